Context: an optimization exercise on an open-source flow, tuned for small area. The choices shown serve that exercise and are no tape-out recipe. RTL that was checked went through simulation tests only; none was proved equivalent to the original. The runs stand in the order in which they began. Some may have run side by side, so a run need not build on the results above it, and the first need not be the original design. Not every run is shown, and edits may drop behaviour that the tests do not exercise. Only the layout flow was run in runs 2 and 6; the RTL was not checked for function there.

==> design/flow/design.v <==
module Brent_Kung_Adder(A,B,S);
	input	[64 - 1:0]	A;
	input	[64 - 1:0]	B;
	output	[64:0]		S;
	wire	[64 / 4 * 2 - 1:0]	r_temp;
	wire	[64 / 4 * 2 - 1:0]	r;
	wire	[64 / 4:0]		cin;
	wire	[64 / 4 * 2 - 1:0]	q;
	assign cin[0] = 1'b0;
	generate
	genvar i;
	for(i = 0;i < 64 / 4;i = i + 1) begin: parallel_FA_CLA_prefix
		group_q_generation #(.Groupsize(4))
		f(.a(A[4 * (i + 1) - 1:4 * i]),
		  .b(B[4 * (i + 1) - 1:4 * i]),
		  .cin(cin[i]),
		  .s(S[4 * (i + 1) - 1:4 * i]),
		  .qg(q[i * 2 + 1:i * 2]));
	end
	parallel_prefix_tree_first_half #(.Treesize(64 / 4))
	t1(.q(q[64 / 4 * 2 - 1:0]),
	   .r(r_temp[64 / 4 * 2 - 1:0]));
	parallel_prefix_tree_second_half #(.Treesize(64 / 4))
	t2(.q(r_temp[64 / 4 * 2 - 1:0]),
	   .r(r[64 / 4 * 2 - 1:0]));
	for(i = 0;i < 64 / 4;i = i + 1) begin: cin_generation
		cin_generation_logic f(.r(r[2 * i + 1:2 * i]),
							   .c0(1'b0),
							   .cin(cin[i + 1]));
	end
	assign S[64] = cin[64 / 4];
	endgenerate
endmodule
module parallel_prefix_tree_first_half #(parameter Treesize = 64 / 4)(q,r);
	input	[Treesize * 2 - 1:0]	q;
	output	[Treesize * 2 - 1:0]	r;
	generate
	genvar i;
	if(Treesize == 2) begin: trival_case
		assign r[1:0] = q[1:0];
		prefix_logic f(.ql(q[1:0]),
					   .qh(q[3:2]),
					   .r(r[3:2]));
	end
	else begin: recursive_case
		wire	[Treesize * 2 - 1:0]	r_temp;
		parallel_prefix_tree_first_half #(.Treesize(Treesize / 2))
		recursion_lsbh(.q(q[Treesize - 1:0]),
					   .r(r_temp[Treesize - 1:0]));
		parallel_prefix_tree_first_half #(.Treesize(Treesize / 2))
		recursion_msbh(.q(q[Treesize * 2 - 1:Treesize]),
					   .r(r_temp[Treesize * 2 - 1:Treesize]));
		for(i = 0;i < Treesize * 2;i = i + 2) begin: parallel_stitch_up
			if(i != Treesize * 2 - 2) begin: parallel_stitch_up_pass
				assign r[i + 1:i] = r_temp[i + 1:i];
			end
			else begin: parallel_stitch_up_produce
				prefix_logic f(.ql(r_temp[Treesize - 1:Treesize - 2]),
							   .qh(r_temp[Treesize * 2 - 1:Treesize * 2 - 2]),
							   .r(r[Treesize * 2 - 1:Treesize * 2 - 2]));
			end
		end
	end
	endgenerate
endmodule
module parallel_prefix_tree_second_half #(parameter Treesize = 64 / 4)(q,r);
	input	[Treesize * 2 - 1:0]	q;
	output	[Treesize * 2 - 1:0]	r;
	wire	[Treesize * 2 * ($clog2(Treesize) - 1) - 1:0]	r_temp;
	assign r_temp[Treesize * 2 - 1:0] = q[Treesize * 2 - 1:0];
	generate
	genvar i, j;
	for(i = 0;i < $clog2(Treesize) - 2;i = i + 1) begin: second_half_level
		assign r_temp[Treesize * 2 * (i + 1) + ((Treesize / (2 ** i)) - 1 - 2 ** ($clog2(Treesize / 4) - i)) * 2 - 1:Treesize * 2 * (i + 1)] = r_temp[Treesize * 2 * i + ((Treesize / (2 ** i)) - 1 - 2 ** ($clog2(Treesize / 4) - i)) * 2 - 1:Treesize * 2 * i];
		for(j = (Treesize / (2 ** i)) - 1 - 2 ** ($clog2(Treesize / 4) - i);j < Treesize;j = j + 2 ** ($clog2(Treesize / 2) - i)) begin: second_half_level_logic
			prefix_logic f(.ql(r_temp[Treesize * 2 * i + (j - 2 ** ($clog2(Treesize / 4) - i)) * 2 + 1:Treesize * 2 * i + (j - 2 ** ($clog2(Treesize / 4) - i)) * 2]),
						   .qh(r_temp[Treesize * 2 * i + j * 2 + 1:Treesize * 2 * i + j * 2]),
						   .r(r_temp[Treesize * 2 * (i + 1) + j * 2 + 1:Treesize * 2 * (i + 1) + j * 2]));
			if(j != Treesize - 1 - 2 ** ($clog2(Treesize / 4) - i)) begin: second_half_level_direct_connect
				assign r_temp[Treesize * 2 * (i + 1) + (j + 2 ** ($clog2(Treesize / 2) - i)) * 2 - 1:Treesize * 2 * (i + 1) + j * 2 + 2] = r_temp[Treesize * 2 * i + (j + 2 ** ($clog2(Treesize / 2) - i)) * 2 - 1:Treesize * 2 * i + j * 2 + 2];
			end
		end
		assign r_temp[Treesize * 2 * (i + 2) - 1:Treesize * 2 * (i + 2) - (2 ** ($clog2(Treesize / 4) - i)) * 2] = r_temp[Treesize * 2 * (i + 1) - 1:Treesize * 2 * (i + 1) - (2 ** ($clog2(Treesize / 4) - i)) * 2];
	end
	assign r[1:0] = r_temp[Treesize * 2 * ($clog2(Treesize) - 2) + 1:Treesize * 2 * ($clog2(Treesize) - 2)];
	for(i = 1;i < Treesize;i = i + 2) begin: final_r_odd
		assign r[i * 2 + 1:i * 2] = r_temp[Treesize * 2 * ($clog2(Treesize) - 2) + i * 2 + 1:Treesize * 2 * ($clog2(Treesize) - 2) + i * 2];
	end
	for(i = 2;i < Treesize;i = i + 2) begin: final_r_even
		prefix_logic f(.ql(r_temp[Treesize * 2 * ($clog2(Treesize) - 2) + i * 2 - 1:Treesize * 2 * ($clog2(Treesize) - 2) + i * 2 - 2]),
					   .qh(r_temp[Treesize * 2 * ($clog2(Treesize) - 2) + i * 2 + 1:Treesize * 2 * ($clog2(Treesize) - 2) + i * 2]),
					   .r(r[i * 2 + 1:i * 2]));
	end
	endgenerate
endmodule
module group_q_generation #(parameter Groupsize = 4)(a,b,cin,s,qg);
	input	[Groupsize - 1:0]	a;
	input	[Groupsize - 1:0]	b;
	input				cin;
	output	[Groupsize - 1:0]	s;
	output	[1:0]			qg;
	wire	[2 * Groupsize - 1:0]	q;
	wire	[Groupsize - 1:0]	c;
	assign c[0] = cin;
	generate
	genvar i;
	for(i = 0;i < Groupsize;i = i + 1) begin: parallel_FA_CLA_prefix
		FA_CLA_prefix f(.a(a[i]),
						.b(b[i]),
						.cin(c[i]),
						.s(s[i]),
						.q(q[i * 2 + 1:i * 2]));
		if(i != Groupsize - 1)begin: special_case
			assign c[i + 1] = q[i * 2 + 1] | q[i * 2] & c[i];
		end
	end
	if(Groupsize == 1) begin: case_gs1
		assign qg[1] = q[1];
		assign qg[0] = q[0];
	end
	else if(Groupsize == 2) begin: case_gs2
		assign qg[1] = q[3] | (q[1] & q[2]);
		assign qg[0] = q[2] & q[0];
	end
	else if(Groupsize == 4) begin: case_gs4
		assign qg[1] = q[7] | (q[5] & q[6]) | (q[3] & q[6] & q[4]) | (q[1] & q[6] & q[4] & q[2]);
		assign qg[0] = q[6] & q[4] & q[2] & q[0];
	end
	else if(Groupsize == 8) begin: case_gs8
		assign qg[1] = q[15] | (q[13] & q[14]) | (q[11] & q[14] & q[12]) | (q[9] & q[14] & q[12] & q[10]) | (q[7] & q[14] & q[12] & q[10] & q[8]) | (q[5] & q[14] & q[12] & q[10] & q[8] & q[6]) | (q[3] & q[14] & q[12] & q[10] & q[8] & q[6] & q[4]) | (q[1] & q[14] & q[12] & q[10] & q[8] & q[6] & q[4] & q[2]);
		assign qg[0] = q[14] & q[12] & q[10] & q[8] & q[6] & q[4] & q[2] & q[0];
	end
	endgenerate
endmodule
module cin_generation_logic(r,c0,cin);
	input	[1:0]	r;
	input		c0;
	output		cin;
	assign cin = (r[0] & c0) | r[1];
endmodule
module prefix_logic(ql,qh,r);
	input	[1:0]	ql;
	input	[1:0]	qh;
	output	[1:0]	r;
	assign r[0] = qh[0] & ql[0];
	assign r[1] = (qh[0] & ql[1]) | qh[1];
endmodule
module FA_CLA_prefix(a,b,cin,s,q);
	input 		a;
	input 		b;
	input 		cin;
	output 		s;
	output	[1:0]	q;
	assign q[0] = a ^ b;
	assign s = q[0] ^ cin;
	assign q[1] = a & b;
endmodule
module MULT3 (
	clock,
	dataa,
	datab,
	result);
	input	  clock;
	input signed	[31:0]  dataa;
	input signed	[31:0]  datab;
	output signed	[63:0]  result;
assign result = dataa * datab;
endmodule
module mont_reduce_1(
a,
t
);
parameter MONT = -1044 ;   
parameter QINV = 58728449  ;  
parameter WIDTH = 32    ;  
input signed [63:0] a;       
output reg signed [WIDTH-1:0] t;  
always @* begin
    t = a * QINV;   
end
endmodule
module mont_reduce_2(
a,
t,
result
);
parameter KYBER_Q = 8380417 ; 
parameter WIDTH = 32    ;  
input signed [63:0] a;       
input signed [31:0] t;       
output reg signed [WIDTH-1:0] result;  
reg signed [63:0] t2;
always @* begin
    t2 = a - t*KYBER_Q;     
    result = t2[63:32];         
end
endmodule
module mux_xx2_p(clk, rst_n, a,b,c,d,s,o);
    input clk;
	 input rst_n;
    input [1:0] s;
    input [31:0] a,b,c,d;
    output reg [31:0] o;
    always @(posedge clk) begin
	     if(rst_n) begin
		     o <= 'd0;
		  end
		  else begin
		     case(s)
           2'b00 : o <= a;
           2'b01 : o <= b;
           2'b10 : o <= c;
           default : o <= d;
           endcase
		  end
	 end
endmodule
module butterfly(
	clk,
	rst,
	mode,
	a,
	b,
	w,
	c,
	d
	);
	input clk;
	input rst;
	input [31:0] a;
	input [31:0] b;
	input [31:0] w;
	input [1:0] mode;  
	output [31:0] c;
	output [31:0] d;
	wire [31:0] c_ntt,c_intt,c_bp;
	wire [31:0] d_ntt,d_intt,d_bp;
	wire [63:0] sum; 
	wire [63:0] sub;
	wire [63:0] mult_vw, mult_uw;
	wire [31:0] t_vw;
	wire [31:0] ba_vw;
	wire [63:0] add_a,add_b,sub_a,sub_b, sub_t;
	wire [31:0] cmux,dmux;
	wire [31:0] sub_m;
	wire sum_c, sub_c;
	reg [31:0] a1, b1, a2, b2, a3, b3, a4, b4, a5, b5;
   reg [31:0] t_vw1, ba_vw1;
   reg [63:0] mult_vw1, mult_uw1, mult_vw2, mult_uw2, mult_vw3, mult_uw3;
	reg [63:0] sum1;
	reg [63:0] sub1, sub_t1;
	reg [63:0] add_a1,add_b1,sub_a1,sub_b1;
   reg [1:0] mode1, mode2, mode3, mode4, mode5;
	MULT3 iMULT_0(clk,b,w,mult_vw);
	MULT3 iMULT_1(clk,a,w,mult_uw);
   always @(posedge clk) begin
	   if(rst) begin
		   a1 <= 'd0;
			b1 <= 'd0;
		   mult_vw1 <= 'd0;
			mult_uw1 <= 'd0;
			mode1 <= 'd0;
		end else begin
		   a1 <= a;
			b1 <= b;
		   mult_vw1 <= mult_vw;
			mult_uw1 <= mult_uw;
		   mode1 <= mode;	
		end
	end
	mont_reduce_1 imont_reduce_1_0 (mult_vw1,t_vw);
	always @(posedge clk) begin
	   if(rst) begin
		   a2 <= 'd0;
			b2 <= 'd0;
		   mult_vw2 <= 'd0;
			mult_uw2 <= 'd0;
			t_vw1 <= 'd0;
			mode2 <= 'd0;	
		end else begin
		   a2 <= a1;
			b2 <= b1;
		   mult_vw2 <= mult_vw1;
			mult_uw2 <= mult_uw1;
			t_vw1 <= t_vw;
			mode2 <= mode1;	
		end
	end
	mont_reduce_2 imont_reduce_2_0 (mult_vw2,t_vw1,ba_vw);
	always @(posedge clk) begin
	   if(rst) begin
		   a3 <= 'd0;
			b3 <= 'd0;
		   ba_vw1 <= 'd0;
			mode3 <= 'd0;
		   mult_vw3 <= 'd0;
			mult_uw3 <= 'd0;			
		end else begin
		   a3 <= a2;
			b3 <= b2;
		   ba_vw1 <= ba_vw;
			mode3 <= mode2;	
		   mult_vw3 <= mult_vw2;
			mult_uw3 <= mult_uw2;
		end
	end
	assign add_a = {32'b0, a3};
	assign add_b = (mode3==2'b00)? {32'b0, ba_vw1} : {32'b0, b3};
	assign sub_a = (mode3==2'b00)? {32'b0, a3} : mult_uw3;
	assign sub_b = (mode3==2'b00)? (~{32'b0, ba_vw1} + 1) : (~mult_vw3 + 1);
	always @(posedge clk) begin
	   if(rst) begin
		   a4 <= 'd0;
			b4 <= 'd0;
			mode4 <= 'd0;
			add_a1 <= 'd0;
			add_b1 <= 'd0;
			sub_a1 <= 'd0;
			sub_b1 <= 'd0;
		end else begin
		   a4 <= a3;
			b4 <= b3;
			mode4 <= mode3;
			add_a1 <= add_a;
			add_b1 <= add_b;
			sub_a1 <= sub_a;
			sub_b1 <= sub_b;
		end
	end
	Brent_Kung_Adder  iBKmodADD (add_a1,add_b1,{sum_c,sum});
	Brent_Kung_Adder  iBKmodSUB (sub_a1,sub_b1,{sub_c,sub});
	mont_reduce_1 imont_reduce_sub_1 (sub,sub_t);
	always @(posedge clk) begin
	   if(rst) begin
		   a5 <= 'd0;
			b5 <= 'd0;
		   sum1 <= 'd0;
			sub1 <= 'd0;
			sub_t1 <= 'd0;
			mode5 <= 'd0;
		end else begin
		   a5 <= a4;
			b5 <= b4;
		   sum1 <= sum;
			sub1 <= sub;
			sub_t1 <= sub_t;
			mode5 <= mode4;
		end
	end
	mont_reduce_2 imont_reduce_sub_2 (sub1,sub_t1,sub_m);
	assign c_ntt = sum1[31:0];
	assign d_ntt = sub1[31:0];
	assign c_intt = sum1[31:0];
	assign d_intt = sub_m[31:0];
	assign c_bp = a5;
	assign d_bp = b5;
	mux_xx2_p imux_xx21 (clk,rst,c_ntt,c_intt,c_bp,16'b0,mode5,cmux);
	mux_xx2_p imux_xx22 (clk,rst,d_ntt,d_intt,d_bp,16'b0,mode5,dmux);
	assign c = cmux;
	assign d = dmux;
endmodule
==> design/flow/run.sh <==
#!/bin/bash
# synth_recipe.tcl (not shown) runs the flow's synth.tcl, then flattens the netlist and writes it again
# the make line also repeats each setting of config.mk as NAME=value (left out here)
make -C /OpenROAD-flow-scripts/flow DESIGN_CONFIG=/design/flow/config.mk WORK_HOME=/design/flow/orfs CLKGATE_MAP_FILE= SYNTH_SCRIPT=/design/flow/synth_recipe.tcl finish
==> design/flow/config.mk <==
export PLATFORM = sky130hd
export DESIGN_NAME = butterfly
export DESIGN_NICKNAME = butterfly
export VERILOG_FILES = /design/flow/design.v
export SDC_FILE = /design/flow/constraint.sdc
export NUM_CORES = 4
export LEC_CHECK = 0
export CAP_MARGIN = 20
export CORE_MARGIN = 2
export CORE_UTILIZATION = 45
export SLEW_MARGIN = 20
==> design/flow/constraint.sdc <==
create_clock -name core_clock -period 10.0 [get_ports {clk}]
set_input_delay 2.0000 -clock core_clock [delete_from_list [all_inputs] [get_ports {clk}]]
set_output_delay 2.0000 -clock core_clock [all_outputs]
set_load 0.01 [all_outputs]
==> results of run 1 <==
worst max-delay path by stage:
| stage | slack, ps | depth (start not counted) | endpoint | start |
|---|---|---|---|---|
| detailed placement | -210 | 29 | mult_uw1[57] | a[17] |
| global route | 0.4 | 35 | ba_vw1[29] | t_vw1[5] |
| CTS | 240 | 34 | imux_xx22.o[31] | sub_t1[13] |
| global placement | -90 | 28 | mult_uw1[57] | a[23] |
| finish | 540 | 35 | ba_vw1[29] | t_vw1[5] |
| floorplan | 330 | 26 | mult_uw1[60] | w[5] |
cell usage after synthesis, types with 30 or more instances:
master / number
sky130_fd_sc_hd__o21a_1: 50
sky130_fd_sc_hd__a21boi_0: 35
sky130_fd_sc_hd__nand3_1: 73
sky130_fd_sc_hd__o32a_1: 33
sky130_fd_sc_hd__fa_1: 2744
sky130_fd_sc_hd__or3_1: 41
sky130_fd_sc_hd__a21o_1: 228
sky130_fd_sc_hd__mux2i_1: 38
sky130_fd_sc_hd__inv_1: 3048
sky130_fd_sc_hd__dfxtp_1: 1104
sky130_fd_sc_hd__o21ai_0: 189
sky130_fd_sc_hd__clkbuf_1: 605
sky130_fd_sc_hd__and2_1: 548
sky130_fd_sc_hd__o21bai_1: 69
sky130_fd_sc_hd__xnor2_1: 270
sky130_fd_sc_hd__and3_1: 37
sky130_fd_sc_hd__nand4_1: 60
sky130_fd_sc_hd__nand2b_1: 97
sky130_fd_sc_hd__a31oi_1: 44
sky130_fd_sc_hd__nor3_1: 69
sky130_fd_sc_hd__nor2b_1: 741
sky130_fd_sc_hd__nand2_1: 1750
sky130_fd_sc_hd__nor2_1: 472
sky130_fd_sc_hd__a211oi_1: 30
sky130_fd_sc_hd__ha_1: 1136
sky130_fd_sc_hd__xor2_1: 158
sky130_fd_sc_hd__a21oi_1: 418
cell families (layout without fill, tap and decap cells):
family                     count (synthesis)  after routing  share of synthesized area
and+or+nand+nor                         3997           3997                      0.142
adders and majority gates               3880           3880                      0.505
buffers and inverters                   3670           4060                      0.101
AOI/OAI and AO/OA                       1274           1274                     0.0602
DFF                                     1104           1104                      0.161
xor gates and xnor gates                 429            429                     0.0275
muxes                                     50             50                    0.00376
other                                      0              4                          0
registers in the layout, indices dropped and copies added (netlist names), 51 cells and up:
signal	cells
mult_uw3	64
sub_b1	64
mult_uw2	64
mult_vw2	51
mult_vw1	64
sub_a1	64
mult_uw1	64
sub1	64
mult_vw3	64
cell type report:
type / count / area [µm²] / share of cell area
diodes: 4 / 10.0 / 0.0000661
clock buffers: 151 / 3260 / 0.0215
clock inverters: 64 / 942 / 0.00622
inverters: 3048 / 11400 / 0.0755
multi-input cells: 9630 / 101000 / 0.668
flip-flops and latches: 1104 / 22100 / 0.146
well taps: 3978 / 4980 / 0.0328
repair buffers: 797 / 7620 / 0.0503
metal layers:
layer	global-route usage	routed length, µm	vias to the layer above
met5	0	62	-
met4	0.0873	14700	10
met3	0.0329	23500	498
met2	0.398	169000	2765
met1	0.363	172000	47743
li1	-	-	43715
per-stage QoR:
| step | hold slack (ps) | utilization | instance area [µm²] |
|---|---|---|---|
| after global routing | 406 | 0.500 | 152000 |
| after CTS | 388 | 0.500 | 151000 |
| after floorplan | 414 | - | 137000 |
| after global placement | 418 | 0.486 | 147000 |
| final | 374 | 0.500 | 152000 |
| after detailed placement | 420 | 0.486 | 147000 |
==> flow_summary.ini, run 1 <==
[critical_path]
crit_path_end_kind = register
regToRegSetupSlack_ps = 540
sort_of_element_at_the_start_of_the_critical_path = register
ff2ff_path_depth = 35
buffer_and_inverter_count_on_the_worst_path = 6
slowest_delay_ps = 550
criticalPathCategory = reg2reg
critical_path_peak_fanout = 6
critPathArrivalTime_ps = 10000
worst_path_max_delay_cell = sky130_fd_sc_hd__fa_1
crit_top_cell = sky130_fd_sc_hd__fa_1
critPathRequiredTime_ps = 10540
crit_family = adder cells
critical_r2r_capture = ba_vw1[29]
worst_r2r_startpoint = t_vw1[5]

[grt]
overflow = 0
groute.usage.overall = 0.254
initial_antenna_violation_count = 23
pin_count_of_the_biggest_net_entering_global_routing = 182
grt_pass1_wl_mm = 603
grt_pass1_vias = 101433

[die]
die_width_um = 556
dieHeight_um = 556
floorplan.rows = 202
fp.coreArea_mm2 = 0.303
floorplan.io_pins = 164
full_die_area_mm2 = 0.309
start_util = 0.452

[synth]
synthesis.area_per_instance_um2 = 9.51
synthDistinctLibCells = 89
synth_top_cells_by_area = sky130_fd_sc_hd__fa_1 (40%), sky130_fd_sc_hd__dfxtp_1 (16%), sky130_fd_sc_hd__ha_1 (10%)
synth_area_leader_cell = sky130_fd_sc_hd__fa_1
yosys_warnings = 6
yosys_most_used_dff = sky130_fd_sc_hd__dfxtp_1
syn-instance-count = 14404
ys_seq_elements = 1104
postSynth.asyncResetShare = 0
synth.yosys.seq_area_share = 0.161
synth_enable_flop_cells = 0
syn_area_mm2 = 0.137
synth_top_area_frac = 0.401

[route]
vias = 94731
dr.pass1.iters = 5
detail_route.vias_per_cell = 5.05
post_drt_wl_per_cell_um = 20.2
drt_first_iter_violations = 6082
post-route-drc-count = 0
ant_nets = 0
totalWireLength_mm = 379

[worst_hold_path]
hold_path_end = b3[28]
worst_hold_path_type = reg2reg
worstHoldPathCells = 1
worst_hold_startpoint = b2[28]

[place]
dp_slack_ps = -211
hpwlAfterDp_mm = 323
port_buffers = 163
numPlacedInstances = 18557
gpl.final_weighted_congestion = 0.934

[cts]
path_clk_slew_ps = 70
clock_network_latency_to_the_later_pin_of_the_worst_skew_pair_ps = 800
cts_repair_resize_count = 0
clock_tree.htree_level_count = 3
cts.hold.buffers_added = 0
cts_max_path_buffers = 3
tritoncts = built
cts-root-buf = sky130_fd_sc_hd__clkbuf_16
cts_num_sinks = 1104
postCtsSetupRepairBufs = 0
cts_made_buffers = 116

[finish]
fillCellCount = 28441
layout-drive-gt1-share = 0.0646
mostFrequentLayoutCells = sky130_fd_sc_hd__inv_1 (3047), sky130_fd_sc_hd__fa_1 (2744), sky130_fd_sc_hd__nand2_1 (1750), sky130_fd_sc_hd__ha_1 (1136), sky130_fd_sc_hd__dfxtp_1 (1101)
layout.cells.non_filler = 18776
final_common_cell = sky130_fd_sc_hd__inv_1
layout.nets = 18677
synthToLayoutAreaGrowth_pct = 10.6

[timing]
period_minus_slack_ps = 9460
worstMarginPinSlew_ps = 1040
finalSetupViolCount = 0
setup_slack_ps = 542
tns_ps = 0
skew_ps = 96.6
relative_slew_slack = 0.307
unrepaired_setup_endpoints_after_global_routing = false
max_clock_freq_mhz = 106
total_count_of_hold_check_failures_in_the_final_report = 0
drv_slew = 0
layout_worst_path_cycle_share = 0.946

[status]
outcome = timing/DRC/antenna clean

[job]
timing.max_cap.violations = 0
Power of run 1 is left out: the tool's default activity adds up to more than one toggle a clock period on the data nets, which glitch-free logic cannot reach.
--- run 2: outline of the changes from run 1 ---
design/flow/design.v: 361 -> 3910 lines; modules unchanged: 0
  butterfly: edited, 144 -> 3888 lines, shown in part
  bf_fa: new, 6 lines
  bf_ha: new, 6 lines
  bf_bsel: new, 5 lines
  bf_bseln: new, 5 lines
  removed: Brent_Kung_Adder, parallel_prefix_tree_first_half, parallel_prefix_tree_second_half, group_q_generation, cin_generation_logic, prefix_logic, FA_CLA_prefix, MULT3, mont_reduce_1, mont_reduce_2, mux_xx2_p
==> module butterfly as of run 2, first 6 of 3888 lines <==
module butterfly(clk, rst, mode, a, b, w, c, d);
  input clk;
  input rst;
  input [1:0] mode;
  input [31:0] a, b, w;
  output reg [31:0] c, d;
==> module bf_fa as of run 2 <==
module bf_fa(a, b, c, s, co);
  input a, b, c;
  output s, co;
  assign s = a ^ b ^ c;
  assign co = (a & b) | (a & c) | (b & c);
endmodule
==> module bf_ha as of run 2 <==
module bf_ha(a, b, s, co);
  input a, b;
  output s, co;
  assign s = a ^ b;
  assign co = a & b;
endmodule
==> module bf_bsel as of run 2 <==
module bf_bsel(one, two, neg, y1, y0, pp);
  input one, two, neg, y1, y0;
  output pp;
  assign pp = ((one & y1) | (two & y0)) ^ neg;
endmodule
==> module bf_bseln as of run 2 <==
module bf_bseln(one, two, neg, y1, y0, pp);
  input one, two, neg, y1, y0;
  output pp;
  assign pp = ~(((one & y1) | (two & y0)) ^ neg);
endmodule
--- a/design/flow/config.mk
+++ b/design/flow/config.mk
@@ -9,3 +9,4 @@
 export CORE_MARGIN = 2
 export CORE_UTILIZATION = 45
 export SLEW_MARGIN = 20
+export SYNTH_HIERARCHICAL = 1
==> run 2 against run 1 <==
Effect of this change:
- the layout now fails its checks (negative setup slack)
- count of clock-buffer cells in the layout decreased by 101
- wire length decreased by 65%
- global-route usage increased by 1.9 points
- die area decreased by 68%
- sequential cell count decreased by 681
- sequential share of layout area increased by 0.47 points
- non-clock buffer count increased by 42
- register-to-register slack got worse by 890 ps
- critical endpoint is now c2[31]
==> flow_summary.ini, run 2 <==
[critical_path]
crit_top_cell = sky130_fd_sc_hd__a21o_1
critPathArrivalTime_ps = 10800
sort_of_element_at_the_start_of_the_critical_path = register
critPathRequiredTime_ps = 10450
critical_path_peak_fanout = 3
worst_path_max_delay_cell = sky130_fd_sc_hd__fa_2
criticalPathCategory = reg2reg
crit_path_end_kind = register
slowest_delay_ps = 560

[synth]
synth_area_leader_cell = sky130_fd_sc_hd__fa_1
ys_seq_elements = 423
synth_top_cells_by_area = sky130_fd_sc_hd__fa_1 (27%), sky130_fd_sc_hd__dfxtp_1 (20%), sky130_fd_sc_hd__a22oi_2 (15%)
syn-instance-count = 3778
synthDistinctLibCells = 71
synth_enable_flop_cells = 0
syn_area_mm2 = 0.0434
yosys_most_used_dff = sky130_fd_sc_hd__dfxtp_1
synth_commonest_cells = sky130_fd_sc_hd__xnor2_1 (620), sky130_fd_sc_hd__fa_1 (575), sky130_fd_sc_hd__a22oi_2 (528)
yosys.cell_count.top_type = sky130_fd_sc_hd__xnor2_1
synth_top_area_frac = 0.266
synthesis.area_per_instance_um2 = 11.5
postSynth.asyncResetShare = 0
synth.yosys.seq_area_share = 0.195
yosys_warnings = 7

[finish]
layout-drive-gt1-share = 0.362
largest_reg_flops = 64
mostFrequentLayoutCells = sky130_fd_sc_hd__buf_4 (593), sky130_fd_sc_hd__xnor2_1 (578), sky130_fd_sc_hd__a22oi_2 (528), sky130_fd_sc_hd__fa_1 (487), sky130_fd_sc_hd__dfxtp_1 (416)
layout.cells.non_filler = 5923
fillCellCount = 7928
final_common_cell = sky130_fd_sc_hd__buf_4
insertedDiodeCount = 0
layout.nets = 5626
synthToLayoutAreaGrowth_pct = 30.0
largest-register = p1

[grt]
met3_usage = 0.0405
met2_demand_to_capacity_share_in_global_routing = 0.451
grt_pass1_wl_mm = 207
grt_pass1_vias = 33939
groute.usage.overall = 0.273
pin_count_of_the_biggest_net_entering_global_routing = 65
grt.busiest_layer = met2
initial_antenna_violation_count = 1
overflow = 0
met1_usage = 0.375

[route]
post_drt_wl_per_cell_um = 22.7
drt_first_iter_violations = 1537
ant_nets = 0
detail_route.vias_per_cell = 5.44
dr.pass1.iters = 5
vias = 32201
post-route-drc-count = 0
totalWireLength_mm = 134

[timing]
max_clock_freq_mhz = 96.6
worstMarginPinSlew_ps = 922
setup_slack_ps = -350
total_count_of_hold_check_failures_in_the_final_report = 0
drv_slew = 0
relative_slew_slack = 0.385
skew_ps = 25.3
finalSetupViolCount = 12
period_minus_slack_ps = 10350
layout_worst_path_cycle_share = 1.04
unrepaired_setup_endpoints_after_global_routing = true

[cts]
cts_num_sinks = 423
cts_made_buffers = 41
tritoncts = built
cts.hold.buffers_added = 0
cts_max_path_buffers = 3
clock_network_latency_to_the_later_pin_of_the_worst_skew_pair_ps = 580
clock_tree.htree_level_count = 2
cts-root-buf = sky130_fd_sc_hd__clkbuf_16
path_clk_slew_ps = 60

[place]
gpl.final_weighted_congestion = 0.948
numPlacedInstances = 5768
hpwlAfterDp_mm = 110
port_buffers = 163

[die]
floorplan.io_pins = 164
floorplan.rows = 113
fp.coreArea_mm2 = 0.0953
dieHeight_um = 314
start_util = 0.455
die_width_um = 314
full_die_area_mm2 = 0.0988

[status]
outcome = finished with violations
violatedChecks = negative setup slack

[worst_hold_path]
worst_hold_path_type = reg2reg

[job]
timing.max_cap.violations = 0
run 2: cell types whose count changed after synthesis, sizes merged, moves of 293 or more:
cell / change
inv: -2783
fa: -2169
nand2: -1651
ha: -814
nor2b: -706
dfxtp: -681
clkbuf: -576
a22oi: +527
and2: -405
xnor2: +350
nor2: -345
a21oi: -293
run 2: modules after synthesis, one instance, submodules excluded:
module,cell area (µm²),times used,cells inside
bf_bsel,21.3,512,2
butterfly,22400,1,2235
bf_fa,20.0,487,1
bf_bseln,21.3,16,2
run 2: through the flow:
stage	worst slack [ps]	TNS (ps)	hold slack (ps)	util	area [µm²]
3_5_place_dp	-1160	-41300	312	0.555	52900
3_3_place_gp	-1050	-36610	310	0.555	52900
4_1_cts	-272	-830	319	0.581	55300
6_report	-350	-1770	320	0.591	56400
5_1_grt	-900	-14940	323	0.591	56400
2_1_floorplan	-393	-5150	310	-	44300
run 2: worst paths after layout:
kind,from,to,slack [ps],cells after the start
setup / recovery,p1[1],c2[31],-350,50
hold / removal,d4[25],d5[25],320,0
setup reg to reg,p1[1],c2[31],-350,50
hold reg to reg,d4[25],d5[25],320,0
run 2: per-layer routing:
metal  share of wire  wire (µm)
met1            0.44      59500
met2            0.47      63400
met3           0.059       7930
met4           0.026       3530
met5        0.000089         12
run 2: cells by family (layout without fill, tap and decap cells):
group,count (synthesis),in the layout,share of synthesized area
flip-flops,423,423,0.195
AO/OA/AOI/OAI,878,879,0.206
multiplexers,14,14,0.00323
AND/OR/NAND/NOR,555,555,0.0669
buffers and inverters,299,1177,0.0259
XOR/XNOR,712,713,0.144
adder cells (fa/ha/maj),897,897,0.358
run 2: critical path: cells and delay by family (launching register included):
kind	cells	cell delay (ps)
compound gates	29	5030
xor+xnor	4	520
fa+ha+maj	10	3580
buf+inv	4	370
flops	1	350
simple gates	3	360
run 2: area by class of cell:
| class | instances | area (µm²) | area share |
|---|---|---|---|
| clock buffer | 50 | 1100 | 0.0195 |
| inverter | 266 | 998 | 0.0177 |
| timing repair buffer | 839 | 7540 | 0.134 |
| multi-input combinational | 3058 | 36300 | 0.644 |
| clock inverter | 22 | 343 | 0.00608 |
| tap | 1265 | 1580 | 0.0281 |
| sequential | 423 | 8490 | 0.151 |
run 2: repair_timing:
action,in CTS,in global routing
pin swaps,99,143
gates cloned,4,1
setup endpoints to repair,59,59
buffers inserted,46,38
resized for setup,120,169
hold endpoints to repair,0,0
Power of run 2 is left out for the same reason.
--- run 3: outline of the changes from run 2 ---
design/flow/design.v: 3910 -> 4403 lines; modules unchanged: 4
  butterfly: edited, 3888 -> 4381 lines, shown in part
==> module butterfly as of run 3, first 6 of 4381 lines <==
module butterfly(clk, rst, mode, a, b, w, c, d);
  input clk;
  input rst;
  input [1:0] mode;
  input [31:0] a, b, w;
  output reg [31:0] c, d;
==> run 3 against run 2 <==
Effect of this change:
- the run now finishes clean
- final area is 15% lower
- first-iteration DRC count up 77%
- global-route usage is 0.50 points higher
- hold slack lost 21 ps
- wire length rose by 1.6%
- sequential cell count rose by 36
- sequential share of layout area up 4.1 points
- critical path depth decreased by 9
- clock skew up 23 ps
- die area fell by 0.64%
- count of clock-buffer cells in the layout rose by 12
==> flow_summary.ini, run 3 <==
[finish]
sequential_cell_area_mm2 = 0.00921
final_common_cell = sky130_fd_sc_hd__fa_1
fillCellCount = 8558
largestRegisters = p2 x64, y1 x33
multi_input_comb_area_mm2 = 0.0322
layout-drive-gt1-share = 0.0739
final_core_util = 0.506
largest_reg_flops = 64
mostFrequentLayoutCells = sky130_fd_sc_hd__fa_1 (619), sky130_fd_sc_hd__xnor2_1 (564), sky130_fd_sc_hd__a22oi_1 (480), sky130_fd_sc_hd__dfxtp_1 (448), sky130_fd_sc_hd__ha_1 (390)
final_instance_area_mm2 = 0.0480
layout.nets = 5138
synthToLayoutAreaGrowth_pct = 11.5
insertedDiodeCount = 0
largest-register = p2

[synth]
synth_commonest_cells = sky130_fd_sc_hd__fa_1 (620), sky130_fd_sc_hd__xnor2_1 (566), sky130_fd_sc_hd__a22oi_1 (480)
ys_seq_elements = 459
synth_top_family_by_area = adder cells
synthesis.area_per_instance_um2 = 10.7
yosys_warnings = 7
postSynth.asyncResetShare = 0
synth_top_area_frac = 0.288
synth.yosys.seq_area_share = 0.213
synth_xor_area_frac = 0.132
yosys_most_used_dff = sky130_fd_sc_hd__dfxtp_1
synth_compound_area_frac = 0.141
synth.mux.area_fraction = 0.00848
synth_area_leader_cell = sky130_fd_sc_hd__fa_1
yosys.cell_count.top_type = sky130_fd_sc_hd__fa_1
synthDistinctLibCells = 71
syn-instance-count = 4011
synth_top_cells_by_area = sky130_fd_sc_hd__fa_1 (29%), sky130_fd_sc_hd__dfxtp_1 (21%), sky130_fd_sc_hd__xnor2_1 (12%)
synth_simple_gate_area_frac = 0.0562
syn_area_mm2 = 0.0431
synth_enable_flop_cells = 0
synthAdderAreaFrac = 0.401

[route]
ant_nets = 0
dr.pass1.iters = 6
top_signal_layer_used = met5
detail_route.vias_per_cell = 5.86
m1WireLength_mm = 54.8
post_drt_wl_per_cell_um = 25.7
post-route-drc-count = 0
totalWireLength_mm = 137
wl_met3_mm = 12.5
drt_first_iter_violations = 2715
detailroute.wirelength.met2_mm = 62.8
vias = 31215

[critical_path]
critical_path_peak_fanout = 3
crit_path_end_kind = register
worst_path_max_delay_cell = sky130_fd_sc_hd__fa_1
crit_family = adder cells
critPathRequiredTime_ps = 10490
critPathArrivalTime_ps = 10050
criticalPathCategory = reg2reg
slowest_delay_ps = 530
buffer_and_inverter_count_on_the_worst_path = 3
crit_top_cell = sky130_fd_sc_hd__fa_1
sort_of_element_at_the_start_of_the_critical_path = register

[timing]
skew_ps = 48.5
unrepaired_setup_endpoints_after_global_routing = true
finalHoldWorstSlack_ps = 299
relative_slew_slack = 0.185
period_minus_slack_ps = 9560
total_count_of_hold_check_failures_in_the_final_report = 0
layout_worst_path_cycle_share = 0.956
finalSetupViolCount = 0
worstMarginPinSlew_ps = 1220
tns_ps = 0
max_clock_freq_mhz = 105
drv_slew = 0

[grt]
pin_count_of_the_biggest_net_entering_global_routing = 65
grt_pass1_vias = 32835
initial_antenna_violation_count = 8
groute.usage.overall = 0.278
grt_pass1_wl_mm = 206
overflow = 0

[job]
timing.max_cap.violations = 0

[cts]
clock_network_latency_to_the_later_pin_of_the_worst_skew_pair_ps = 640
cts_num_sinks = 459
clock_tree.htree_level_count = 2
cts_made_buffers = 49
cts-root-buf = sky130_fd_sc_hd__clkbuf_16
cts_max_path_buffers = 3
cts.hold.buffers_added = 0
tritoncts = built
path_clk_slew_ps = 60

[worst_hold_path]
worst_hold_path_type = reg2reg

[place]
hpwlAfterDp_mm = 96.9
placedInstanceArea_mm2 = 0.0463
port_buffers = 163
gpl.final_weighted_congestion = 0.921

[die]
die_width_um = 313
floorplan.rows = 113
full_die_area_mm2 = 0.0982
start_util = 0.454
dieHeight_um = 313
floorplan.io_pins = 164
fp.coreArea_mm2 = 0.0949

[status]
outcome = timing/DRC/antenna clean
-- run 3: cell type report --
| class | instances | area share |
|---|---|---|
| clock inverters | 20 | 0.00691 |
| flip-flops and latches | 459 | 0.192 |
| repair buffers | 281 | 0.0524 |
| well taps | 1265 | 0.0330 |
| multi-input cells | 3016 | 0.671 |
| clock buffers | 62 | 0.0280 |
| inverters | 221 | 0.0173 |
-- run 3: modules after synthesis (local to each module, per instance) --
module     copies in the design  flip-flops and latches
butterfly                     1                     459
bf_fa                       549                       0
-- run 3: stage by stage --
stage               setup slack, ps  std cells
floorplan                      1030       4011
global placement                174       5240
detailed placement             69.1       5240
CTS                            91.9       5322
global route                  0.282       5324
finish                          442       5324
-- run 3: path summary, 6_finish.rpt --
| path | startpoint | end | slack, ps | cells past startpoint |
|---|---|---|---|---|
| min reg2reg | c3[6] | c4[6] | 300 | 0 |
| max reg2reg | p2[14] | d3[23] | 440 | 41 |
| max | p2[14] | d3[23] | 440 | 41 |
| min | c3[6] | c4[6] | 300 | 0 |
-- run 3: cell families (layout without fill, tap and decap cells) --
group,Yosys count,in the layout
and+or+nand+nor,476,476
xor gates and xnor gates,651,651
buffers and inverters,536,584
muxes,36,36
DFF,459,459
adders and majority gates,1010,1010
AOI/OAI and AO/OA,843,843
-- run 3: layer usage --
layer / up-vias / global-route usage
met5: - / 0
met4: 12 / 0.115
li1: 13556 / -
met1: 15493 / 0.361
met3: 420 / 0.0588
met2: 1734 / 0.453
-- run 3: worst reg2reg max path, delay by kind of cell (launching register included) --
family                   cells  cell delay (ps)
AO/OA/AOI/OAI               14             2350
XOR/XNOR                     3              500
adder cells (fa/ha/maj)     13             5060
buffers and inverters        3              230
flip-flops                   1              310
AND/OR/NAND/NOR              8             1000
-- run 3: repair_timing --
action                                  in CTS  in global routing
pin swaps                                    0                  4
gates resized for setup                      1                 16
setup buffers                                0                  2
endpoints found under the setup margin       1                 17
Power of run 3 is left out for the same reason.
--- run 4: outline of the changes from run 3 ---
design/flow/design.v: 4403 -> 4459 lines; modules unchanged: 4
  butterfly: edited, 4381 -> 4430 lines, shown in part
  bf_benc: new, 7 lines
==> module butterfly as of run 4, first 6 of 4430 lines <==
module butterfly(clk, rst, mode, a, b, w, c, d);
  input clk;
  input rst;
  input [1:0] mode;
  input [31:0] a, b, w;
  output reg [31:0] c, d;
==> module bf_benc as of run 4 <==
module bf_benc(hi, mid, lo, one, two, neg);
  input hi, mid, lo;
  output one, two, neg;
  assign one = mid ^ lo;
  assign two = (hi & ~mid & ~lo) | (~hi & mid & lo);
  assign neg = hi;
endmodule
removed: design/flow/run.sh
==> design/flow/flow/run.sh (new file) <==
#!/bin/bash
# Own flow: the standard layout (standard.sh), with smaller port buffers and a
# lighter clock tree (no dummy loads). standard.sh's output goes to flow_standard.log in
# this folder; ORFS's per-step logs stay under orfs/logs.
set -euo pipefail
export BUFFER_PORTS_ARGS="-buffer_cell sky130_fd_sc_hd__buf_1"
export CTS_ARGS="-sink_clustering_enable -repair_clock_nets -dont_use_dummy_load -buf_list {sky130_fd_sc_hd__clkbuf_4 sky130_fd_sc_hd__clkbuf_8 sky130_fd_sc_hd__clkbuf_16}"
bash standard.sh > flow_standard.log 2>&1
==> design/flow/standard.sh (new file) <==
#!/bin/bash
# synth_recipe.tcl (not shown) runs the flow's synth.tcl, then flattens the netlist and writes it again
# the make line also repeats each setting of config.mk as NAME=value (left out here)
make -C /OpenROAD-flow-scripts/flow DESIGN_CONFIG=/design/flow/config.mk WORK_HOME=/design/flow/orfs CLKGATE_MAP_FILE= SYNTH_SCRIPT=/design/flow/synth_recipe.tcl "${@:-finish}"
==> run 4 against run 3 <==
Effect of this change:
- non-clock buffer count is 20 lower
- count of clock-buffer cells in the layout is 12 lower
- sequential cell count is 1 lower
- synthesized cell count is 2.8% higher
- first-iteration DRC count is 6.6% higher
- cell count is 0.32% higher
- critical path type unchanged
==> flow_summary.ini, run 4 <==
[status]
outcome = timing/DRC/antenna clean

[grt]
groute.usage.overall = 0.272
grt.busiest_layer = met2
pin_count_of_the_biggest_net_entering_global_routing = 100
met1_usage = 0.361
met2_demand_to_capacity_share_in_global_routing = 0.431
overflow = 0
grt_pass1_wl_mm = 201
initial_antenna_violation_count = 2
grt_pass1_vias = 32257
met3_usage = 0.0679

[timing]
relative_slew_slack = 0.194
finalSetupViolCount = 0
total_count_of_hold_check_failures_in_the_final_report = 0
layout_worst_path_cycle_share = 0.818
drv_slew = 0
max_clock_freq_mhz = 122
tns_ps = 0
period_minus_slack_ps = 8180
unrepaired_setup_endpoints_after_global_routing = false
skew_ps = 41.7
worstMarginPinSlew_ps = 1210

[finish]
sequential_cell_area_mm2 = 0.00921
layout-drive-gt1-share = 0.0602
fillCellCount = 8750
multi_input_comb_area_mm2 = 0.0316
synthToLayoutAreaGrowth_pct = 7.08
mostFrequentLayoutCells = sky130_fd_sc_hd__xnor2_1 (591), sky130_fd_sc_hd__fa_1 (591), sky130_fd_sc_hd__a22oi_1 (514), sky130_fd_sc_hd__dfxtp_1 (433), sky130_fd_sc_hd__ha_1 (269)
largestRegisters = p2 x64, y1 x33
largest_reg_flops = 64
layout.cells.non_filler = 5341
insertedDiodeCount = 0
layout.nets = 5049
largest-register = p2

[synth]
syn-instance-count = 4122
synth.yosys.seq_area_share = 0.215
yosys_most_used_dff = sky130_fd_sc_hd__dfxtp_1
syn_area_mm2 = 0.0427
synth_commonest_cells = sky130_fd_sc_hd__fa_1 (591), sky130_fd_sc_hd__xnor2_1 (591), sky130_fd_sc_hd__a22oi_1 (514)
ys_seq_elements = 458
synthesis.area_per_instance_um2 = 10.4
synth_top_cells_by_area = sky130_fd_sc_hd__fa_1 (28%), sky130_fd_sc_hd__dfxtp_1 (21%), sky130_fd_sc_hd__xnor2_1 (12%)
yosys_warnings = 7
synth_enable_flop_cells = 0
synthDistinctLibCells = 78
synth_top_area_frac = 0.277
postSynth.asyncResetShare = 0
synth_area_leader_cell = sky130_fd_sc_hd__fa_1

[die]
start_util = 0.456
die_width_um = 312
full_die_area_mm2 = 0.0973
fp.coreArea_mm2 = 0.0936
dieHeight_um = 312
floorplan.rows = 112
floorplan.io_pins = 164

[route]
post_drt_wl_per_cell_um = 25.0
ant_nets = 0
vias = 31227
drt_first_iter_violations = 2895
post-route-drc-count = 0
detail_route.vias_per_cell = 5.85
dr.pass1.iters = 6
totalWireLength_mm = 133

[place]
port_buffers = 163
hpwlAfterDp_mm = 95.5
gpl.final_weighted_congestion = 0.995
numPlacedInstances = 5290

[critical_path]
critPathRequiredTime_ps = 10500
crit_path_end_kind = register
criticalPathCategory = reg2reg
sort_of_element_at_the_start_of_the_critical_path = register
critPathArrivalTime_ps = 8670
worst_r2r_startpoint = w1[9]
crit_top_cell = sky130_fd_sc_hd__fa_1
critical_path_peak_fanout = 22
crit_path_cell_trace = nand2b_1, o22ai_4, a22oi_1, xnor2_1, fa_1, fa_1, fa_1, fa_1, fa_1, ha_1, a21oi_1, o21ai_0, a22oi_1, o211ai_1, o21ai_1, o31ai_1, a211o_1, a21oi_1, xnor2_1
crit_start = w1[9]
worst_path_max_delay_cell = sky130_fd_sc_hd__o22ai_4
slowest_delay_ps = 860

[cts]
cts.hold.buffers_added = 0
cts-root-buf = sky130_fd_sc_hd__clkbuf_16
clock_network_latency_to_the_later_pin_of_the_worst_skew_pair_ps = 630
clock_tree.htree_level_count = 2
tritoncts = built
cts_max_path_buffers = 3
postCtsSetupRepairBufs = 0
cts_repair_resize_count = 0
path_clk_slew_ps = 60
cts_made_buffers = 50
cts_num_sinks = 458

[job]
timing.max_cap.violations = 0

[worst_hold_path]
worst_hold_path_type = reg2reg
worst_hold_startpoint = a1[29]
[run 4: critical path, delay by kind of cell, from the launching register on]
family,cells,cell delay (ps)
AO/OA/AOI/OAI,10,3810
adder cells (fa/ha/maj),6,2810
flip-flops,1,810
XOR/XNOR,2,400
AND/OR/NAND/NOR,1,190
[run 4: kinds of logic after synthesis]
logic type,count (synthesis),share of synthesized area
AOI/OAI and AO/OA,922,0.157
muxes,1,0.000235
other,1,0.0000879
DFF,458,0.215
xor gates and xnor gates,705,0.145
and+or+nand+nor,629,0.0771
adders and majority gates,860,0.356
buffers and inverters,546,0.0501
[run 4: worst paths after layout]
path                            slack (ps)  endpoint  depth (start not counted)
worst max-delay path                  1820    p2[53]                         19
worst min-delay path                   300    a2[29]                          0
worst max register to register        1820    p2[53]                         19
worst min register to register         300    a2[29]                          0
[run 4: stage by stage]
step	cell area [µm²]	util	setup slack [ps]	hold WS (ps)
floorplan	42700	-	3450	310
global placement	44400	0.474	2200	310
detailed placement	44400	0.474	2150	312
CTS	45700	0.488	2090	298
global route	45700	0.488	1650	297
finish	45700	0.488	1820	296
[run 4: area by class of cell]
type,count,area share
flip-flops and latches,458,0.201
well taps,1254,0.0343
repair buffers,261,0.0298
inverters,198,0.0163
multi-input cells,3120,0.691
clock buffers,50,0.0274
[run 4: per-module statistics from Yosys, one instance, submodules excluded]
module	area, µm²	flops+latches	times used	cells
bf_benc	38.8	0	16	5
bf_fa	20.0	0	550	1
butterfly	31000	458	1	3492
[run 4: layer usage]
| metal | up-vias | wire length, µm | share of wire |
|---|---|---|---|
| met1 | 15548 | 55000 | 0.41 |
| li1 | 13801 | - | - |
| met3 | 287 | 13400 | 0.10 |
| met5 | - | 0 | 0 |
| met2 | 1591 | 60200 | 0.45 |
| met4 | 0 | 4770 | 0.036 |
Power of run 4 is left out for the same reason.
==> run 5: changes to the inputs <==
==> design/flow/flow/run.sh (replaced) <==
#!/bin/bash
# Own flow: the standard layout (standard.sh), with smaller port buffers and a
# lighter clock tree (no dummy loads). standard.sh's output goes to flow_standard.log in
# this folder; ORFS's per-step logs stay under orfs/logs.
set -euo pipefail
export BUFFER_PORTS_ARGS="-buffer_cell sky130_fd_sc_hd__buf_1"
export CTS_ARGS="-sink_clustering_enable -repair_clock_nets -dont_use_dummy_load -buf_list {sky130_fd_sc_hd__clkbuf_8}"
bash standard.sh > flow_standard.log 2>&1
==> run 5 against run 4 <==
Effect of this change:
- non-clock buffer count unchanged
- wire length increased by 0.28%
- cell count increased by 0.56%
- setup slack improved by 80 ps
- register-to-register slack improved by 80 ps
- global-route usage increased by 0.13 points
- largest cell class unchanged
- first-iteration DRC count increased by 3.4%
==> flow_summary.ini, run 5 <==
[synth]
synth_enable_flop_cells = 0
synth_area_leader_cell = sky130_fd_sc_hd__fa_1
synth_top_area_frac = 0.277
synth_commonest_cells = sky130_fd_sc_hd__fa_1 (591), sky130_fd_sc_hd__xnor2_1 (591), sky130_fd_sc_hd__a22oi_1 (514)
synthDistinctLibCells = 78
yosys_warnings = 7
postSynth.asyncResetShare = 0
syn-instance-count = 4122
synthesis.area_per_instance_um2 = 10.4
syn_area_mm2 = 0.0427
synth.yosys.seq_area_share = 0.215
synth_top_cells_by_area = sky130_fd_sc_hd__fa_1 (28%), sky130_fd_sc_hd__dfxtp_1 (21%), sky130_fd_sc_hd__xnor2_1 (12%)
yosys_most_used_dff = sky130_fd_sc_hd__dfxtp_1
ys_seq_elements = 458

[route]
vias = 31504
detail_route.vias_per_cell = 5.87
ant_nets = 0
post-route-drc-count = 0
dr.pass1.iters = 6
post_drt_wl_per_cell_um = 24.9
drt_first_iter_violations = 2993
totalWireLength_mm = 134

[grt]
groute.usage.overall = 0.273
overflow = 0
initial_antenna_violation_count = 5
grt_pass1_wl_mm = 202
grt_pass1_vias = 32441
pin_count_of_the_biggest_net_entering_global_routing = 100

[finish]
largestRegisters = p2 x64, y1 x33
largest_reg_flops = 64
synthToLayoutAreaGrowth_pct = 6.64
layout.nets = 5076
largest-register = p2
mostFrequentLayoutCells = sky130_fd_sc_hd__xnor2_1 (591), sky130_fd_sc_hd__fa_1 (591), sky130_fd_sc_hd__a22oi_1 (514), sky130_fd_sc_hd__dfxtp_1 (433), sky130_fd_sc_hd__ha_1 (269)
layout-drive-gt1-share = 0.0664
fillCellCount = 8780

[critical_path]
sort_of_element_at_the_start_of_the_critical_path = register
critical_path_peak_fanout = 22
critPathArrivalTime_ps = 8680
criticalPathCategory = reg2reg
critPathRequiredTime_ps = 10580
crit_path_end_kind = register

[place]
hpwlAfterDp_mm = 95.5
dp_slack_ps = 2150
port_buffers = 163
gpl.final_weighted_congestion = 0.995

[die]
fp.coreArea_mm2 = 0.0936
die_width_um = 312
full_die_area_mm2 = 0.0973
floorplan.rows = 112
start_util = 0.456
dieHeight_um = 312
floorplan.io_pins = 164

[timing]
setup_slack_ps = 1900
drv_slew = 0
relative_slew_slack = 0.205
skew_ps = 81.1
layout_worst_path_cycle_share = 0.810
tns_ps = 0
max_clock_freq_mhz = 124
worstMarginPinSlew_ps = 1190
unrepaired_setup_endpoints_after_global_routing = false
total_count_of_hold_check_failures_in_the_final_report = 0
finalSetupViolCount = 0
period_minus_slack_ps = 8100

[cts]
cts.hold.buffers_added = 0
postCtsSetupRepairBufs = 0
cts_max_path_buffers = 3
cts-root-buf = sky130_fd_sc_hd__clkbuf_8
tritoncts = built
cts_repair_resize_count = 0
path_clk_slew_ps = 60
clock_network_latency_to_the_later_pin_of_the_worst_skew_pair_ps = 730
cts_made_buffers = 77
cts_num_sinks = 458
clock_tree.htree_level_count = 3

[worst_hold_path]
worst_hold_path_type = reg2reg

[job]
timing.max_cap.violations = 0

[status]
outcome = timing/DRC/antenna clean
## run 5: cell counts after synthesis
No cell type changed its count.
## run 5: path summary, 6_finish.rpt
| path | endpoint | from | slack (ps) | cells past startpoint |
|---|---|---|---|---|
| setup / recovery | p2[53] | w1[9] | 1900 | 19 |
| hold / removal | a2[22] | a1[22] | 270 | 0 |
| setup reg to reg | p2[53] | w1[9] | 1900 | 19 |
| hold reg to reg | a2[22] | a1[22] | 270 | 0 |
## run 5: per-layer routing
layer / global-route usage / up-vias / wire, µm / part of all wire
li1: - / 13852 / - / -
met1: 0.363 / 15707 / 55100 / 0.41
met2: 0.430 / 1643 / 60300 / 0.45
met3: 0.0729 / 300 / 13700 / 0.10
met4: 0.0984 / 2 / 4630 / 0.035
met5: 0 / - / 11 / 0.000082
## run 5: Yosys stat by module (local to each module, per instance)
module,flops+latches,cells
bf_benc,0,5
bf_fa,0,1
butterfly,458,3492
## run 5: worst max-delay path, cell delays in order (launching register included)
cell and delay (ps):
sky130_fd_sc_hd__dfxtp_2 800, sky130_fd_sc_hd__nand2b_1 190, sky130_fd_sc_hd__o22ai_4 850, sky130_fd_sc_hd__a22oi_1 210, sky130_fd_sc_hd__xnor2_1 260, sky130_fd_sc_hd__fa_1 500, sky130_fd_sc_hd__fa_1 550, sky130_fd_sc_hd__fa_1 430
sky130_fd_sc_hd__fa_1 540, sky130_fd_sc_hd__fa_1 430, sky130_fd_sc_hd__ha_1 360, sky130_fd_sc_hd__a21oi_1 80, sky130_fd_sc_hd__o21ai_0 730, sky130_fd_sc_hd__a22oi_1 280, sky130_fd_sc_hd__o211ai_1 560, sky130_fd_sc_hd__o21ai_1 190
sky130_fd_sc_hd__o31ai_1 510, sky130_fd_sc_hd__a211o_1 240, sky130_fd_sc_hd__a21oi_1 90, sky130_fd_sc_hd__xnor2_1 140
## run 5: per-stage QoR
stage / hold slack [ps] / instances / util / cell area, µm²
6_report: 266 / 5371 / 0.486 / 45500
5_1_grt: 277 / 5370 / 0.486 / 45500
4_1_cts: 268 / 5367 / 0.486 / 45500
3_5_place_dp: 312 / 5290 / 0.474 / 44400
3_3_place_gp: 310 / 5290 / 0.474 / 44400
2_1_floorplan: 310 / 4124 / - / 42700
## run 5: cell families after synthesis
logic type / synth area share
AO/OA/AOI/OAI: 0.157
XOR/XNOR: 0.145
adder cells (fa/ha/maj): 0.356
buffers and inverters: 0.0501
flip-flops: 0.215
multiplexers: 0.000235
other: 0.0000879
AND/OR/NAND/NOR: 0.0771
## run 5: layout make-up
class / count / area [µm²] / share of cell area
antenna: 3 / 7.51 / 0.000165
clock buffer: 77 / 1060 / 0.0233
inverter: 198 / 743 / 0.0163
multi-input combinational: 3120 / 31600 / 0.694
sequential: 458 / 9210 / 0.202
tap: 1254 / 1570 / 0.0345
timing repair buffer: 261 / 1360 / 0.0299
Power of run 5 is left out for the same reason.
==> run 6: too many edits to list; what changed since run 5 <==
design/flow/design.v: 4459 -> 4435 lines; modules unchanged: 5
  butterfly: edited, 4430 -> 4399 lines, shown in part
  bf_udec: new, 7 lines
==> module butterfly as of run 6, first 6 of 4399 lines <==
module butterfly(clk, rst, mode, a, b, w, c, d);
  input clk;
  input rst;
  input [1:0] mode;
  input [31:0] a, b, w;
  output reg [31:0] c, d;
==> module bf_udec as of run 6 <==
module bf_udec(y1, y0, one, two, three);
  input y1, y0;
  output one, two, three;
  assign one = ~y1 & y0;
  assign two = y1 & ~y0;
  assign three = y1 & y0;
endmodule
==> run 6 against run 5 <==
Effect of this change:
- hold slack gained 35 ps
- first-iteration DRC count up 1.9%
- critical endpoint is now p2[63]
- area after synthesis fell by 1.4%
==> flow_summary.ini, run 6 <==
[status]
outcome = timing/DRC/antenna clean

[die]
die_width_um = 310
floorplan.io_pins = 164
start_util = 0.452
floorplan.rows = 112
fp.coreArea_mm2 = 0.0930
full_die_area_mm2 = 0.0960
dieHeight_um = 310

[finish]
largestRegisters = p2 x64, y1 x33
layout-drive-gt1-share = 0.0692
mostFrequentLayoutCells = sky130_fd_sc_hd__xnor2_1 (604), sky130_fd_sc_hd__fa_1 (557), sky130_fd_sc_hd__a22oi_1 (513), sky130_fd_sc_hd__dfxtp_1 (434), sky130_fd_sc_hd__ha_1 (289)
largest-register = p2
largest_reg_flops = 64
layout.nets = 5009
synthToLayoutAreaGrowth_pct = 6.79
final_common_cell = sky130_fd_sc_hd__xnor2_1

[synth]
yosys_warnings = 7
syn_area_mm2 = 0.0421
synth_top_area_frac = 0.265
synth_commonest_cells = sky130_fd_sc_hd__xnor2_1 (604), sky130_fd_sc_hd__fa_1 (557), sky130_fd_sc_hd__a22oi_1 (513)
synthAdderAreaFrac = 0.351
yosys.cell_count.top_type = sky130_fd_sc_hd__xnor2_1
synth_simple_gate_area_frac = 0.0788
synth.mux.area_fraction = 0
synth_top_cells_by_area = sky130_fd_sc_hd__fa_1 (26%), sky130_fd_sc_hd__dfxtp_1 (22%), sky130_fd_sc_hd__xnor2_1 (13%)
synth_compound_area_frac = 0.161
yosys_most_used_dff = sky130_fd_sc_hd__dfxtp_1
postSynth.asyncResetShare = 0
synth.yosys.seq_area_share = 0.218
synth_area_leader_cell = sky130_fd_sc_hd__fa_1
synthDistinctLibCells = 78
ys_seq_elements = 458
synth_xor_area_frac = 0.145
synthesis.area_per_instance_um2 = 10.3
synth_enable_flop_cells = 0
syn-instance-count = 4066
synth_top_family_by_area = adder cells

[critical_path]
sort_of_element_at_the_start_of_the_critical_path = register
criticalPathCategory = reg2reg
worst_r2r_startpoint = w1[15]
crit_path_end_kind = register
critical_r2r_capture = p2[63]
ff2ff_path_depth = 21
critPathArrivalTime_ps = 8840
critical_path_peak_fanout = 23
regToRegSetupSlack_ps = 1690
critPathRequiredTime_ps = 10540

[cts]
postCtsSetupRepairBufs = 0
tritoncts = built
clock_tree.htree_level_count = 3
cts_max_path_buffers = 3
cts_repair_resize_count = 0
cts_num_sinks = 458
cts_made_buffers = 76
cts.hold.buffers_added = 0
path_clk_slew_ps = 50
clock_network_latency_to_the_later_pin_of_the_worst_skew_pair_ps = 690
cts-root-buf = sky130_fd_sc_hd__clkbuf_8

[grt]
grt_pass1_vias = 31606
overflow = 0
groute.usage.overall = 0.273
grt_pass1_wl_mm = 197
initial_antenna_violation_count = 4
pin_count_of_the_biggest_net_entering_global_routing = 97

[timing]
tns_ps = 0
period_minus_slack_ps = 8310
finalSetupViolCount = 0
skew_ps = 61.6
max_clock_freq_mhz = 120
worstMarginPinSlew_ps = 1190
total_count_of_hold_check_failures_in_the_final_report = 0
layout_worst_path_cycle_share = 0.831
drv_slew = 0
unrepaired_setup_endpoints_after_global_routing = false
relative_slew_slack = 0.205

[worst_hold_path]
worst_hold_startpoint = d4[19]
hold_path_end = d5[19]
worstHoldPathCells = 0
worst_hold_path_type = reg2reg

[place]
hpwlAfterDp_mm = 94.9
port_buffers = 163
gpl.final_weighted_congestion = 0.949

[job]
timing.max_cap.violations = 0

[route]
post-route-drc-count = 0
drt_first_iter_violations = 3050
totalWireLength_mm = 130
ant_nets = 0
dr.pass1.iters = 7
detail_route.vias_per_cell = 5.84
post_drt_wl_per_cell_um = 24.4
vias = 31079
## run 6: cell count changes after synthesis, sizes merged, moves of 8 or more
cell	previous run	this run
a31oi	7	18
nand4	21	13
a21oi	115	104
fa	591	557
xnor2	591	604
nor2	89	99
inv	198	155
a21o	51	61
ha	269	289
xor2	114	93
## run 6: worst max path at each step
stage | slack (ps) | start | cells past startpoint | to
floorplan | 3410 | w1[13] | 20 | p2[55]
global placement | 1820 | w1[15] | 21 | p2[52]
detailed placement | 1760 | w1[15] | 21 | p2[52]
CTS | 1750 | w1[15] | 21 | p2[63]
global route | 1310 | w1[15] | 21 | p2[63]
finish | 1690 | w1[15] | 21 | p2[63]
## run 6: through the flow
step	utilization	worst slack, ps	cells	hold WS [ps]	area (µm²)
floorplan	-	3410	4068	310	42100
global placement	0.471	1820	5238	310	43900
detailed placement	0.471	1760	5238	312	43900
CTS	0.483	1750	5314	300	44900
global route	0.483	1310	5318	304	44900
finish	0.483	1690	5319	301	44900
## run 6: kinds of logic (layout without fill, tap and decap cells)
family | Yosys count | in the layout
AND/OR/NAND/NOR | 636 | 636
AO/OA/AOI/OAI | 931 | 931
buffers and inverters | 497 | 490
other | 1 | 7
flip-flops | 458 | 458
adder cells (fa/ha/maj) | 846 | 846
XOR/XNOR | 697 | 697
## run 6: critical path, cell delays in order (launching register included)
cell                       delay [ps]
sky130_fd_sc_hd__dfxtp_2          920
sky130_fd_sc_hd__nand2_1          140
sky130_fd_sc_hd__o22ai_2          870
sky130_fd_sc_hd__buf_4            300
sky130_fd_sc_hd__a22oi_1           90
sky130_fd_sc_hd__xnor2_1          290
sky130_fd_sc_hd__fa_1             490
sky130_fd_sc_hd__fa_1             540
sky130_fd_sc_hd__fa_1             510
sky130_fd_sc_hd__fa_1             430
sky130_fd_sc_hd__fa_1             570
sky130_fd_sc_hd__fa_1             450
sky130_fd_sc_hd__ha_1             430
sky130_fd_sc_hd__nand3_1          170
sky130_fd_sc_hd__nor3_1           370
sky130_fd_sc_hd__and2_1           270
sky130_fd_sc_hd__o311ai_0         300
sky130_fd_sc_hd__a21oi_2          410
sky130_fd_sc_hd__nor3_4           130
sky130_fd_sc_hd__o211ai_1         230
sky130_fd_sc_hd__a31oi_1          130
sky130_fd_sc_hd__xnor2_1          130
## run 6: Yosys stat by module (local to each module, per instance)
| module | cells | copies in the design | area [µm²] |
|---|---|---|---|
| bf_fa | 1 | 516 | 20.0 |
| butterfly | 3470 | 1 | 31100 |
| bf_benc | 5 | 16 | 38.8 |
## run 6: cell type report
type,instances,area (µm²)
Sequential cell,458,9200
Timing Repair Buffer,259,1370
Multi-Input combinational cell,3113,31200
Clock buffer,76,1050
Inverter,155,582
Tap cell,1254,1570
Fill cell,8682,48100
Antenna cell,4,10.0
## run 6: per-layer routing
layer  global-route usage  vias up  share of wire
li1                     -    13762              -
met1                0.366    15387           0.42
met2                0.417     1632           0.44
met3               0.0710      298          0.099
met4                0.117        0          0.044
met5                    0        -              0
Power of run 6 is left out for the same reason.
==> run 7: changes to the inputs <==
--- a/design/flow/design.v
+++ b/design/flow/design.v
@@ -4387,14 +4387,14 @@
   reg [31:0] c3, c4, c5, d3, d4, d5;
   reg v3, v4, v5;
   always @(posedge clk) begin
-    c3 <= {s2_837, s2_836, s2_835, s2_834, s2_833, s2_832, s2_831, s2_830, s2_829, s2_828, s2_827, s2_826, s2_825, s2_824, s2_823, s2_822, s2_821, s2_820, s2_819, s2_818, s2_817, s2_816, s2_815, s2_814, s2_813, s2_812, s2_811, s2_810, s2_809, s2_808, s2_807, s2_503}; d3 <= {s2_1332, s2_1331, s2_1330, s2_1329, s2_1328, s2_1327, s2_1326, s2_1325, s2_1324, s2_1323, s2_1322, s2_1321, s2_1320, s2_1319, s2_1318, s2_1317, s2_1316, s2_1315, s2_1314, s2_1313, s2_1312, s2_1311, s2_1310, s2_1309, s2_1308, s2_1307, s2_1306, s2_1305, s2_1304, s2_1303, s2_1302, s2_1301};
+    c3 <= ~{s2_837, s2_836, s2_835, s2_834, s2_833, s2_832, s2_831, s2_830, s2_829, s2_828, s2_827, s2_826, s2_825, s2_824, s2_823, s2_822, s2_821, s2_820, s2_819, s2_818, s2_817, s2_816, s2_815, s2_814, s2_813, s2_812, s2_811, s2_810, s2_809, s2_808, s2_807, s2_503}; d3 <= ~{s2_1332, s2_1331, s2_1330, s2_1329, s2_1328, s2_1327, s2_1326, s2_1325, s2_1324, s2_1323, s2_1322, s2_1321, s2_1320, s2_1319, s2_1318, s2_1317, s2_1316, s2_1315, s2_1314, s2_1313, s2_1312, s2_1311, s2_1310, s2_1309, s2_1308, s2_1307, s2_1306, s2_1305, s2_1304, s2_1303, s2_1302, s2_1301};
     c4 <= c3; d4 <= d3;
     c5 <= c4; d5 <= d4;
     v3 <= v2 & ~rst;
     v4 <= v3 & ~rst;
     v5 <= v4 & ~rst;
-    c <= (v5 & ~rst) ? c5 : 32'd0;
-    d <= (v5 & ~rst) ? d5 : 32'd0;
+    c <= ~(c5 | {32{~v5 | rst}});
+    d <= ~(d5 | {32{~v5 | rst}});
   end
 endmodule
 module bf_fa(a, b, c, s, co);
==> design/flow/flow/run.sh (replaced) <==
#!/bin/bash
# Own flow: the standard layout (standard.sh), with smaller port buffers and a
# lighter clock tree (no dummy loads). standard.sh's output goes to flow_standard.log in
# this folder; ORFS's per-step logs stay under orfs/logs.
set -euo pipefail
export BUFFER_PORTS_ARGS="-buffer_cell sky130_fd_sc_hd__buf_1"
export CTS_ARGS="-sink_clustering_enable -repair_clock_nets -dont_use_dummy_load -buf_list {sky130_fd_sc_hd__clkbuf_4}"
bash standard.sh > flow_standard.log 2>&1
==> run 7 against run 6 <==
Effect of this change:
- still clean
- via count decreased by 2.4%
- sequential share of layout area increased by 0.45 points
- fmax is 3.8% lower
- area after synthesis is 2.2% lower
- count of clock-buffer cells in the layout rose by 40
- critical endpoint is now p2[57]
==> flow_summary.ini, run 7 <==
[status]
outcome = timing/DRC/antenna clean

[critical_path]
critPathArrivalTime_ps = 9440
slowest_delay_ps = 800
sort_of_element_at_the_start_of_the_critical_path = register
criticalPathCategory = reg2reg
critPathRequiredTime_ps = 10810
crit_path_end_kind = register
crit_path_cell_trace = nand2b_1, o22ai_2, buf_4, a22oi_1, xnor2_1, fa_1, fa_1, fa_1, fa_1, fa_1, fa_1, ha_1, a21o_1, a21o_1, a2111oi_0, or3_1, o21ai_0, a221o_1, o2bb2ai_1, a21oi_1, nor3_1, o41ai_1, xnor2_1
worst_path_max_delay_cell = sky130_fd_sc_hd__dfxtp_2
critical_path_peak_fanout = 23
crit_top_cell = sky130_fd_sc_hd__fa_1

[grt]
groute.usage.overall = 0.269
initial_antenna_violation_count = 7
pin_count_of_the_biggest_net_entering_global_routing = 97
overflow = 0
grt_pass1_vias = 30810
grt_pass1_wl_mm = 190

[synth]
postSynth.asyncResetShare = 0
synthesis.area_per_instance_um2 = 10.4
synth_top_cells_by_area = sky130_fd_sc_hd__fa_1 (27%), sky130_fd_sc_hd__dfxtp_1 (22%), sky130_fd_sc_hd__xnor2_1 (13%)
yosys_most_used_dff = sky130_fd_sc_hd__dfxtp_1
synth_commonest_cells = sky130_fd_sc_hd__xnor2_1 (615), sky130_fd_sc_hd__fa_1 (557), sky130_fd_sc_hd__a22oi_1 (513)
synth.yosys.seq_area_share = 0.223
synthDistinctLibCells = 61
yosys.cell_count.top_type = sky130_fd_sc_hd__xnor2_1
syn_area_mm2 = 0.0412
yosys_warnings = 7
syn-instance-count = 3956
synth_top_area_frac = 0.271
ys_seq_elements = 458
synth_enable_flop_cells = 0
synth_area_leader_cell = sky130_fd_sc_hd__fa_1

[route]
ant_nets = 0
drt_first_iter_violations = 2883
dr.pass1.iters = 7
post-route-drc-count = 0
post_drt_wl_per_cell_um = 24.2
totalWireLength_mm = 126
vias = 30325
detail_route.vias_per_cell = 5.83

[finish]
synthToLayoutAreaGrowth_pct = 6.75
fillCellCount = 8408
largest-register = p2
layout.cells.non_filler = 5203
largest_reg_flops = 64
layout.nets = 4969
mostFrequentLayoutCells = sky130_fd_sc_hd__xnor2_1 (615), sky130_fd_sc_hd__fa_1 (557), sky130_fd_sc_hd__a22oi_1 (513), sky130_fd_sc_hd__dfxtp_1 (434), sky130_fd_sc_hd__ha_1 (289)
layout-drive-gt1-share = 0.0798
largestRegisters = p2 x64, y1 x33
final_common_cell = sky130_fd_sc_hd__xnor2_1

[cts]
cts_max_path_buffers = 3
cts_num_sinks = 458
postCtsSetupRepairBufs = 0
cts_repair_resize_count = 0
path_clk_slew_ps = 60
cts-root-buf = sky130_fd_sc_hd__clkbuf_4
tritoncts = built
cts.hold.buffers_added = 0
cts_made_buffers = 116
clock_network_latency_to_the_later_pin_of_the_worst_skew_pair_ps = 920
clock_tree.htree_level_count = 3

[timing]
unrepaired_setup_endpoints_after_global_routing = false
drv_slew = 0
max_clock_freq_mhz = 116
skew_ps = 133
total_count_of_hold_check_failures_in_the_final_report = 0
period_minus_slack_ps = 8630
relative_slew_slack = 0.176
worstMarginPinSlew_ps = 1230
finalSetupViolCount = 0
tns_ps = 0
layout_worst_path_cycle_share = 0.863

[die]
full_die_area_mm2 = 0.0939
start_util = 0.456
fp.coreArea_mm2 = 0.0903
floorplan.rows = 110
dieHeight_um = 306
die_width_um = 306
floorplan.io_pins = 164

[worst_hold_path]
worst_hold_path_type = reg2reg

[place]
port_buffers = 163
numPlacedInstances = 5081
hpwlAfterDp_mm = 94.0
gpl.final_weighted_congestion = 0.951

[job]
timing.max_cap.violations = 0
[run 7: cell count changes after synthesis, sizes merged, moves of 7 or more]
cell   previous run  this run
inv             155       130
xnor2           604       615
a21o             61        54
nand2           161       132
a21oi           104       115
and4              8         0
a31oi            18        10
o21ai            93        73
nor2             99       162
and2            188       119
nor2b            26        36
[run 7: stage by stage]
stage,worst slack (ps),util,hold WS (ps),area (µm²)
global route,969,0.487,282,44000
global placement,1660,0.477,310,43100
CTS,1500,0.487,290,43900
floorplan,2890,-,310,41200
detailed placement,1570,0.477,312,43100
finish,1370,0.487,266,44000
[run 7: final timing paths]
path	from	endpoint	slack (ps)	cells past startpoint
max	w1[3]	p2[57]	1370	23
min	d5[28]	d[28]	270	1
max reg2reg	w1[3]	p2[57]	1370	23
min reg2reg	d5[28]	d[28]	270	1
[run 7: cells by family (layout without fill, tap and decap cells)]
| kind of cell | Yosys count | after routing | share of synthesized area |
|---|---|---|---|
| DFF | 458 | 458 | 0.223 |
| adders and majority gates | 846 | 846 | 0.359 |
| xor gates and xnor gates | 713 | 713 | 0.152 |
| other | 1 | 9 | 0.0000911 |
| buffers and inverters | 471 | 534 | 0.0446 |
| and+or+nand+nor | 599 | 599 | 0.0724 |
| AOI/OAI and AO/OA | 863 | 863 | 0.149 |
| muxes | 5 | 5 | 0.00122 |
[run 7: cell type report]
cell class,instances,area (µm²),share of cell area
Sequential cell,458,9200,0.209
Antenna cell,6,15.0,0.000342
Tap cell,1176,1470,0.0335
Multi-Input combinational cell,3029,30300,0.690
Timing Repair Buffer,288,1580,0.0358
Inverter,130,488,0.0111
Clock buffer,116,871,0.0198
[run 7: modules after synthesis (local to each module, per instance)]
module | copies in the design | flip-flops and latches
bf_benc | 16 | 0
bf_fa | 516 | 0
butterfly | 1 | 458
[run 7: per-layer routing]
metal	share of wire	vias up	track usage
li1	-	13494	-
met1	0.42	14958	0.360
met2	0.45	1552	0.419
met3	0.095	315	0.0614
met4	0.043	6	0.110
met5	0.00033	-	0
[run 7: critical path, delay by kind of cell, from the launching register on]
kind / cells / cell delay [ps]
and+or+nand+nor: 3 / 590
buffers and inverters: 1 / 300
DFF: 1 / 800
adders and majority gates: 7 / 3220
AOI/OAI and AO/OA: 10 / 3180
xor gates and xnor gates: 2 / 420
Power of run 7 is left out for the same reason.
==> run 8: changes to the inputs <==
==> design/flow/flow/run.sh (replaced) <==
#!/bin/bash
# Own flow: the standard layout (standard.sh), with smaller port buffers and a
# lighter clock tree (no dummy loads). standard.sh's output goes to flow_standard.log in
# this folder; ORFS's per-step logs stay under orfs/logs.
set -euo pipefail
export BUFFER_PORTS_ARGS="-buffer_cell sky130_fd_sc_hd__buf_1"
export CTS_ARGS="-sink_clustering_enable -repair_clock_nets -dont_use_dummy_load -buf_list {sky130_fd_sc_hd__clkbuf_8} -sink_clustering_size 16 -sink_clustering_max_diameter 80"
bash standard.sh > flow_standard.log 2>&1
==> run 8 against run 7 <==
Effect of this change:
- fmax rose by 0.50%
- clock skew fell by 54 ps
- area after synthesis did not move
- count of clock-buffer cells in the layout fell by 75
- via count fell by 1.7%
- critical endpoint unchanged
- critical path depth did not move
- die area did not move
- final area fell by 0.71%
- global-route usage fell by 0.19 points
- sequential cell count did not move
- register-to-register slack improved by 40 ps
==> flow_summary.ini, run 8 <==
[place]
hpwlAfterDp_mm = 94.0
gpl.final_weighted_congestion = 0.951
port_buffers = 163

[timing]
period_minus_slack_ps = 8590
relative_slew_slack = 0.164
skew_ps = 78.3
layout_worst_path_cycle_share = 0.859
unrepaired_setup_endpoints_after_global_routing = false
worstMarginPinSlew_ps = 1250
total_count_of_hold_check_failures_in_the_final_report = 0
finalSetupViolCount = 0
drv_slew = 0
tns_ps = 0
max_clock_freq_mhz = 116

[critical_path]
worst_r2r_startpoint = w1[3]
sort_of_element_at_the_start_of_the_critical_path = register
critical_path_peak_fanout = 23
criticalPathCategory = reg2reg
critPathArrivalTime_ps = 9200
regToRegSetupSlack_ps = 1410
critPathRequiredTime_ps = 10610
crit_path_end_kind = register
crit_start = w1[3]

[synth]
syn_area_mm2 = 0.0412
synth_enable_flop_cells = 0
yosys_warnings = 7
postSynth.asyncResetShare = 0
yosys.cell_count.top_type = sky130_fd_sc_hd__xnor2_1
synthesis.area_per_instance_um2 = 10.4
synthDistinctLibCells = 61
synth.yosys.seq_area_share = 0.223
yosys_most_used_dff = sky130_fd_sc_hd__dfxtp_1
synth_top_area_frac = 0.271
synth_top_cells_by_area = sky130_fd_sc_hd__fa_1 (27%), sky130_fd_sc_hd__dfxtp_1 (22%), sky130_fd_sc_hd__xnor2_1 (13%)
synth_commonest_cells = sky130_fd_sc_hd__xnor2_1 (615), sky130_fd_sc_hd__fa_1 (557), sky130_fd_sc_hd__a22oi_1 (513)
syn-instance-count = 3956
synth_area_leader_cell = sky130_fd_sc_hd__fa_1
ys_seq_elements = 458

[finish]
largestRegisters = p2 x64, y1 x33
layout.nets = 4894
largest-register = p2
mostFrequentLayoutCells = sky130_fd_sc_hd__xnor2_1 (615), sky130_fd_sc_hd__fa_1 (557), sky130_fd_sc_hd__a22oi_1 (513), sky130_fd_sc_hd__dfxtp_1 (434), sky130_fd_sc_hd__ha_1 (289)
largest_reg_flops = 64
fillCellCount = 8403
sequential_cell_area_mm2 = 0.00920
synthToLayoutAreaGrowth_pct = 5.99
final_common_cell = sky130_fd_sc_hd__xnor2_1
layout-drive-gt1-share = 0.0623
multi_input_comb_area_mm2 = 0.0303

[route]
ant_nets = 0
totalWireLength_mm = 126
vias = 29813
drt_first_iter_violations = 2956
post-route-drc-count = 0
dr.pass1.iters = 7
post_drt_wl_per_cell_um = 24.6
detail_route.vias_per_cell = 5.82

[grt]
groute.usage.overall = 0.267
pin_count_of_the_biggest_net_entering_global_routing = 97
grt_pass1_vias = 30217
initial_antenna_violation_count = 5
overflow = 0
grt_pass1_wl_mm = 189

[die]
dieHeight_um = 306
floorplan.rows = 110
floorplan.io_pins = 164
fp.coreArea_mm2 = 0.0903
start_util = 0.456
full_die_area_mm2 = 0.0939
die_width_um = 306

[job]
timing.max_cap.violations = 0

[worst_hold_path]
worst_hold_startpoint = c3[21]
worst_hold_path_type = reg2reg

[cts]
cts_num_sinks = 458
postCtsSetupRepairBufs = 0
cts_max_path_buffers = 3
clock_tree.htree_level_count = 2
clock_network_latency_to_the_later_pin_of_the_worst_skew_pair_ps = 700
path_clk_slew_ps = 100
cts_repair_resize_count = 0
cts_made_buffers = 41
cts.hold.buffers_added = 0
cts-root-buf = sky130_fd_sc_hd__clkbuf_8
tritoncts = built

[status]
outcome = timing/DRC/antenna clean
run 8: cell counts after synthesis:
Identical to the previous run, type by type.
run 8: cell families (layout without fill, tap and decap cells):
kind of cell,Yosys count,in the layout,synth area share
compound gates,863,863,0.149
fa+ha+maj,846,846,0.359
xor+xnor,713,713,0.152
simple gates,599,599,0.0724
buf+inv,471,459,0.0446
flops,458,458,0.223
mux,5,5,0.00122
other cells,1,6,0.0000911
run 8: per-stage QoR:
stage | worst slack (ps) | util | hold WS, ps | instances | instance area [µm²]
after global routing | 1050 | 0.483 | 310 | 5124 | 43600
after global placement | 1660 | 0.477 | 310 | 5081 | 43100
after CTS | 1530 | 0.483 | 291 | 5122 | 43600
final | 1410 | 0.483 | 295 | 5125 | 43600
after floorplan | 2890 | - | 310 | 3958 | 41200
after detailed placement | 1570 | 0.477 | 312 | 5081 | 43100
run 8: modules after synthesis (local to each module, per instance):
module | flip-flops and latches | cell area (µm²)
bf_benc | 0 | 38.8
bf_fa | 0 | 20.0
butterfly | 458 | 30200
run 8: cell type report:
cell class / count / area share
inverter: 130 / 0.0112
timing repair buffer: 288 / 0.0361
sequential: 458 / 0.211
tap: 1176 / 0.0337
clock buffer: 41 / 0.0129
antenna: 3 / 0.000172
multi-input combinational: 3029 / 0.695
run 8: worst paths after layout:
path / cells after the start / to
worst max-delay path: 23 / p2[57]
worst min-delay path: 0 / c4[21]
worst max register to register: 23 / p2[57]
worst min register to register: 0 / c4[21]
run 8: critical path, stage by stage, from the launching register on:
cell	delay, ps
sky130_fd_sc_hd__dfxtp_2	790
sky130_fd_sc_hd__nand2b_1	130
sky130_fd_sc_hd__o22ai_2	770
sky130_fd_sc_hd__buf_4	300
sky130_fd_sc_hd__a22oi_1	90
sky130_fd_sc_hd__xnor2_1	260
sky130_fd_sc_hd__fa_1	470
sky130_fd_sc_hd__fa_1	550
sky130_fd_sc_hd__fa_1	450
sky130_fd_sc_hd__fa_1	440
sky130_fd_sc_hd__fa_1	550
sky130_fd_sc_hd__fa_1	420
sky130_fd_sc_hd__ha_1	340
sky130_fd_sc_hd__a21o_1	200
sky130_fd_sc_hd__a21o_1	200
sky130_fd_sc_hd__a2111oi_0	370
sky130_fd_sc_hd__or3_1	190
sky130_fd_sc_hd__o21ai_0	120
sky130_fd_sc_hd__a221o_1	340
sky130_fd_sc_hd__o2bb2ai_1	220
sky130_fd_sc_hd__a21oi_1	500
sky130_fd_sc_hd__nor3_1	260
sky130_fd_sc_hd__o41ai_1	370
sky130_fd_sc_hd__xnor2_1	160
run 8: per-layer routing:
layer	share of wire	global-route usage
met1	0.43	0.362
met2	0.45	0.417
met3	0.086	0.0567
met4	0.042	0.105
met5	0.00022	0
Power of run 8 is left out for the same reason.
==> run 9: changes to the inputs <==
==> design/flow/flow/run.sh (replaced) <==
#!/bin/bash
# Own flow: the standard layout (standard.sh), with smaller port buffers and a
# lighter clock tree (no dummy loads). standard.sh's output goes to flow_standard.log in
# this folder; ORFS's per-step logs stay under orfs/logs.
set -euo pipefail
export BUFFER_PORTS_ARGS="-buffer_cell sky130_fd_sc_hd__buf_1"
export CTS_ARGS="-sink_clustering_enable -repair_clock_nets -dont_use_dummy_load -buf_list {sky130_fd_sc_hd__clkbuf_8} -sink_clustering_size 20 -sink_clustering_max_diameter 100"
bash standard.sh > flow_standard.log 2>&1
==> run 9 against run 8 <==
Effect of this change:
- hold slack worse by 1.3 ps
- cell count shrank 0.14%
- area after synthesis stayed put
- register-to-register slack about the same
- highest routed layer unchanged
- clock skew rose by 24 ps
- critical path depth is the same
- final area shrank 0.22%
- sequential cell count unchanged
- count of clock-buffer cells in the layout fell by 7
- die area did not move
- via count up 0.38%
- fmax is essentially flat
==> flow_summary.ini, run 9 <==
[timing]
period_minus_slack_ps = 8590
worstMarginPinSlew_ps = 1230
relative_slew_slack = 0.183
skew_ps = 102
tns_ps = 0
finalSetupViolCount = 0
total_count_of_hold_check_failures_in_the_final_report = 0
layout_worst_path_cycle_share = 0.859
drv_slew = 0
unrepaired_setup_endpoints_after_global_routing = false
max_clock_freq_mhz = 116

[synth]
yosys_warnings = 7
synth_area_leader_cell = sky130_fd_sc_hd__fa_1
synth_compound_area_frac = 0.149
ys_seq_elements = 458
synth_commonest_cells = sky130_fd_sc_hd__xnor2_1 (615), sky130_fd_sc_hd__fa_1 (557), sky130_fd_sc_hd__a22oi_1 (513)
synth.yosys.seq_area_share = 0.223
synth_simple_gate_area_frac = 0.0724
yosys.cell_count.top_type = sky130_fd_sc_hd__xnor2_1
yosys_most_used_dff = sky130_fd_sc_hd__dfxtp_1
synthesis.area_per_instance_um2 = 10.4
synth_top_cells_by_area = sky130_fd_sc_hd__fa_1 (27%), sky130_fd_sc_hd__dfxtp_1 (22%), sky130_fd_sc_hd__xnor2_1 (13%)
synth_xor_area_frac = 0.152
synth.mux.area_fraction = 0.00122
syn_area_mm2 = 0.0412
synthDistinctLibCells = 61
synth_top_family_by_area = adder cells
postSynth.asyncResetShare = 0
synth_top_area_frac = 0.271
syn-instance-count = 3956
synth_enable_flop_cells = 0
synthAdderAreaFrac = 0.359

[place]
port_buffers = 163
hpwlAfterDp_mm = 94.0
gpl.final_weighted_congestion = 0.951

[grt]
grt_pass1_wl_mm = 189
pin_count_of_the_biggest_net_entering_global_routing = 97
groute.usage.overall = 0.266
grt_pass1_vias = 30140
overflow = 0
initial_antenna_violation_count = 5

[cts]
clock_network_latency_to_the_later_pin_of_the_worst_skew_pair_ps = 700
cts-root-buf = sky130_fd_sc_hd__clkbuf_8
clock_tree.htree_level_count = 2
cts_repair_resize_count = 0
cts_num_sinks = 458
path_clk_slew_ps = 120
cts_max_path_buffers = 3
tritoncts = built
cts.hold.buffers_added = 0
postCtsSetupRepairBufs = 0
cts_made_buffers = 34

[route]
post_drt_wl_per_cell_um = 24.5
vias = 29925
post-route-drc-count = 0
totalWireLength_mm = 126
dr.pass1.iters = 6
detail_route.vias_per_cell = 5.85
ant_nets = 0
drt_first_iter_violations = 2799

[critical_path]
crit_path_end_kind = register
criticalPathCategory = reg2reg
critical_path_peak_fanout = 23
sort_of_element_at_the_start_of_the_critical_path = register
crit_path_cell_trace = nand2b_1, o22ai_2, buf_4, a22oi_1, xnor2_1, fa_1, fa_1, fa_1, fa_1, fa_1, fa_1, ha_1, a21o_1, a21o_1, a2111oi_0, or3_1, o21ai_0, a221o_1, o2bb2ai_1, a21oi_1, nor3_1, o41ai_1, xnor2_1
slowest_delay_ps = 800
ff2ff_path_depth = 23
critPathRequiredTime_ps = 10620
crit_top_cell = sky130_fd_sc_hd__fa_1
worst_path_max_delay_cell = sky130_fd_sc_hd__dfxtp_2
critPathArrivalTime_ps = 9210

[die]
floorplan.io_pins = 164
floorplan.rows = 110
start_util = 0.456
die_width_um = 306
fp.coreArea_mm2 = 0.0903
dieHeight_um = 306
full_die_area_mm2 = 0.0939

[finish]
largest_reg_flops = 64
synthToLayoutAreaGrowth_pct = 5.75
layout.nets = 4887
layout-drive-gt1-share = 0.0607
largest-register = p2
largestRegisters = p2 x64, y1 x33
final_common_cell = sky130_fd_sc_hd__xnor2_1
mostFrequentLayoutCells = sky130_fd_sc_hd__xnor2_1 (615), sky130_fd_sc_hd__fa_1 (557), sky130_fd_sc_hd__a22oi_1 (513), sky130_fd_sc_hd__dfxtp_1 (434), sky130_fd_sc_hd__ha_1 (289)

[worst_hold_path]
worst_hold_path_type = reg2reg
worstHoldPathCells = 0

[status]
outcome = timing/DRC/antenna clean

[job]
timing.max_cap.violations = 0
## run 9: cell counts after synthesis
No cell type changed its count.
## run 9: worst paths after layout
check             slack (ps)    from     end
setup / recovery        1410   w1[3]  p2[57]
hold / removal           290  c3[21]  c4[21]
setup reg to reg        1410   w1[3]  p2[57]
hold reg to reg          290  c3[21]  c4[21]
## run 9: logic make-up after synthesis
family                   after synthesis
XOR/XNOR                             713
multiplexers                           5
flip-flops                           458
AO/OA/AOI/OAI                        863
other                                  1
adder cells (fa/ha/maj)              846
buffers and inverters                471
AND/OR/NAND/NOR                      599
## run 9: layout make-up
class | instances | area, µm²
Fill cell | 8412 | 46700
Multi-Input combinational cell | 3029 | 30300
Sequential cell | 458 | 9200
Timing Repair Buffer | 288 | 1580
Tap cell | 1176 | 1470
Inverter | 130 | 488
Clock buffer | 34 | 468
Antenna cell | 3 | 7.51
## run 9: modules after synthesis (local to each module, per instance)
| module | flops+latches | area (µm²) | cells inside |
|---|---|---|---|
| bf_benc | 0 | 38.8 | 5 |
| bf_fa | 0 | 20.0 | 1 |
| butterfly | 458 | 30200 | 3360 |
## run 9: worst max-delay path: cells and delay by family (launching register included)
kind            cells  cell delay (ps)
xor+xnor            2              420
fa+ha+maj           7             3230
buf+inv             1              310
simple gates        3              590
flops               1              800
compound gates     10             3180
## run 9: metrics by stage
| step | setup WS [ps] | instances | hold slack, ps | util | area (µm²) |
|---|---|---|---|---|---|
| after floorplan | 2890 | 3958 | 310 | - | 41200 |
| after global placement | 1660 | 5081 | 310 | 0.477 | 43100 |
| after detailed placement | 1570 | 5081 | 312 | 0.477 | 43100 |
| after CTS | 1540 | 5115 | 287 | 0.482 | 43500 |
| after global routing | 1040 | 5117 | 313 | 0.482 | 43500 |
| final | 1410 | 5118 | 293 | 0.482 | 43500 |
## run 9: metal layers
metal  share of wire  vias to the layer above  global-route usage
li1                -                    13275                   -
met1            0.42                    14934               0.363
met2            0.44                     1430               0.418
met3           0.089                      282              0.0538
met4           0.042                        4               0.100
met5         0.00018                        -                   0
Power of run 9 is left out for the same reason.
==> run 10: changes to the inputs <==
==> design/flow/flow/run.sh (replaced) <==
#!/bin/bash
# Own flow: the standard layout (standard.sh), with smaller port buffers and a
# lighter clock tree (no dummy loads). standard.sh's output goes to flow_standard.log in
# this folder; ORFS's per-step logs stay under orfs/logs.
set -euo pipefail
export BUFFER_PORTS_ARGS="-buffer_cell sky130_fd_sc_hd__buf_1"
export CTS_ARGS="-sink_clustering_enable -repair_clock_nets -dont_use_dummy_load -buf_list {sky130_fd_sc_hd__clkbuf_8} -sink_clustering_size 16 -sink_clustering_max_diameter 80"
bash standard.sh > flow_standard.log 2>&1
--- a/design/flow/config.mk
+++ b/design/flow/config.mk
@@ -7,6 +7,6 @@
 export LEC_CHECK = 0
 export CAP_MARGIN = 20
 export CORE_MARGIN = 2
-export CORE_UTILIZATION = 45
+export CORE_UTILIZATION = 58
 export SLEW_MARGIN = 20
 export SYNTH_HIERARCHICAL = 1
==> run 10 against run 9 <==
Effect of this change:
- still clean on timing, DRC and antenna
- utilization increased by 13 points
- fmax shrank 6.4%
- sequential share of layout area increased by 0.23 points
- register-to-register slack worse by 590 ps
- sequential cell count stayed put
- clock skew is 13 ps lower
- final area shrank 0.86%
- hold slack got worse by 21 ps
- cell count fell by 5.0%
- area after synthesis did not move
- wire length up 6.7%
- critical endpoint is now p2[56]
- highest routed layer unchanged
==> flow_summary.ini, run 10 <==
[status]
outcome = timing/DRC/antenna clean

[critical_path]
regToRegSetupSlack_ps = 820
criticalPathCategory = reg2reg
sort_of_element_at_the_start_of_the_critical_path = register
slowest_delay_ps = 860
crit_path_end_kind = register
worst_r2r_startpoint = w1[3]
ff2ff_path_depth = 21
critical_r2r_capture = p2[56]
critical_path_peak_fanout = 22
worst_path_max_delay_cell = sky130_fd_sc_hd__o22ai_2
critPathRequiredTime_ps = 10500
critPathArrivalTime_ps = 9680
crit_path_cell_trace = nand2b_1, o22ai_2, buf_4, a22oi_1, xnor2_1, fa_1, fa_1, fa_1, fa_1, ha_1, and3_1, nand3_1, o21ai_0, a21oi_1, o21ai_0, inv_1, o2bb2ai_1, a21oi_1, nor3_1, o22ai_1, xnor2_1
crit_top_cell = sky130_fd_sc_hd__fa_1

[timing]
finalSetupViolCount = 0
max_clock_freq_mhz = 109
tns_ps = 0
skew_ps = 89.0
layout_worst_path_cycle_share = 0.918
period_minus_slack_ps = 9180
setup_slack_ps = 821
total_count_of_hold_check_failures_in_the_final_report = 0
unrepaired_setup_endpoints_after_global_routing = false
relative_slew_slack = 0.150
finalHoldWorstSlack_ps = 272
worstMarginPinSlew_ps = 1270
drv_slew = 0

[cts]
cts_made_buffers = 41
cts-root-buf = sky130_fd_sc_hd__clkbuf_8
cts_num_sinks = 458
cts_max_path_buffers = 3
path_clk_slew_ps = 100
cts_repair_resize_count = 0
postCtsSetupRepairBufs = 0
clock_network_latency_to_the_later_pin_of_the_worst_skew_pair_ps = 680
clock_tree.htree_level_count = 2
cts.hold.buffers_added = 0
tritoncts = built

[synth]
synth_top_cells_by_area = sky130_fd_sc_hd__fa_1 (27%), sky130_fd_sc_hd__dfxtp_1 (22%), sky130_fd_sc_hd__xnor2_1 (13%)
yosys.cell_count.top_type = sky130_fd_sc_hd__xnor2_1
ys_seq_elements = 458
synthesis.area_per_instance_um2 = 10.4
synth_enable_flop_cells = 0
syn_area_mm2 = 0.0412
synth.yosys.seq_area_share = 0.223
postSynth.asyncResetShare = 0
yosys_warnings = 7
yosys_most_used_dff = sky130_fd_sc_hd__dfxtp_1
synth_area_leader_cell = sky130_fd_sc_hd__fa_1
synthDistinctLibCells = 61
synth_top_area_frac = 0.271
syn-instance-count = 3956
synth_commonest_cells = sky130_fd_sc_hd__xnor2_1 (615), sky130_fd_sc_hd__fa_1 (557), sky130_fd_sc_hd__a22oi_1 (513)

[die]
fp.coreArea_mm2 = 0.0701
dieHeight_um = 270
die_width_um = 270
full_die_area_mm2 = 0.0731
start_util = 0.587
floorplan.io_pins = 164
floorplan.rows = 97

[job]
timing.max_cap.violations = 0

[route]
vias = 30862
ant_nets = 0
totalWireLength_mm = 134
detail_route.vias_per_cell = 6.35
drt_first_iter_violations = 3164
post_drt_wl_per_cell_um = 27.6
dr.pass1.iters = 7
post-route-drc-count = 0

[finish]
layout-drive-gt1-share = 0.0590
fillCellCount = 5953
synthToLayoutAreaGrowth_pct = 4.84
layout.nets = 4865
sequential_cell_area_mm2 = 0.00922
largest-register = p2
mostFrequentLayoutCells = sky130_fd_sc_hd__xnor2_1 (615), sky130_fd_sc_hd__fa_1 (557), sky130_fd_sc_hd__a22oi_1 (513), sky130_fd_sc_hd__dfxtp_1 (419), sky130_fd_sc_hd__ha_1 (289)
final_common_cell = sky130_fd_sc_hd__xnor2_1
largestRegisters = p2 x64, y1 x33
largest_reg_flops = 64
multi_input_comb_area_mm2 = 0.0304

[grt]
overflow = 0
groute.usage.overall = 0.366
grt_pass1_wl_mm = 201
pin_count_of_the_biggest_net_entering_global_routing = 95
grt_pass1_vias = 32551
initial_antenna_violation_count = 9

[place]
dp_slack_ps = 1130
hpwlAfterDp_mm = 101
gpl.final_weighted_congestion = 1.00
port_buffers = 163

[worst_hold_path]
worst_hold_startpoint = c3[17]
worstHoldPathCells = 0
worst_hold_path_type = reg2reg
hold_path_end = c4[17]
## run 10: changes by cell type in the layout (fill, tap and decap cells not counted), moves of 2 or more
cell / delta
sky130_fd_sc_hd__buf_4: -28
sky130_fd_sc_hd__dfxtp_1: -15
sky130_fd_sc_hd__dfxtp_2: +14
sky130_fd_sc_hd__clkbuf_8: +7
sky130_fd_sc_hd__o22ai_2: -3
sky130_fd_sc_hd__o22ai_4: +3
sky130_fd_sc_hd__buf_12: -2
sky130_fd_sc_hd__xor2_2: -2
sky130_fd_sc_hd__xor2_4: +2
## run 10: per-layer routing
layer | up-vias | part of all wire | track usage
met5 | - | 0.00037 | 0
met4 | 8 | 0.065 | 0.205
met3 | 456 | 0.10 | 0.0879
met2 | 1798 | 0.45 | 0.580
met1 | 15353 | 0.38 | 0.460
li1 | 13247 | - | -
## run 10: logic make-up after synthesis
family,share of synthesized area
flip-flops,0.223
AND/OR/NAND/NOR,0.0724
XOR/XNOR,0.152
adder cells (fa/ha/maj),0.359
buffers and inverters,0.0446
AO/OA/AOI/OAI,0.149
multiplexers,0.00122
other,0.0000911
## run 10: Yosys stat by module (local to each module, per instance)
module     flip-flops and latches  cells  area [µm²]  copies in the design
bf_fa                           0      1        20.0                   516
butterfly                     458   3360       30200                     1
bf_benc                         0      5        38.8                    16
## run 10: worst max path at each step
| stage | end | depth (start not counted) | slack (ps) | from |
|---|---|---|---|---|
| after floorplan | d3[23] | 27 | 2890 | p2[26] |
| after global placement | p2[60] | 21 | 1330 | w1[1] |
| after detailed placement | p2[60] | 21 | 1130 | w1[3] |
| after CTS | p2[56] | 21 | 1150 | w1[3] |
| after global routing | p2[60] | 21 | 650 | w1[3] |
| final | p2[56] | 21 | 820 | w1[3] |
## run 10: area by class of cell
type                       instances  share of cell area
sequential                       458               0.214
inverter                         130              0.0113
tap                              940              0.0272
antenna                            3            0.000174
timing repair buffer             259              0.0310
multi-input combinational       3029               0.704
clock buffer                      41              0.0131
## run 10: critical path, delay by kind of cell (launching register included)
family | cells | cell delay, ps
compound gates | 8 | 3770
fa+ha+maj | 5 | 2350
simple gates | 4 | 1040
flops | 1 | 810
buf+inv | 2 | 660
xor+xnor | 2 | 410
## run 10: stage by stage
step,util,cell area [µm²],std cells
CTS,0.615,43100,4856
detailed placement,0.607,42600,4815
global placement,0.607,42600,4815
finish,0.615,43200,4860
global route,0.615,43200,4858
floorplan,-,41200,3958
Power of run 10 is left out for the same reason.
==> run 11: changes to the inputs <==
--- a/design/flow/config.mk
+++ b/design/flow/config.mk
@@ -7,6 +7,6 @@
 export LEC_CHECK = 0
 export CAP_MARGIN = 20
 export CORE_MARGIN = 2
-export CORE_UTILIZATION = 58
+export CORE_UTILIZATION = 64
 export SLEW_MARGIN = 20
 export SYNTH_HIERARCHICAL = 1
==> run 11 against run 10 <==
Effect of this change:
- cell count down 2.1%
- clock skew increased by 4.4 ps
- fmax increased by 5.2%
- hold slack worse by 26 ps
- sequential share of layout area up 0.084 points
- critical path depth up 1
- global-route usage rose by 2.6 points
- count of clock-buffer cells in the layout down 2
- setup slack improved by 450 ps
==> flow_summary.ini, run 11 <==
[critical_path]
regToRegSetupSlack_ps = 1270
crit_top_cell = sky130_fd_sc_hd__fa_1
worst_path_max_delay_cell = sky130_fd_sc_hd__dfxtp_2
ff2ff_path_depth = 22
criticalPathCategory = reg2reg
crit_family = adder cells
buffer_and_inverter_count_on_the_worst_path = 1
crit_path_end_kind = register
critPathArrivalTime_ps = 9330
critical_r2r_capture = p2[57]
crit_path_cell_trace = nand2_1, o22ai_2, buf_4, a22oi_1, xnor2_1, fa_1, fa_1, fa_1, fa_1, fa_1, fa_1, ha_1, a21o_1, a2111oi_0, or3_1, o21ai_0, a221o_1, o2bb2ai_1, a21oi_1, nor3_1, o41ai_1, xnor2_1
critical_path_peak_fanout = 22
critPathRequiredTime_ps = 10600
slowest_delay_ps = 880
sort_of_element_at_the_start_of_the_critical_path = register
worst_r2r_startpoint = w1[13]

[finish]
largest_reg_flops = 64
largestRegisters = p2 x64, y1 x33
layout-drive-gt1-share = 0.0558
synthToLayoutAreaGrowth_pct = 4.30
largest-register = p2
final_common_cell = sky130_fd_sc_hd__xnor2_1
layout.nets = 4858
final_instance_area_mm2 = 0.0429
mostFrequentLayoutCells = sky130_fd_sc_hd__xnor2_1 (615), sky130_fd_sc_hd__fa_1 (557), sky130_fd_sc_hd__a22oi_1 (513), sky130_fd_sc_hd__dfxtp_1 (426), sky130_fd_sc_hd__ha_1 (289)
layout.cells.non_filler = 4759
fillCellCount = 4953

[die]
floorplan.io_pins = 164
fp.coreArea_mm2 = 0.0633
dieHeight_um = 258
die_width_um = 258
start_util = 0.650
floorplan.rows = 92
full_die_area_mm2 = 0.0664

[grt]
overflow = 0
grt_pass1_vias = 33057
met3_usage = 0.0997
initial_antenna_violation_count = 5
met1_usage = 0.487
grt_pass1_wl_mm = 196
grt.busiest_layer = met2
groute.usage.overall = 0.392
met2_demand_to_capacity_share_in_global_routing = 0.618
pin_count_of_the_biggest_net_entering_global_routing = 96

[synth]
synth.yosys.seq_area_share = 0.223
synthDistinctLibCells = 61
synth_commonest_cells = sky130_fd_sc_hd__xnor2_1 (615), sky130_fd_sc_hd__fa_1 (557), sky130_fd_sc_hd__a22oi_1 (513)
synth_enable_flop_cells = 0
syn-instance-count = 3956
synth_top_area_frac = 0.271
postSynth.asyncResetShare = 0
yosys_most_used_dff = sky130_fd_sc_hd__dfxtp_1
synth_area_leader_cell = sky130_fd_sc_hd__fa_1
yosys_warnings = 7
ys_seq_elements = 458
synthesis.area_per_instance_um2 = 10.4
syn_area_mm2 = 0.0412
synth_top_cells_by_area = sky130_fd_sc_hd__fa_1 (27%), sky130_fd_sc_hd__dfxtp_1 (22%), sky130_fd_sc_hd__xnor2_1 (13%)
yosys.cell_count.top_type = sky130_fd_sc_hd__xnor2_1

[route]
vias = 31246
post-route-drc-count = 0
drt_first_iter_violations = 3820
totalWireLength_mm = 130
dr.pass1.iters = 7
post_drt_wl_per_cell_um = 27.4
detail_route.vias_per_cell = 6.57
ant_nets = 0

[cts]
clock_network_latency_to_the_later_pin_of_the_worst_skew_pair_ps = 670
path_clk_slew_ps = 90
clock_tree.htree_level_count = 2
cts.hold.buffers_added = 0
cts_repair_resize_count = 0
cts_num_sinks = 458
cts-root-buf = sky130_fd_sc_hd__clkbuf_8
tritoncts = built
postCtsSetupRepairBufs = 0
cts_max_path_buffers = 3
cts_made_buffers = 39

[timing]
period_minus_slack_ps = 8730
total_count_of_hold_check_failures_in_the_final_report = 0
unrepaired_setup_endpoints_after_global_routing = false
skew_ps = 93.4
layout_worst_path_cycle_share = 0.873
tns_ps = 0
drv_slew = 0
max_clock_freq_mhz = 115
relative_slew_slack = 0.208
finalSetupViolCount = 0
worstMarginPinSlew_ps = 1190

[place]
numPlacedInstances = 4717
hpwlAfterDp_mm = 96.5
placedInstanceArea_mm2 = 0.0424
gpl.final_weighted_congestion = 1.08
port_buffers = 163

[worst_hold_path]
worstHoldPathCells = 0
worst_hold_path_type = reg2reg
hold_path_end = c4[15]
worst_hold_startpoint = c3[15]

[status]
outcome = timing/DRC/antenna clean

[job]
timing.max_cap.violations = 0
run 11: cell counts after synthesis:
No cell type changed its count.
run 11: routing by layer:
layer | wire length (µm) | part of all wire | vias up
li1 | - | - | 13247
met1 | 48200 | 0.37 | 15411
met2 | 58100 | 0.45 | 2034
met3 | 14400 | 0.11 | 552
met4 | 9500 | 0.073 | 2
met5 | 14 | 0.00011 | -
run 11: worst max path at each step:
stage               startpoint     end  depth (start not counted)  slack (ps)
floorplan               p2[26]  d3[23]                         27        2890
global placement        w1[13]  p2[60]                         22        1770
detailed placement      w1[13]  p2[57]                         22        1550
CTS                     w1[13]  p2[57]                         22        1540
global route            w1[13]  p2[57]                         22         790
finish                  w1[13]  p2[57]                         22        1270
run 11: per-module statistics from Yosys, one instance, submodules excluded:
module | cells inside | copies in the design | flip-flops and latches | cell area, µm²
butterfly | 3360 | 1 | 458 | 30200
bf_benc | 5 | 16 | 0 | 38.8
bf_fa | 1 | 516 | 0 | 20.0
run 11: cell families after synthesis:
group	Yosys count	synth area share
buffers and inverters	471	0.0446
adders and majority gates	846	0.359
and+or+nand+nor	599	0.0724
xor gates and xnor gates	713	0.152
muxes	5	0.00122
AOI/OAI and AO/OA	863	0.149
other	1	0.0000911
DFF	458	0.223
run 11: area by class of cell:
| cell class | instances | area, µm² | share of cell area |
|---|---|---|---|
| Clock buffer | 39 | 537 | 0.0125 |
| Inverter | 130 | 488 | 0.0114 |
| Tap cell | 846 | 1060 | 0.0246 |
| Sequential cell | 458 | 9210 | 0.214 |
| Antenna cell | 3 | 7.51 | 0.000175 |
| Timing Repair Buffer | 254 | 1290 | 0.0302 |
| Multi-Input combinational cell | 3029 | 30300 | 0.707 |
run 11: per-stage QoR:
| step | hold slack (ps) | utilization | setup slack [ps] |
|---|---|---|---|
| 5_1_grt | 275 | 0.678 | 788 |
| 3_5_place_dp | 312 | 0.670 | 1550 |
| 3_3_place_gp | 310 | 0.670 | 1770 |
| 4_1_cts | 250 | 0.678 | 1540 |
| 2_1_floorplan | 310 | - | 2890 |
| 6_report | 247 | 0.678 | 1270 |
Power of run 11 is left out for the same reason.
==> run 12: changes to the inputs <==
--- a/design/flow/config.mk
+++ b/design/flow/config.mk
@@ -7,6 +7,6 @@
 export LEC_CHECK = 0
 export CAP_MARGIN = 20
 export CORE_MARGIN = 2
-export CORE_UTILIZATION = 64
+export CORE_UTILIZATION = 52
 export SLEW_MARGIN = 20
 export SYNTH_HIERARCHICAL = 1
==> run 12 against run 11 <==
Effect of this change:
- final area is 0.61% higher
- via count shrank 4.5%
- wire length down 2.7%
- critical path depth increased by 5
- cell count increased by 4.3%
- area after synthesis is the same
- first-iteration DRC count fell by 30%
- clock skew down 25 ps
- still clean
- setup slack better by 400 ps
- register-to-register slack better by 400 ps
- synthesized cell count is the same
- largest cell class unchanged
- die area rose by 23%
==> flow_summary.ini, run 12 <==
[timing]
total_count_of_hold_check_failures_in_the_final_report = 0
skew_ps = 67.9
drv_slew = 0
finalSetupViolCount = 0
finalHoldWorstSlack_ps = 323
unrepaired_setup_endpoints_after_global_routing = false
max_clock_freq_mhz = 120
worstMarginPinSlew_ps = 1120
tns_ps = 0
layout_worst_path_cycle_share = 0.832
relative_slew_slack = 0.251
period_minus_slack_ps = 8320

[route]
detail_route.vias_per_cell = 6.01
vias = 29825
post_drt_wl_per_cell_um = 25.5
totalWireLength_mm = 127
drt_first_iter_violations = 2675
dr.pass1.iters = 6
ant_nets = 0
post-route-drc-count = 0

[worst_hold_path]
worst_hold_startpoint = d3[7]
worst_hold_path_type = reg2reg
hold_path_end = d4[7]
worstHoldPathCells = 0

[finish]
mostFrequentLayoutCells = sky130_fd_sc_hd__xnor2_1 (615), sky130_fd_sc_hd__fa_1 (557), sky130_fd_sc_hd__a22oi_1 (513), sky130_fd_sc_hd__dfxtp_1 (428), sky130_fd_sc_hd__ha_1 (289)
largestRegisters = p2 x64, y1 x33
largest-register = p2
layout.nets = 4859
synthToLayoutAreaGrowth_pct = 4.94
fillCellCount = 7061
layout-drive-gt1-share = 0.0557
largest_reg_flops = 64
final_common_cell = sky130_fd_sc_hd__xnor2_1

[synth]
synth_top_area_frac = 0.271
yosys.cell_count.top_type = sky130_fd_sc_hd__xnor2_1
synth_enable_flop_cells = 0
synth.yosys.seq_area_share = 0.223
synth_area_leader_cell = sky130_fd_sc_hd__fa_1
ys_seq_elements = 458
postSynth.asyncResetShare = 0
syn-instance-count = 3956
synth_top_cells_by_area = sky130_fd_sc_hd__fa_1 (27%), sky130_fd_sc_hd__dfxtp_1 (22%), sky130_fd_sc_hd__xnor2_1 (13%)
synth_commonest_cells = sky130_fd_sc_hd__xnor2_1 (615), sky130_fd_sc_hd__fa_1 (557), sky130_fd_sc_hd__a22oi_1 (513)
synthesis.area_per_instance_um2 = 10.4
yosys_warnings = 7
yosys_most_used_dff = sky130_fd_sc_hd__dfxtp_1
syn_area_mm2 = 0.0412
synthDistinctLibCells = 61

[critical_path]
regToRegSetupSlack_ps = 1680
worst_r2r_startpoint = p2[0]
critical_path_peak_fanout = 5
critPathArrivalTime_ps = 8900
ff2ff_path_depth = 27
crit_path_end_kind = register
sort_of_element_at_the_start_of_the_critical_path = register
critical_r2r_capture = d3[23]
criticalPathCategory = reg2reg
critPathRequiredTime_ps = 10580

[cts]
cts_max_path_buffers = 3
cts_made_buffers = 38
path_clk_slew_ps = 110
tritoncts = built
cts.hold.buffers_added = 0
cts-root-buf = sky130_fd_sc_hd__clkbuf_8
clock_network_latency_to_the_later_pin_of_the_worst_skew_pair_ps = 640
postCtsSetupRepairBufs = 0
cts_num_sinks = 458
clock_tree.htree_level_count = 2
cts_repair_resize_count = 0

[place]
port_buffers = 163
hpwlAfterDp_mm = 94.3
gpl.final_weighted_congestion = 0.971

[grt]
initial_antenna_violation_count = 7
grt_pass1_wl_mm = 191
overflow = 0
grt_pass1_vias = 30353
groute.usage.overall = 0.312
pin_count_of_the_biggest_net_entering_global_routing = 96

[die]
fp.coreArea_mm2 = 0.0787
start_util = 0.523
full_die_area_mm2 = 0.0814
floorplan.io_pins = 164
floorplan.rows = 103
die_width_um = 285
dieHeight_um = 285

[status]
outcome = timing/DRC/antenna clean

[job]
timing.max_cap.violations = 0
## run 12: critical path, cell delays in order, from the launching register on
cell and delay [ps]:
sky130_fd_sc_hd__dfxtp_1 440, sky130_fd_sc_hd__fa_1 470, sky130_fd_sc_hd__fa_1 480, sky130_fd_sc_hd__ha_1 330, sky130_fd_sc_hd__or2_2 280, sky130_fd_sc_hd__a21oi_1 160, sky130_fd_sc_hd__a31oi_1 70, sky130_fd_sc_hd__and2_1 200
sky130_fd_sc_hd__o21ai_0 290, sky130_fd_sc_hd__nor2b_1 260, sky130_fd_sc_hd__nor2_1 90, sky130_fd_sc_hd__nor2_1 190, sky130_fd_sc_hd__xnor2_1 210, sky130_fd_sc_hd__ha_1 290, sky130_fd_sc_hd__fa_1 580, sky130_fd_sc_hd__fa_1 450
sky130_fd_sc_hd__fa_1 470, sky130_fd_sc_hd__a21o_1 180, sky130_fd_sc_hd__a21o_1 200, sky130_fd_sc_hd__a2111oi_0 790, sky130_fd_sc_hd__o21bai_1 270, sky130_fd_sc_hd__a31oi_1 410, sky130_fd_sc_hd__o31a_1 280, sky130_fd_sc_hd__o21ai_0 250
sky130_fd_sc_hd__a21boi_0 310, sky130_fd_sc_hd__xnor2_1 150, sky130_fd_sc_hd__nor2_1 50, sky130_fd_sc_hd__a21oi_1 110
## run 12: Yosys stat by module, one instance, submodules excluded
module / flops+latches / times used / cell area (µm²) / cells inside
bf_benc: 0 / 16 / 38.8 / 5
bf_fa: 0 / 516 / 20.0 / 1
butterfly: 458 / 1 / 30200 / 3360
## run 12: metrics by stage
step	util	instances	area (µm²)	setup WS (ps)
2_1_floorplan	-	3958	41200	2890
3_3_place_gp	0.542	4923	42700	1830
3_5_place_dp	0.542	4923	42700	1690
4_1_cts	0.548	4961	43200	1750
5_1_grt	0.549	4962	43200	1080
6_report	0.549	4966	43200	1680
## run 12: area by class of cell
| type | count | area, µm² | share of cell area |
|---|---|---|---|
| multi-input combinational | 3029 | 30400 | 0.702 |
| sequential | 458 | 9210 | 0.213 |
| tap | 1050 | 1310 | 0.0304 |
| timing repair buffer | 256 | 1310 | 0.0303 |
| clock buffer | 38 | 523 | 0.0121 |
| inverter | 130 | 488 | 0.0113 |
| antenna | 5 | 12.5 | 0.000290 |
## run 12: kinds of logic (layout without fill, tap and decap cells)
group | Yosys count | in the layout | synth area share
xor gates and xnor gates | 713 | 713 | 0.152
other | 1 | 8 | 0.0000911
buffers and inverters | 471 | 424 | 0.0446
muxes | 5 | 5 | 0.00122
adders and majority gates | 846 | 846 | 0.359
DFF | 458 | 458 | 0.223
and+or+nand+nor | 599 | 599 | 0.0724
AOI/OAI and AO/OA | 863 | 863 | 0.149
## run 12: worst max-delay path by stage
stage,end,from,cells past startpoint,slack [ps]
after floorplan,d3[23],p2[26],27,2890
after global placement,p2[57],w1[3],22,1830
after detailed placement,p2[57],w1[13],23,1690
after CTS,p2[57],w1[13],23,1750
after global routing,d3[23],p2[2],27,1080
final,d3[23],p2[0],27,1680
## run 12: routing by layer
layer	wire length [µm]	part of all wire	global-route usage
met1	52400	0.41	0.422
met2	57900	0.46	0.498
met3	10500	0.083	0.0513
met4	5860	0.046	0.131
met5	0	0	0
Power of run 12 is left out for the same reason.

static timing again, ports no longer ideal:
The flow's constraints put no driver on any port. The routed layouts listed below were extracted and timed again, unchanged, in two steps.
Step 1: set_driving_cell puts a clkbuf_16 on clk and a buf_2 on each other input, an assumption about the parent block.
Step 2 also shifts input and output timing later by t, the mid clock arrival at the registers, as if the neighbouring blocks saw the same clock.
a / b / c = ideal ports / drivers / drivers and shift; a / b = the first two.
run	t, ns	setup slack, ns	hold WS [ns]	worst slew at a driven data input, ns	pins driven straight from the clock port
run 1	0.835	0.542 / 0.542 / -0.151	0.374 / 0.374 / 0.374	0.13	1
run 2	0.613	-0.350 / -0.350 / -0.607	0.320 / 0.320 / 0.320	0.06	1
run 3	0.690	0.442 / 0.442 / 0.442	0.299 / 0.299 / 0.299	0.07	1
run 4	0.677	1.824 / 1.824 / 1.824	0.296 / 0.296 / 0.296	0.11	1
run 5	0.754	1.904 / 1.904 / 1.904	0.266 / 0.266 / 0.266	0.11	1
run 6	0.719	1.694 / 1.694 / 1.694	0.301 / 0.301 / 0.301	0.11	1
run 7	0.925	1.369 / 1.369 / 1.369	0.266 / 0.266 / 0.266	0.07	1
run 8	0.721	1.412 / 1.412 / 1.412	0.295 / 0.295 / 0.295	0.07	1
run 9	0.716	1.406 / 1.406 / 1.406	0.293 / 0.293 / 0.293	0.07	1
run 10	0.691	0.821 / 0.821 / 0.821	0.272 / 0.272 / 0.272	0.06	1
run 11	0.688	1.273 / 1.273 / 1.273	0.247 / 0.247 / 0.247	0.05	1
run 12	0.669	1.678 / 1.678 / 1.678	0.323 / 0.323 / 0.323	0.08	1
Met with ideal ports but missed after step 2: setup timing in run 1. The setup slack of run 1, which loses most, moves by 0.000 ns with the drivers and by -0.693 ns with both steps.
